This design comes from an exercise in tuning for small area and a short achievable clock period on the open sky130 flow, not from production work.
RTL that was checked went through simulation tests only; none was proved equivalent to the original.
Order is by start time. A run may have started before the one above it ended, and the first run may already hold edits.
The series may have gaps, and a smaller design here may also do less where the tests do not look.
For run 11, only the layout was checked, not whether the RTL still works.
Power figures rest on the tool's default switching activity, not on a simulated workload.

--- design/flow/config.mk ---
export PLATFORM = sky130hd
export DESIGN_NAME = pll
export DESIGN_NICKNAME = pll
export VERILOG_FILES = /design/flow/design.v
export SDC_FILE = /design/flow/constraint.sdc
export NUM_CORES = 4
export LEC_CHECK = 0
export CAP_MARGIN = 20
export CORE_MARGIN = 2
export CORE_UTILIZATION = 40
export PLACE_DENSITY = 0.6
export SLEW_MARGIN = 20
--- design/flow/constraint.sdc ---
create_clock -name core_clock -period 5.2 [get_ports {i_clk}]
set_input_delay 1.0400 -clock core_clock [delete_from_list [all_inputs] [get_ports {i_clk}]]
set_output_delay 1.0400 -clock core_clock [all_outputs]
set_load 0.01 [all_outputs]
--- design/flow/design.v ---
module pll #(
    parameter PHASE_BITS = 32,
    parameter [0:0] OPT_TRACK_FREQUENCY = 1'b1,
    parameter [PHASE_BITS-1:0] INITIAL_PHASE_STEP = 0,
    parameter [0:0] OPT_GLITCHLESS = 1'b1
) (
    input wire i_clk,
    input wire i_reset,
    input wire i_ld,
    input wire [PHASE_BITS-1:0] i_step,
    input wire i_ce,
    input wire i_input,
    input wire [4:0] i_lgcoeff,
    output wire [PHASE_BITS-1:0] o_phase,
    output reg [1:0] o_err
);
    localparam MSB = PHASE_BITS - 1;
    reg agreed_output, lead;
    wire phase_err;
    reg [MSB:0] ctr, phase_correction, freq_correction, r_step;
    always @(posedge i_clk)
    if (i_reset)
        agreed_output <= 1'b0;
    else if (i_ce) begin
        if ((i_input) && (ctr[MSB]))
            agreed_output <= 1'b1;
        else if ((!i_input) && (!ctr[MSB]))
            agreed_output <= 1'b0;
    end
    always @(*) begin
        if (agreed_output)
            lead = (!ctr[MSB]) && (i_input);
        else
            lead = (ctr[MSB]) && (!i_input);
    end
    assign phase_err = (ctr[MSB] != i_input);
    always @(posedge i_clk)
        phase_correction <= {1'b1, {(MSB){1'b0}}} >> i_lgcoeff;
    always @(posedge i_clk)
    if (i_reset)
        ctr <= 0;
    else if (i_ce) begin
        if (!phase_err)
            ctr <= ctr + r_step;
        else if (lead) begin
            if (!OPT_GLITCHLESS || r_step > phase_correction)
                ctr <= ctr + r_step - phase_correction;
        end else begin
            ctr <= ctr + r_step + phase_correction;
        end
    end
    assign o_phase = ctr;
    always @(posedge i_clk)
        freq_correction <= {3'b001, {(MSB-2){1'b0}}} >> (2 * i_lgcoeff);
    always @(posedge i_clk)
    if (i_reset)
        r_step <= INITIAL_PHASE_STEP;
    else if (i_ld)
        r_step <= {1'b0, i_step[MSB-1:0]};
    else if ((i_ce) && (OPT_TRACK_FREQUENCY) && (phase_err)) begin
        if (lead)
            r_step <= r_step - freq_correction;
        else
            r_step <= r_step + freq_correction;
    end
    always @(posedge i_clk)
    if (i_reset)
        o_err <= 2'h0;
    else if (i_ce)
        o_err <= (!phase_err) ? 2'b00 : (lead ? 2'b11 : 2'b01);
endmodule
--- design/flow/run.sh ---
#!/bin/bash
# synth_recipe.tcl (not shown) runs the flow's synth.tcl, then flattens the netlist and writes it again
# the make line also repeats each setting of config.mk as NAME=value (left out here)
make -C /OpenROAD-flow-scripts/flow DESIGN_CONFIG=/design/flow/config.mk WORK_HOME=/design/flow/orfs CLKGATE_MAP_FILE= SYNTH_SCRIPT=/design/flow/synth_recipe.tcl finish
==> metrics.md, run 1 <==
| Metric | Value |
|---|---|
| Count of non-filler cells in the finished layout | 1867 |
| Root buffer cell | clkbuf_16 |
| RSZ-0062 raised after global routing | true |
| Core ar. | 0.02504 mm2 |
| Hold_sp | ctr[4] |
| Hold Path Class | reg2reg |
| Die height | 163.2 um |
| Hold depth | 2 |
| Global route total overflow | 0 |
| Crit path max-delay family | compound AO/OA/AOI/OAI gates |
| Number of synthesized flops with an enable pin | 0 |
| Multi-input logic area | between 0.007 and 0.008 mm2 |
| Fillers | roughly 2.6k |
| Share of cells above drive strength 1 | 14.05% |
| WS Path Type | in2reg |
| Worst path cell trace | clkdlybuf4s50_1 > inv_1 > ha_1 > mux2_2 > a31oi_1 > xnor2_1 > ha_1 > a21o_1 > or3_1 > o21ai_0 > buf_4 > a21oi_2 > o31ai_1 > buf_4 > a211oi_2 > mux2i_1 > xnor3_1 > nand2_1 > mux2_1 |
| DR vias/cell | 5.536 |
| Worst setup SP type | input pin |
| Placed inst area | approximately 0.012 mm2 |
| Max IR drop VDD | around 270 uV |
| Sequential cell area fraction in the yosys report | around 20% |
| Clock latency (worst-skew pair) | about 0.38 ns |
| Final setup vio count | 0 |
| H-tree depth | 3 |
| Worst Clk Skew | approximately 0.014 ns |
| Setup TNS | 0 ns |
| Pre-CTS setup slack | -0.3185 ns |
| Routed WL | between 30000 and 40000 um |
| First-pass GRT wire length | 52580 um |
| Area growth from synthesis to layout | 25.41% |
| P_leak | approximately 6 nW |
| Final Hold Fails | 0 |
| Placed Cells | roughly 1.9k |
| Final instance area | between 0.01 and 0.015 mm2 |
| Die W | ~160 um |
| Effective utilization at floorplan | around two fifths |
| Status | complete, no violations |
| Most common cell after layout, fill and taps aside | buf_4 |
| Io pins | 76 |
| Num CTS Buffers | 9 |
| Pwr per Cell Area | 546.2 mW/mm2 |
| Predominant post-synthesis flop cell | dfxtp_1 |
| Average size of a mapped cell | between 7 and 8 um2 |
| Most frequent cells in the layout | buf_4 (163), nor2_1 (160), a21oi_1 (137) |
| Row cnt | just under 60 |
| Clock Tree Buf Depth | 2 |
| Slowest cell on crit path | clkdlybuf4s50_1 |
| Vias in the first global route | roughly 10k |
| Tot Pwr | 6.946 mW |
| Final Max Tran Viols | 0 |
| Critical Path End Type | register |
| Cells on worst reg2reg path | 20 |
| Max Fclk | 198.6 MHz |
| CTS tree | done |
| Tot GR Track Use | 24.98% |
| CTS Sinks | 99 |
| Library cells used by synthesis | 73 |
| Die footprint | 0.02664 mm2 |
| Initial antenna violation count | 0 |
| Fin util | about 50% |
| Worst EP arrival | approximately 5.3 ns |
| Drt first pass iters | 7 |
| Hold path endpoint | ctr[4] |
| #FFs+latches synth | slightly below 100 |
| Worst Path Buf+Inv | 4 |
| Clk pin slew, worst setup/hold paths | 0.09 ns |
| Reg2Reg Setup Slack | around 0.25 ns |
| Fin Hold WS | approximately 0.52 ns |
| Vias post-DR | 10.34k |
| Setup ws final | between 0.15 and 0.2 ns |
| Routed Antenna Nets | 0 |
| IO buf count | 74 |
| WL/cell | between 15 and 20 um |
| Ys async rst share | 0% |
| Initial drt markers | between 600 and 700 |
| RD Place Congestion | 0.9308 |
| FF-to-FF End | ctr[31] |
| Reg2reg start | r_step[5] |
| Max-cap viol count | 0 |
| Critical path's largest stage delay | slightly above 0.5 ns |
| Slew @ Worst Pin | around 0.74 ns |
| WP data required | between 5 and 6 ns |
| Final Cycle Share | about 97% |
| Antenna diodes | 0 |
| Post-Syn Area | between 0.01 and 0.015 mm2 |
| Pin count of the biggest net entering global routing | 44 |
| Relative slew slack | about half |
| Ys Warns | 1 |
| Residual DRC count | 0 |
| Crit-path max FO | 9 |
| # nets final | 1706 |
| Synth Instances | 1336 |
| Post-DP HPWL | 26750 um |
| Mapped Nets | approximately 1.5k |
| Register area | between 0.0015 and 0.002 mm2 |
| Tmin final | 5.035 ns |
==> final cells by class <==
type	count	area share [%]
multi-input cells	1127	61.44
well taps	330	3.247
flip-flops and latches	99	15.59
clock inverters	6	0.6002
clock buffers	10	1.879
inverters	57	1.683
repair buffers	238	15.57
==> sequential cells by signal, indices dropped and copies added, names as in the netlist <==
| signal | count |
|---|---|
| agreed_output | 1 |
| ctr | 32 |
| freq_correction | 1 |
| o_err | 2 |
| phase_correction | 31 |
| r_step | 32 |
==> what timing repair did <==
item / in CTS / in global routing
hold buffers: 0 / 0
setup endpoints to repair: 1 / 9
resized for setup: 5 / 16
pin swaps: 1 / 5
buffers inserted: 0 / 1
==> logic make-up after synthesis <==
| group | share of synthesized area, % |
|---|---|
| AND/OR/NAND/NOR | 20.29 |
| AO/OA/AOI/OAI | 27.74 |
| adder cells (fa/ha/maj) | 16.44 |
| XOR/XNOR | 10.23 |
| buffers and inverters | 4.146 |
| flip-flops | 19.55 |
| multiplexers | 1.616 |
==> power by group <==
| part | switching [mW] | internal, mW | total [mW] |
|---|---|---|---|
| Combinational | 2.62 | 2.51 | 5.12 |
| Sequential | 0.168 | 0.887 | 1.05 |
| Clock | 0.370 | 0.398 | 0.768 |
| Total | 3.16 | 3.79 | 6.95 |
==> layer usage <==
metal  share of wire [%]  vias up  global-route usage, %
li1                    -     5279                      -
met1                  45     4770                  31.22
met2                  48      231                  43.57
met3                 3.2       55                  3.022
met4                 3.8        0                  9.815
met5                   0        -                      0
==> worst max-delay path by stage <==
| stage | endpoint | cells past startpoint | from |
|---|---|---|---|
| finish | ctr[31] | 19 | i_input |
| global placement | ctr[30] | 19 | i_input |
| detailed placement | ctr[30] | 19 | i_input |
| global route | ctr[31] | 19 | i_input |
| floorplan | ctr[31] | 19 | i_input |
| CTS | ctr[31] | 21 | ctr[0] |
==> synth_stat cells (all sizes together), types with 15 or more instances <==
cell type | n | share of area, %
xnor2 | 86 | 7.5
nor3 | 25 | 1.2
nand4 | 20 | 1.2
clkbuf | 48 | 1.8
nand2 | 101 | 3.8
nor2b | 19 | 1.2
a21o | 69 | 5.1
a21oi | 140 | 6.9
nor2 | 160 | 5.9
o21ai | 64 | 3.2
nand2b | 15 | 0.93
inv | 56 | 2.1
ha | 130 | 16
xor2 | 29 | 2.5
nand3 | 28 | 1.4
a211oi | 28 | 2.1
a31oi | 15 | 0.93
dfxtp | 99 | 20
o21a | 15 | 1.1
==> tightest hold or removal path, delay by kind of cell, from the launching register on <==
family           cells  cell delay (ns)
flip-flops           1             0.33
AND/OR/NAND/NOR      2             0.15
==> run 2: changes to the inputs <==
==> design/flow/design.v (replaced) <==
module pll #(
    parameter PHASE_BITS = 32,
    parameter [0:0] OPT_TRACK_FREQUENCY = 1'b1,
    parameter [PHASE_BITS-1:0] INITIAL_PHASE_STEP = 0,
    parameter [0:0] OPT_GLITCHLESS = 1'b1
) (
    input wire i_clk,
    input wire i_reset,
    input wire i_ld,
    input wire [PHASE_BITS-1:0] i_step,
    input wire i_ce,
    input wire i_input,
    input wire [4:0] i_lgcoeff,
    output wire [PHASE_BITS-1:0] o_phase,
    output reg [1:0] o_err
);
    reg agreed_output;
    reg [31:0] ctr, r_step;
    reg [4:0] lgc;        
    always @(posedge i_clk)
        lgc <= i_lgcoeff;
    wire [31:0] pge, fge;
    genvar i, l;
    generate
        for (i = 0; i < 32; i = i + 1) begin : g_mask
            assign pge[i] = (lgc >= 31 - i);
            if (i >= 1 && i <= 29 && (i % 2) == 1)
                assign fge[i] = (lgc >= (29 - i) / 2) && (lgc < 15);
            else if (i >= 30)
                assign fge[i] = (lgc < 15);
            else if (i >= 1)
                assign fge[i] = fge[i-1];
            else
                assign fge[i] = 1'b0;
        end
    endgenerate
    wire [31:0] pc = pge & ~{pge[30:0], 1'b0};
    wire s = ctr[31];
    wire pe = s ^ i_input;
    wire lead = agreed_output ^ s;      
    wire [31:0] g0 = ctr & r_step;
    wire [31:0] p0 = ctr ^ r_step;
    wire [31:0] G [0:5];
    wire [31:0] P [0:5];
    assign G[0] = g0;
    assign P[0] = p0;
    generate
        for (l = 0; l < 5; l = l + 1) begin : g_lvl
            for (i = 0; i < 32; i = i + 1) begin : g_bit
                if ((i >> l) & 1) begin
                    assign G[l+1][i] = G[l][i] | (P[l][i] & G[l][((i >> l) << l) - 1]);
                    assign P[l+1][i] = P[l][i] & P[l][((i >> l) << l) - 1];
                end else begin
                    assign G[l+1][i] = G[l][i];
                    assign P[l+1][i] = P[l][i];
                end
            end
        end
    endgenerate
    wire [31:0] sum0 = p0 ^ {G[5][30:0], 1'b0};
    wire [31:0] m = (sum0 ^ {32{lead}}) | ~pge;
    wire [31:0] A [0:5];
    assign A[0] = m;
    generate
        for (l = 0; l < 5; l = l + 1) begin : g_alvl
            for (i = 0; i < 32; i = i + 1) begin : g_abit
                if ((i >> l) & 1)
                    assign A[l+1][i] = A[l][i] & A[l][((i >> l) << l) - 1];
                else
                    assign A[l+1][i] = A[l][i];
            end
        end
    endgenerate
    wire [31:0] pflip = pge & {A[5][30:0], 1'b1};
    wire above = |(r_step & {pge[30:0], 1'b0});
    wire rk = |(r_step & pc);
    wire below = |(r_step & ~pge);
    wire cmp = above | (rk & below);
    wire hold = lead & ~cmp;
    wire [31:0] fm = (r_step ^ {32{lead}}) | ~fge;
    wire [31:0] B [0:5];
    assign B[0] = fm;
    generate
        for (l = 0; l < 5; l = l + 1) begin : g_blvl
            for (i = 0; i < 32; i = i + 1) begin : g_bbit
                if ((i >> l) & 1)
                    assign B[l+1][i] = B[l][i] & B[l][((i >> l) << l) - 1];
                else
                    assign B[l+1][i] = B[l][i];
            end
        end
    endgenerate
    wire [31:0] fflip = fge & {B[5][30:0], 1'b1};
    always @(posedge i_clk)
    if (i_reset)
        agreed_output <= 1'b0;
    else if (i_ce && !pe)
        agreed_output <= s;
    always @(posedge i_clk)
    if (i_reset)
        ctr <= 0;
    else if (i_ce)
        ctr <= !pe ? sum0 : hold ? ctr : (sum0 ^ pflip);
    assign o_phase = ctr;
    always @(posedge i_clk)
    if (i_reset)
        r_step <= 0;
    else if (i_ld)
        r_step <= {1'b0, i_step[30:0]};
    else if (i_ce && pe)
        r_step <= r_step ^ fflip;
    always @(posedge i_clk)
    if (i_reset)
        o_err <= 2'h0;
    else if (i_ce)
        o_err <= {pe & lead, pe};
endmodule
==> metrics.md, run 2 <==
| Metric | Value |
|---|---|
| Pwr per Cell Area | 250.3 mW/mm2 (-54%) |
| Synth top area share | 19.23% (-0.32 points) |
| Max IR drop VDD | 143.9 uV (-46%) |
| # nets final | 1149 (-33%) |
| Clock latency (worst-skew pair) | 0.35 ns (-0.03 ns) |
| Status | complete, no violations |
| Fillers | 1898 (-26%) |
| Initial antenna violation count | 0 (unchanged) |
| Tmin final | 4.955 ns (-0.07937 ns) |
| Setup ws final | 0.2446 ns (+0.07937 ns) |
| Area growth from synthesis to layout | 19.16% |
| Most common cell after layout, fill and taps aside | nor2_1 |
| Count leader, synth | nor2_1 |
| Final setup vio count | 0 (unchanged) |
| Num CTS Buffers | 9 (unchanged) |
| Routed Antenna Nets | 0 (unchanged) |
| Number of synthesized flops with an enable pin | 0 (unchanged) |
| Clock power frac | 35.4% (+24 points) |
| Placed Cells | 1293 (-30%) |
| Crit-path max FO | 6 (-3) |
| Sequential cell area fraction in the yosys report | 19.23% (-0.32 points) |
| Biggest regs | ctr x32, r_step x32, lgc x5 |
| H-tree depth | 3 (unchanged) |
| Row cnt | 50 (-14%) |
| Predominant post-synthesis flop cell | dfxtp_1 |
| FF-to-FF End | ctr[31] |
| Slowest cell on crit path | or4_4 |
| Post-DP HPWL | 19110 um (-29%) |
| Sequential share of power | 29.7% (+14 points) |
| First-pass GRT wire length | 40260 um (-23%) |
| CTS Sinks | 72 (-27%) |
| Clock Tree Buf Depth | 2 (unchanged) |
| Io pins | 76 (unchanged) |
| Relative slew slack | 39.36% (-11 points) |
| Share of cells above drive strength 1 | 8.364% (-5.7 points) |
| Combinational Power Share | 34.9% (-39 points) |
| WL/cell | 19.40 um (+9.1%) |
| DR vias/cell | 6.011 (+8.6%) |
| Final Max Tran Viols | 0 (unchanged) |
| Worst path cell trace | ha_1 > and2_1 > a221o_1 > a21oi_2 > and2_1 > inv_1 > fa_1 > xnor2_1 > xnor2_1 > o21ai_0 > a31o_1 > or4_4 > nor4_4 > nand4_1 > mux2i_1 > mux2_1 |
| Area leader, netlist | dfxtp_1 |
| Reg2Reg Setup Slack | 0.24 ns (about the same) |
| Hold_sp | o_err[0] |
| Sw frac | 33.80% (-12 points) |
| Max Fclk | 201.8 MHz (+1.6%) |
| Critical Path End Type | register |
| P_int | 1.481 mW (-61%) |
| Vias post-DR | 7874 (-24%) |
| Pin count of the biggest net entering global routing | 46 (+4.5%) |
| Setup TNS | 0 ns (unchanged) |
| Worst setup SP type | register |
| Mapped Nets | 1098 (-27%) |
| #FFs+latches synth | 72 (-27%) |
| Average size of a mapped cell | 7.343 um2 (-3.2%) |
| Worst EP arrival | 5.20 ns (-0.09 ns) |
| Hold Path Class | reg2reg |
| RSZ-0062 raised after global routing | false |
| Initial drt markers | 652 (+6.2%) |
| Core ar. | 0.01852 mm2 (-26%) |
| WS Path Type | reg2reg |
| Final Hold Fails | 0 (unchanged) |
| Die height | 140.9 um (-14%) |
| RD Place Congestion | 0.9857 (+5.9%) |
| Ys async rst share | 0% (unchanged) |
| Cells on worst reg2reg path | 16 (-20%) |
| IO buf count | 74 (unchanged) |
| Slew @ Worst Pin | 0.9083 ns (+0.1729 ns) |
| Drt first pass iters | 6 (-1) |
| Synth Instances | 1021 (-24%) |
| Reg2reg start | r_step[14] |
| Ys Warns | 1 (unchanged) |
| Count of non-filler cells in the finished layout | 1310 (-30%) |
| Hold-fix buffers, CTS | 0 (unchanged) |
| Final Cycle Share | 95.30% (-1.5 points) |
| Hold path endpoint | o_err[0] |
| Post-Syn Area | 0.007497 mm2 (-26%) |
| Effective utilization at floorplan | 40.49% (about the same) |
| Clk pin slew, worst setup/hold paths | 0.06 ns (-0.03 ns) |
| Max-cap viol count | 0 (unchanged) |
| Switching pwr | 755.9 uW (-76%) |
| Pre-CTS setup slack | 0.2249 ns (+0.5434 ns) |
| Top area cells in the synthesized netlist | dfxtp_1 (19%), xnor2_1 (8.9%), nor2_1 (7.1%), a21oi_1 (5.3%), ha_1 (5.0%) |
| Global route total overflow | 0 (unchanged) |
| Routed WL | 25410 um (-23%) |
| Die footprint | 0.01985 mm2 (-25%) |
| Antenna diodes | 0 (unchanged) |
| Residual DRC count | 0 (unchanged) |
| CTS tree | done |
| Die W | 140.9 um (-14%) |
| Worst Clk Skew | 0.005782 ns (-0.007887 ns) |
| Hold depth | 2 (unchanged) |
| Tot GR Track Use | 25.85% (+0.87 points) |
| P_leak | 3.366 nW (-42%) |
| Library cells used by synthesis | 89 (+22%) |
| WP data required | 5.44 ns (-0.02 ns) |
| Top cells by count, synth | nor2_1 (142), nand2_1 (91), a21oi_1 (79) |
| Root buffer cell | clkbuf_16 |
| Critical path's largest stage delay | 0.52 ns (about the same) |
| Most frequent cells in the layout | nor2_1 (142), nand2_1 (91), a21oi_1 (79) |
| Vias in the first global route | 7226 (-28%) |
==> run 2: worst max-delay path, delay by kind of cell, from the launching register on <==
family                     cells  cell delay [ns]
DFF                            1             0.44
AOI/OAI and AO/OA              4             1.02
buffers and inverters          1             0.07
muxes                          2             0.62
xor gates and xnor gates       2             0.44
adders and majority gates      2             0.71
and+or+nand+nor                5             1.56
==> run 2: cells by family (layout without fill, tap and decap cells) <==
logic type | count (synthesis) | count (layout) | share of synthesized area [%]
AO/OA/AOI/OAI | 276 | 276 | 25.85
XOR/XNOR | 111 | 111 | 14.00
adder cells (fa/ha/maj) | 35 | 35 | 6.342
buffers and inverters | 93 | 148 | 4.840
flip-flops | 72 | 72 | 19.23
multiplexers | 21 | 21 | 3.004
AND/OR/NAND/NOR | 413 | 413 | 26.74
==> run 2: power groups by stage <==
stage / Sequential [mW] / Combinational, mW / Clock (mW)
after floorplan: 0.651 / 0.552 / 0
after global placement: 0.675 / 0.766 / 0
after detailed placement: 0.675 / 0.769 / 0
after CTS: 0.663 / 0.776 / 0.801
after global routing: 0.670 / 0.859 / 0.825
final: 0.665 / 0.781 / 0.791
==> run 2: worst max-delay path by stage <==
stage / from / endpoint / slack (ns)
after floorplan: ctr[0] / ctr[31] / 0.71
after global placement: ctr[0] / ctr[31] / 0.33
after detailed placement: ctr[0] / ctr[31] / 0.22
after CTS: ctr[0] / ctr[31] / 0.20
after global routing: r_step[14] / ctr[31] / 0.02
final: r_step[14] / ctr[31] / 0.24
==> run 2: per-stage QoR <==
| step | power, mW | hold WS [ns] | util, % | area, um2 |
|---|---|---|---|---|
| floorplan | 1.203 | 0.4805 | - | 7497 |
| global placement | 1.441 | 0.4545 | 46.16 | 8548 |
| detailed placement | 1.444 | 0.4573 | 46.16 | 8548 |
| CTS | 2.240 | 0.4659 | 48.15 | 8916 |
| global route | 2.355 | 0.4883 | 48.24 | 8934 |
| finish | 2.236 | 0.4638 | 48.24 | 8934 |
==> run 2: area by class of cell <==
cell class | instances | area [um2] | share of cell area (%)
Inverter | 20 | 75.07 | 0.8403
Multi-Input combinational cell | 856 | 5713 | 63.95
Sequential cell | 72 | 1444 | 16.16
Tap cell | 234 | 292.8 | 3.277
Timing Repair Buffer | 113 | 1041 | 11.65
Clock inverter | 5 | 128.9 | 1.443
Clock buffer | 10 | 239.0 | 2.675
==> run 2: metal layers <==
metal	wire length [um]	track usage (%)	part of all wire, %
met2	11270	40.33	44
met3	1572	4.076	6.2
met4	1053	11.05	4.1
met1	11520	35.46	45
met5	0	0	0
==> run 2: what timing repair did <==
| item | in CTS | in global routing |
|---|---|---|
| gates resized for setup | 0 | 2 |
| buffers inserted | 0 | 2 |
| setup endpoints to repair | 0 | 1 |
==> run 3: changes to the inputs <==
--- a/design/flow/config.mk
+++ b/design/flow/config.mk
@@ -11,2 +11,3 @@
 export PLACE_DENSITY = 0.6
+export SETUP_SLACK_MARGIN = 1.5
 export SLEW_MARGIN = 20
==> metrics.md, run 3 <==
| Metric | Value |
|---|---|
| Average size of a mapped cell | 7.343 um2 (unchanged) |
| Worst Clk Skew | 0.008542 ns (+0.002760 ns) |
| Library cells used by synthesis | 89 (unchanged) |
| Row cnt | 50 (unchanged) |
| Critical Path End Type | register |
| Global route total overflow | 0 (unchanged) |
| Reg2reg start | ctr[0] |
| Mapped Nets | 1098 (unchanged) |
| Io pins | 76 (unchanged) |
| Fillers | 1841 (-3.0%) |
| Max Fclk | 226.4 MHz (+12%) |
| Routed Antenna Nets | 0 (unchanged) |
| P_leak | 3.506 nW (+4.2%) |
| Synth top area share | 19.23% (unchanged) |
| WP data required | 5.44 ns (about the same) |
| Pin count of the biggest net entering global routing | 39 (-15%) |
| Final Hold Fails | 0 (unchanged) |
| Clock latency (worst-skew pair) | 0.35 ns (about the same) |
| Antenna diodes | 0 (unchanged) |
| First-pass GRT wire length | 40420 um (+0.39%) |
| RSZ-0062 raised after global routing | true |
| Num CTS Buffers | 9 (unchanged) |
| Core ar. | 0.01852 mm2 (unchanged) |
| Die W | 140.9 um (unchanged) |
| Ys async rst share | 0% (unchanged) |
| RD Place Congestion | 0.9833 (-0.24%) |
| Die height | 140.9 um (unchanged) |
| WS Path Type | reg2reg |
| Post-Syn Area | 0.007497 mm2 (unchanged) |
| Final Cycle Share | 84.94% (-10 points) |
| Top area cells in the synthesized netlist | dfxtp_1 (19%), xnor2_1 (8.9%), nor2_1 (7.1%), a21oi_1 (5.3%), ha_1 (5.0%) |
| Placed Cells | 1291 (-0.15%) |
| Most common cell after layout, fill and taps aside | nor2_1 |
| Final setup vio count | 0 (unchanged) |
| Ys Warns | 1 (unchanged) |
| #FFs+latches synth | 72 (unchanged) |
| Routed WL | 26310 um (+3.5%) |
| Root buffer cell | clkbuf_16 |
| DR vias/cell | 5.948 (-1.0%) |
| Clk pin slew, worst setup/hold paths | 0.06 ns (about the same) |
| Post-DP HPWL | 19280 um (+0.92%) |
| Worst EP arrival | 4.65 ns (-0.55 ns) |
| Sequential cell area fraction in the yosys report | 19.23% (unchanged) |
| Initial antenna violation count | 0 (unchanged) |
| Drt first pass iters | 5 (-1) |
| Clock Tree Buf Depth | 2 (unchanged) |
| Most frequent cells in the layout | nor2_1 (136), nand2_1 (89), a21oi_1 (73), clkdlybuf4s50_1 (73), xnor2_1 (69) |
| FF-to-FF End | ctr[31] |
| Tot GR Track Use | 25.89% (+0.045 points) |
| Vias in the first global route | 7306 (+1.1%) |
| Max-cap viol count | 0 (unchanged) |
| IO buf count | 74 (unchanged) |
| Status | complete, no violations |
| Hold_sp | o_err[0] |
| Synth Instances | 1021 (unchanged) |
| Slew @ Worst Pin | 0.9207 ns (+0.01238 ns) |
| CTS Sinks | 72 (unchanged) |
| Initial drt markers | 579 (-11%) |
| Relative slew slack | 38.32% (-1.0 points) |
| Tot Pwr | 2.265 mW (+1.3%) |
| Predominant post-synthesis flop cell | dfxtp_1 |
| Die footprint | 0.01985 mm2 (unchanged) |
| WL/cell | 19.77 um (+1.9%) |
| Vias post-DR | 7917 (+0.55%) |
| Crit-path max FO | 5 (-1) |
| Count leader, synth | nor2_1 |
| Pwr per Cell Area | 239.5 mW/mm2 (-4.3%) |
| Worst setup SP type | register |
| # nets final | 1169 (+1.7%) |
| Final Max Tran Viols | 0 (unchanged) |
| Biggest regs | ctr x32, r_step x32, lgc x5 |
| Area leader, netlist | dfxtp_1 |
| Number of synthesized flops with an enable pin | 0 (unchanged) |
| Top cells by count, synth | nor2_1 (142), nand2_1 (91), a21oi_1 (79) |
| Hold depth | 2 (unchanged) |
| Setup TNS | 0 ns (unchanged) |
| CTS tree | done |
| Max IR drop VDD | 136.2 uV (-5.4%) |
| Effective utilization at floorplan | 40.49% (unchanged) |
| Fin util | 51.07% (+2.8 points) |
| Residual DRC count | 0 (unchanged) |
| Hold path endpoint | o_err[0] |
| Reg2Reg Setup Slack | 0.78 ns (+0.54 ns) |
| Hold Path Class | reg2reg |
| Count of non-filler cells in the finished layout | 1331 (+1.6%) |
| Cells on worst reg2reg path | 18 (+2) |
| Tmin final | 4.417 ns (-0.5386 ns) |
| Share of cells above drive strength 1 | 15.59% (+7.2 points) |
| H-tree depth | 3 (unchanged) |
| Area growth from synthesis to layout | 26.15% |
-- run 3: worst max-delay path by stage --
stage,slack (ns),to,startpoint,cells after the start
final,0.78,ctr[31],ctr[0],18
after CTS,0.76,ctr[31],ctr[0],17
after global routing,0.62,ctr[31],ctr[0],18
after detailed placement,0.42,ctr[31],r_step[7],16
after floorplan,0.92,ctr[31],r_step[0],18
after global placement,0.46,ctr[31],r_step[7],16
-- run 3: kinds of logic after synthesis --
logic type	Yosys count	share of synthesized area [%]
buf+inv	93	4.840
mux	21	3.004
simple gates	413	26.74
xor+xnor	111	14.00
flops	72	19.23
compound gates	276	25.85
fa+ha+maj	35	6.342
-- run 3: layout make-up --
cell class | instances | area (um2) | area share [%]
Clock buffer | 11 | 232.7 | 2.461
Clock inverter | 5 | 106.4 | 1.124
Inverter | 20 | 75.07 | 0.7938
Multi-Input combinational cell | 856 | 6057 | 64.04
Sequential cell | 72 | 1473 | 15.57
Tap cell | 234 | 292.8 | 3.096
Timing Repair Buffer | 133 | 1221 | 12.91
-- run 3: report_power, final --
group | internal [mW] | leakage [nW] | switching, mW
Sequential | 0.595 | 0.601 | 0.0725
Clock | 0.470 | 0.160 | 0.260
Combinational | 0.404 | 2.75 | 0.463
Total | 1.47 | 3.51 | 0.796
-- run 3: metrics by stage --
stage | setup WS, ns | hold WS, ns | instance area (um2)
2_1_floorplan | 0.9185 | 0.4805 | 7592
3_3_place_gp | 0.4627 | 0.4479 | 8628
3_5_place_dp | 0.4157 | 0.4465 | 8628
4_1_cts | 0.7603 | 0.4556 | 9135
5_1_grt | 0.6202 | 0.4976 | 9458
6_report | 0.7832 | 0.4540 | 9458
-- run 3: per-layer routing --
| metal | routed length [um] | GRT usage (%) |
|---|---|---|
| met3 | 1722 | 3.635 |
| met5 | 0 | 0 |
| met1 | 11630 | 35.14 |
| met2 | 11930 | 41.23 |
| met4 | 1031 | 11.05 |
-- run 3: worst max-delay path, cell delays in order, from the launching register on --
cell	delay, ns
dfxtp_4	0.36
ha_4	0.12
inv_2	0.04
fa_2	0.34
nand2b_4	0.20
a211oi_4	0.34
o211ai_4	0.12
and2_4	0.19
inv_2	0.05
fa_1	0.44
xnor2_1	0.15
nand2_1	0.10
o21ai_2	0.08
a31o_1	0.19
or4_4	0.46
nor4_4	0.35
nand4_1	0.15
mux2i_1	0.27
mux2_1	0.35
-- run 3: timing repair --
item	in CTS	in global routing
hold buffers	0	0
buffers inserted	9	15
endpoints found under the setup margin	41	39
gates cloned	0	0
hold endpoints to repair	0	0
pin swaps	18	28
resized for setup	27	46
==> run 4: changes to the inputs <==
==> design/flow/flow/run.sh (new file) <==
#!/bin/bash
# Standard layout, except that after the standard synthesis the combinational
# logic is mapped again with a delay-driven ABC script (flow/remap.abc). The
# flip-flops of the standard synthesis are kept as they are (same cells, same
# names); only the gates between them change.
set -euo pipefail
W=$PWD
RES=$W/orfs/results/$FLOW_PLATFORM/pll/base
LIB=$FLOW_HOME/platforms/sky130hd/lib/sky130_fd_sc_hd__tt_025C_1v80.lib
YOSYS=$FLOW_HOME/../tools/install/yosys/bin/yosys
[ -x "$YOSYS" ] || YOSYS=yosys

# 1. the standard synthesis
bash standard.sh synth > $W/log_1_synth.txt 2>&1

# 2. re-map the logic between the flip-flops
cp $RES/1_2_yosys.v $W/std_1_2_yosys.v
DU=""
for c in sky130_fd_sc_hd__probe_p_8 sky130_fd_sc_hd__probec_p_8 \
    $(grep -o "sky130_fd_sc_hd__lpflow_[a-z0-9_]*" $FLOW_HOME/platforms/sky130hd/config.mk); do
  DU="$DU -dont_use $c"
done
cat > $W/remap.ys <<EOS
read_liberty -wb -ignore_miss_func $LIB
read_verilog $W/std_1_2_yosys.v
hierarchy -top $FLOW_TOP
setattr -mod -set keep_hierarchy 1 =sky130_fd_sc_hd__df* =sky130_fd_sc_hd__edf* =sky130_fd_sc_hd__sdf*
flatten -wb
opt_clean -purge
select $FLOW_TOP
abc -script $W/flow/remap.abc -liberty $LIB $DU
opt_clean -purge
hilomap -singleton -hicell sky130_fd_sc_hd__conb_1 HI -locell sky130_fd_sc_hd__conb_1 LO
splitnets
insbuf -buf sky130_fd_sc_hd__buf_4 A X
opt_clean -purge
stat -liberty $LIB
write_verilog -noattr -nohex -nodec -selected $W/remapped.v
EOS
$YOSYS -l $W/log_2_remap.txt -q $W/remap.ys
# same flip-flops as the standard synthesis
grep -oE "sky130_fd_sc_hd__[a-z]*df[a-z0-9_]* +[^ ]+" $W/std_1_2_yosys.v | sort > $W/ff_std.txt
grep -oE "sky130_fd_sc_hd__[a-z]*df[a-z0-9_]* +[^ ]+" $W/remapped.v | sort > $W/ff_new.txt
cmp $W/ff_std.txt $W/ff_new.txt
cp $W/remapped.v $RES/1_2_yosys.v
touch $RES/1_2_yosys.v

# 3. the rest of the standard layout
bash standard.sh finish > $W/log_3_finish.txt 2>&1
==> design/flow/flow/remap.abc (new file) <==
strash
dch -f
map -D 2500
buffer -p
upsize -D 2500
dnsize -D 2500
==> design/flow/standard.sh (new file) <==
#!/bin/bash
# synth_recipe.tcl (not shown) runs the flow's synth.tcl, then flattens the netlist and writes it again
# the make line also repeats each setting of config.mk as NAME=value (left out here)
make -C /OpenROAD-flow-scripts/flow DESIGN_CONFIG=/design/flow/config.mk WORK_HOME=/design/flow/orfs CLKGATE_MAP_FILE= SYNTH_SCRIPT=/design/flow/synth_recipe.tcl "${@:-finish}"
--- a/design/flow/config.mk
+++ b/design/flow/config.mk
@@ -11,3 +11,2 @@
 export PLACE_DENSITY = 0.6
-export SETUP_SLACK_MARGIN = 1.5
 export SLEW_MARGIN = 20
removed: design/flow/run.sh
==> metrics.md, run 4 <==
| Metric | Value |
|---|---|
| Clk pin slew, worst setup/hold paths | 0.07 ns (about the same) |
| Mapped Nets | 1241 (+13%) |
| RSZ-0062 raised after global routing | false |
| Area growth from synthesis to layout | 16.39% |
| WP data required | 5.45 ns (about the same) |
| Critical path's largest stage delay | 0.53 ns (+0.07 ns) |
| Hold Path Class | reg2reg |
| Vias in the first global route | 7248 (-0.79%) |
| Cells on worst reg2reg path | 17 (-1) |
| First-pass GRT wire length | 40160 um (-0.65%) |
| Worst Path Buf+Inv | 2 (unchanged) |
| Share of cells above drive strength 1 | 7.907% (-7.7 points) |
| Routed WL | 26100 um (-0.79%) |
| Status | complete, no violations |
| Hold path endpoint | ctr[9] |
| Relative slew slack | 50.24% (+12 points) |
| Reg2reg start | lgc[3] |
| Post-CTS Repair Setup Buffers | 0 (-9) |
| Clock Tree Buf Depth | 2 (unchanged) |
| Root buffer cell | clkbuf_16 |
| Hold-fix buffers, CTS | 0 (unchanged) |
| Max Fclk | 244.1 MHz (+7.8%) |
| Crit path max-delay family | simple AND/OR/NAND/NOR gates |
| Pwr per Cell Area | 272.1 mW/mm2 (+14%) |
| Most common cell after layout, fill and taps aside | nor2_1 |
| Final Cycle Share | 78.79% (-6.1 points) |
| Combinational Power Share | 38.1% (-0.2 points) |
| Worst EP arrival | 4.35 ns (-0.30 ns) |
| Worst Clk Skew | 0.01166 ns (+0.003122 ns) |
| H-tree depth | 3 (unchanged) |
| P_leak | 3.461 nW (-1.3%) |
| Die height | 137.6 um (-2.3%) |
| Hold depth | 2 (unchanged) |
| CTS Sinks | 72 (unchanged) |
| Average size of a mapped cell | 5.954 um2 (-19%) |
| Slew @ Worst Pin | 0.7370 ns (-0.1837 ns) |
| Io pins | 76 (unchanged) |
| Reg2Reg Setup Slack | 1.18 ns (+0.40 ns) |
| Max IR drop VDD | 183.6 uV (+35%) |
| Routed Antenna Nets | 0 (unchanged) |
| Clock latency (worst-skew pair) | 0.36 ns (about the same) |
| CTS tree | done |
| Final setup vio count | 0 (unchanged) |
| Post_cts resized | 0 (-100%) |
| Final instance area | 0.008309 mm2 (-12%) |
| Crit-path max FO | 5 (unchanged) |
| Synth Instances | 1199 (+17%) |
| Switching pwr | 875.8 uW (+10%) |
| Sw frac | 38.73% (+3.6 points) |
| Setup TNS | 0 ns (unchanged) |
| Tot GR Track Use | 28.10% (+2.2 points) |
| Worst path cell trace | clkdlybuf4s50_1 > xor2_1 > nand2_1 > a21oi_1 > nand2_1 > a21oi_2 > nand2_1 > a21oi_1 > and3_1 > nand2_1 > nor4_4 > nand2_2 > nor2_8 > inv_2 > o21bai_2 > nand3_1 > nand3_1 > o21ai_0 |
| # nets final | 1289 (+10%) |
| Residual DRC count | 0 (unchanged) |
| Pin count of the biggest net entering global routing | 29 (-26%) |
| WS Path Type | in2reg |
| Most frequent cells in the layout | nor2_1 (229), nand2_1 (149), inv_1 (142) |
| Global route total overflow | 0 (unchanged) |
| Clock power frac | 31.5% (-0.7 points) |
| FF-to-FF End | ctr[15] |
| Fin util | 47.87% (-3.2 points) |
| IO buf count | 74 (unchanged) |
| Core ar. | 0.01736 mm2 (-6.3%) |
| Most used cell, CP | nand2_1 |
| Vias post-DR | 8095 (+2.2%) |
| Initial drt markers | 616 (+6.4%) |
| Max-cap viol count | 0 (unchanged) |
| Sequential share of power | 30.3% (+0.8 points) |
| Effective utilization at floorplan | 41.13% (+0.65 points) |
| Worst setup SP type | input pin |
| Initial antenna violation count | 0 (unchanged) |
| Final Hold Fails | 0 (unchanged) |
| Critical Path End Type | register |
| Row cnt | 48 (-4.0%) |
| P_int | 1.386 mW (-5.7%) |
| DR vias/cell | 5.481 (-7.9%) |
| Die W | 137.6 um (-2.3%) |
| WL/cell | 17.67 um (-11%) |
| Die footprint | 0.01893 mm2 (-4.6%) |
| Drt first pass iters | 6 (+1) |
| Post-DP HPWL | 20660 um (+7.1%) |
| Slowest cell on crit path | clkdlybuf4s50_1 |
| Antenna diodes | 0 (unchanged) |
| Final Max Tran Viols | 0 (unchanged) |
| RD Place Congestion | 1.020 (+3.7%) |
| Placed inst area | 0.007978 mm2 (-7.5%) |
| Biggest regs | ctr x32, r_step x32, lgc x5 |
| Hold_sp | ctr[9] |
| Post-Syn Area | 0.007139 mm2 (-4.8%) |
| Tmin final | 4.097 ns (-0.3198 ns) |
| Num CTS Buffers | 9 (unchanged) |
| Ys Warns | 1 (unchanged) |
-- run 4: power groups by stage --
stage	clock (mW)	combinational (mW)	sequential [mW]
2_1_floorplan	0	0.634	0.671
3_3_place_gp	0	0.849	0.696
3_5_place_dp	0	0.852	0.697
4_1_cts	0.724	0.858	0.685
5_1_grt	0.746	0.963	0.694
6_report	0.713	0.862	0.686
-- run 4: routing by layer --
| metal | wire (um) | GRT usage [%] |
|---|---|---|
| met1 | 11870 | 37.08 |
| met2 | 11760 | 45.77 |
| met3 | 1739 | 5.592 |
| met4 | 729 | 9.336 |
| met5 | 0 | 0 |
-- run 4: how the worst max path moves through the flow --
| stage | from | end | slack, ns | cells past startpoint |
|---|---|---|---|---|
| 2_1_floorplan | i_input | ctr[29] | 1.93 | 15 |
| 3_3_place_gp | i_input | ctr[29] | 0.79 | 16 |
| 3_5_place_dp | i_input | ctr[31] | 0.73 | 18 |
| 4_1_cts | i_input | ctr[31] | 1.10 | 18 |
| 5_1_grt | i_input | ctr[31] | 0.74 | 19 |
| 6_report | i_input | ctr[31] | 1.10 | 18 |
-- run 4: metrics by stage --
stage	hold slack, ns	total power [mW]	cells	setup WS, ns
after CTS	0.4897	2.267	1477	1.097
after global placement	0.4812	1.546	1461	0.7855
after floorplan	0.4535	1.305	1199	1.928
final	0.4882	2.261	1477	1.103
after global routing	0.5066	2.403	1477	0.7370
after detailed placement	0.4805	1.549	1461	0.7278
-- run 4: final cells by class --
class                           instances  area, um2
Timing Repair Buffer                   96      905.9
Clock inverter                          5      78.83
Multi-Input combinational cell        896       4696
Inverter                              172      653.1
Clock buffer                           11      252.7
Sequential cell                        72       1441
Tap cell                              225      281.5
Fill cell                            1889       9047
-- run 4: worst min-delay path, delay by kind of cell (launching register included) --
kind,cells,cell delay (ns)
buffers and inverters,1,0.06
DFF,1,0.33
AOI/OAI and AO/OA,1,0.05
==> run 5: changes to the inputs <==
==> design/flow/flow/run.sh (replaced) <==
#!/bin/bash
# Own layout flow. It is the standard layout (standard.sh) except for the
# mapping of the logic between the flip-flops:
#  1. the standard synthesis runs unchanged (standard.sh synth);
#  2. the design is synthesised again with the same Yosys steps up to the
#     flip-flop mapping, so the flip-flops come out with the same names and
#     cells; then the gates are mapped with delay-driven ABC scripts in two
#     parts: the logic fed by the input ports (which arrive late) and the rest;
set -euo pipefail
W=$PWD
RES=$W/orfs/results/$FLOW_PLATFORM/pll/base
LIB=$FLOW_HOME/platforms/sky130hd/lib/sky130_fd_sc_hd__tt_025C_1v80.lib
CFG=$FLOW_HOME/platforms/sky130hd/config.mk
YOSYS=$FLOW_HOME/../tools/install/yosys/bin/yosys
[ -x "$YOSYS" ] || YOSYS=yosys

bash standard.sh synth > $W/log_1_std_synth.txt 2>&1
cp $RES/1_2_yosys.v $W/std_1_2_yosys.v

DU=""
for c in sky130_fd_sc_hd__probe_p_8 sky130_fd_sc_hd__probec_p_8 \
    $(grep -o "sky130_fd_sc_hd__lpflow_[a-z0-9_]*" $CFG); do
  DU="$DU -dont_use $c"
done
cat > $W/own_synth.ys <<EOS
read_liberty -lib $LIB
read_verilog -defer $FLOW_DESIGN
hierarchy -check -top $FLOW_TOP
synth -flatten -nofsm -noshare -top $FLOW_TOP -run :fine
synth -nofsm -noshare -top $FLOW_TOP -run fine:
rename -wire
opt -purge
dfflibmap -liberty $LIB $DU
opt
setundef -zero
select -set ins w:i_ce w:i_reset w:i_ld w:i_step w:i_input
select -set late @ins %co*:-sky130_fd_sc_hd__dfxtp_1[Q] t:sky130_fd_sc_hd__dfxtp_1 %d
select -set early t:* @late %d t:sky130_fd_sc_hd__dfxtp_1 %d
abc -script $W/flow/early.abc -liberty $LIB $DU @early
abc -script $W/flow/late.abc -liberty $LIB $DU @late
opt_clean -purge
hilomap -singleton -hicell sky130_fd_sc_hd__conb_1 HI -locell sky130_fd_sc_hd__conb_1 LO
splitnets
insbuf -buf sky130_fd_sc_hd__buf_4 A X
opt_clean -purge
rename -hide w:*\$func\$*
check -assert -mapped
stat -liberty $LIB
write_verilog -noattr -nohex -nodec $W/own_1_2_yosys.v
EOS
$YOSYS -l $W/log_2_own_synth.txt -q $W/own_synth.ys > /dev/null

grep -oE "sky130_fd_sc_hd__[a-z]*df[a-z0-9_]* +[^ ]+" $W/std_1_2_yosys.v | sort > $W/ff_std.txt
grep -oE "sky130_fd_sc_hd__[a-z]*df[a-z0-9_]* +[^ ]+" $W/own_1_2_yosys.v | sort > $W/ff_own.txt
cmp $W/ff_std.txt $W/ff_own.txt
cp $W/own_1_2_yosys.v $RES/1_2_yosys.v
touch $RES/1_2_yosys.v

bash standard.sh finish > $W/log_3_finish.txt 2>&1
==> design/flow/flow/early.abc (new file) <==
strash
dch -f
map -D 2000
buffer -p
upsize -D 2000
dnsize -D 2000
==> design/flow/flow/late.abc (new file) <==
strash
dch -f
map -D 400
buffer -p
upsize -D 400
dnsize -D 400
removed: design/flow/flow/remap.abc
==> metrics.md, run 5 <==
| Metric | Value |
|---|---|
| Status | complete, no violations |
| Cells on worst reg2reg path | 20 (+3) |
| FF-to-FF End | r_step[31] |
| CTS Sinks | 72 (unchanged) |
| Clock Tree Buf Depth | 2 (unchanged) |
| Row cnt | 52 (+8.3%) |
| Max Fclk | 222.4 MHz (-8.9%) |
| Vias in the first global route | 8526 (+18%) |
| P_int | 1.530 mW (+10%) |
| Num CTS Buffers | 9 (unchanged) |
| Die footprint | 0.02204 mm2 (+16%) |
| Worst Path Buf+Inv | 2 (unchanged) |
| Io pins | 76 (unchanged) |
| Vias post-DR | 9207 (+14%) |
| Post-Syn Area | 0.008348 mm2 (+17%) |
| Slowest cell on crit path | dfxtp_1 |
| Initial antenna violation count | 0 (unchanged) |
| Reg2Reg Setup Slack | 0.70 ns (-0.48 ns) |
| Clk pin slew, worst setup/hold paths | 0.06 ns (about the same) |
| Placed Cells | 1616 (+11%) |
| # nets final | 1400 (+8.6%) |
| Relative slew slack | 29.28% (-21 points) |
| H-tree depth | 3 (unchanged) |
| Hold path endpoint | o_err[0] |
| Tot GR Track Use | 24.88% (-3.2 points) |
| Pin count of the biggest net entering global routing | 65 (+120%) |
| RSZ-0062 raised after global routing | false |
| Initial drt markers | 717 (+16%) |
| Count of non-filler cells in the finished layout | 1633 (+11%) |
| Final Cycle Share | 86.48% (+7.7 points) |
| Sw frac | 39.95% (+1.2 points) |
| Antenna diodes | 0 (unchanged) |
| Area growth from synthesis to layout | 14.85% |
| Reg2reg start | lgc[3] |
| Combinational Power Share | 42.8% (+4.7 points) |
| Synth Instances | 1313 (+9.5%) |
| Worst Clk Skew | 0.006167 ns (-0.005496 ns) |
| Clock power frac | 30.0% (-1.5 points) |
| Post-CTS Repair Setup Buffers | 0 (unchanged) |
| Most common cell after layout, fill and taps aside | nand2_1 |
| Die W | 148.5 um (+7.9%) |
| Most frequent cells in the layout | nand2_1 (283), nor2_1 (160), inv_1 (129) |
| Pwr per Cell Area | 265.7 mW/mm2 (-2.4%) |
| Residual DRC count | 0 (unchanged) |
| Max IR drop VDD | 158.3 uV (-14%) |
| Sequential share of power | 27.2% (-3.1 points) |
| IO buf count | 74 (unchanged) |
| WL/cell | 16.83 um (-4.8%) |
| Core ar. | 0.02036 mm2 (+17%) |
| Hold-fix buffers, CTS | 0 (unchanged) |
| Drt first pass iters | 8 (+2) |
| Clock latency (worst-skew pair) | 0.35 ns (about the same) |
| First-pass GRT wire length | 43990 um (+9.5%) |
| Routed Antenna Nets | 0 (unchanged) |
| Hold_sp | o_err[0] |
| Global route total overflow | 0 (unchanged) |
| Hold depth | 2 (unchanged) |
| Effective utilization at floorplan | 40.99% (-0.14 points) |
| Root buffer cell | clkbuf_16 |
| Mapped Nets | 1355 (+9.2%) |
| Ys Warns | 1 (unchanged) |
| Setup TNS | 0 ns (unchanged) |
| Die height | 148.5 um (+7.9%) |
| Hold Path Class | reg2reg |
| DR vias/cell | 5.638 (+2.9%) |
| Levels on crit path | 20 (+2) |
| Post_cts resized | 0 (unchanged) |
| Max-cap viol count | 0 (unchanged) |
| Final Hold Fails | 0 (unchanged) |
| Routed WL | 27480 um (+5.3%) |
| Crit path max-delay family | simple AND/OR/NAND/NOR gates |
| Worst path cell trace | clkinv_1 > nor2_1 > nand2_1 > nand2_1 > nor2_1 > o21ai_0 > a21boi_0 > nand3_1 > a31oi_1 > o31a_1 > nand2_1 > nor2_1 > inv_1 > nor2_1 > nand2_1 > a311oi_2 > nand2_1 > xor2_1 > nand3_1 > a21oi_1 |
| Worst EP arrival | 4.79 ns (+0.44 ns) |
| Critical Path End Type | register |
| Crit-path max FO | 15 (+10) |
| Critical path's largest stage delay | 0.50 ns (-0.03 ns) |
| Average size of a mapped cell | 6.358 um2 (+6.8%) |
| WS Path Type | reg2reg |
| Slew @ Worst Pin | 1.061 ns (+0.3238 ns) |
| Tot Pwr | 2.548 mW (+13%) |
| Switching pwr | 1.018 mW (+16%) |
| RD Place Congestion | 0.9342 (-8.4%) |
| Tmin final | 4.497 ns (+0.4001 ns) |
| WP data required | 5.49 ns (+0.04 ns) |
| Worst setup SP type | register |
| CTS tree | done |
| P_leak | 4.419 nW (+28%) |
| Final Max Tran Viols | 0 (unchanged) |
| Most used cell, CP | nand2_1 |
| Post-DP HPWL | 20440 um (-1.0%) |
| Final setup vio count | 0 (unchanged) |
| Share of cells above drive strength 1 | 6.383% (-1.5 points) |
| Biggest regs | ctr x32, r_step x32, lgc x5 |
run 5: changes by cell type in the layout (fill, tap and decap cells not counted), sizes merged, moves of 25 or more:
cell    previous run  this run
nand2            158       286
nor2             235       165
a21oi            106        40
nand3b             1        61
o211a              4        61
o21ai            136        79
nand4              8        58
nand3             58        85
xor2              43        69
inv              168       143
run 5: worst max path at each step:
| stage | from | end |
|---|---|---|
| detailed placement | lgc[3] | r_step[30] |
| floorplan | ctr[31] | r_step[30] |
| CTS | lgc[3] | r_step[30] |
| finish | lgc[3] | r_step[31] |
| global placement | r_step[1] | ctr[25] |
| global route | lgc[3] | r_step[31] |
run 5: cell type report:
class / count / area [um2]
Clock buffer: 11 / 252.7
Clock inverter: 5 / 102.6
Fill cell: 2165 / 10780
Inverter: 144 / 555.5
Multi-Input combinational cell: 1043 / 6032
Sequential cell: 72 / 1441
Tap cell: 270 / 337.8
Timing Repair Buffer: 88 / 865.8
run 5: layer usage:
| metal | routed length (um) | GRT usage [%] |
|---|---|---|
| met3 | 1537 | 3.497 |
| met1 | 12470 | 32.88 |
| met2 | 12800 | 41.81 |
| met4 | 671 | 8.190 |
| met5 | 0 | 0 |
run 5: worst reg2reg max path, delay by kind of cell, from the launching register on:
family	cells	cell delay, ns
AO/OA/AOI/OAI	6	1.36
AND/OR/NAND/NOR	11	2.00
XOR/XNOR	1	0.16
flip-flops	1	0.50
buffers and inverters	2	0.40
run 5: through the flow:
step / setup WS (ns) / cell area, um2 / utilization, % / hold slack (ns)
5_1_grt: 0.2897 / 9588 / 47.08 / 0.5089
3_3_place_gp: 0.8954 / 9205 / 45.20 / 0.4602
4_1_cts: 0.7942 / 9560 / 46.95 / 0.4796
6_report: 0.7028 / 9588 / 47.08 / 0.4837
3_5_place_dp: 0.8128 / 9205 / 45.20 / 0.4675
2_1_floorplan: 1.877 / 8348 / - / 0.4611
run 5: power groups by stage:
stage / sequential [mW] / clock (mW) / combinational (mW)
4_1_cts: 0.692 / 0.781 / 1.08
3_5_place_dp: 0.704 / 0 / 1.07
5_1_grt: 0.702 / 0.799 / 1.22
6_report: 0.693 / 0.765 / 1.09
3_3_place_gp: 0.702 / 0 / 1.06
2_1_floorplan: 0.693 / 0 / 0.794
==> run 6: changes to the inputs <==
==> design/flow/flow/early.abc (replaced) <==
strash
dch -f
map -D 2600
buffer -p
upsize -D 2600
dnsize -D 2600
==> metrics.md, run 6 <==
| Metric | Value |
|---|---|
| Average size of a mapped cell | 6.563 um2 (+3.2%) |
| IO buf count | 74 (unchanged) |
| Hold Path Class | reg2reg |
| WS Path Type | reg2reg |
| Multi-input logic area | 0.005725 mm2 (-5.1%) |
| Effective utilization at floorplan | 40.91% (-0.085 points) |
| Root buffer cell | clkbuf_16 |
| Tot GR Track Use | 25.08% (+0.20 points) |
| Critical Path End Type | register |
| Final Max Tran Viols | 0 (unchanged) |
| Drt first pass iters | 7 (-1) |
| Most common cell after layout, fill and taps aside | nand2_1 |
| CTS Sinks | 72 (unchanged) |
| Levels on crit path | 20 (unchanged) |
| Core ar. | 0.01959 mm2 (-3.8%) |
| Max-cap viol count | 0 (unchanged) |
| Die W | 145.5 um (-2.0%) |
| Slew @ Worst Pin | 0.9687 ns (-0.09210 ns) |
| Biggest regs | ctr x32, r_step x32, lgc x5 |
| Routed Antenna Nets | 0 (unchanged) |
| Most used cell, CP | nor2_1 |
| Critical path's largest stage delay | 0.57 ns (+0.07 ns) |
| Status | complete, no violations |
| Antenna diodes | 0 (unchanged) |
| Placed inst area | 0.008897 mm2 (-3.3%) |
| Mapped Nets | 1263 (-6.8%) |
| Worst Path Buf+Inv | 1 (-1) |
| Slowest cell on crit path | dfxtp_1 |
| Post-DP HPWL | 19550 um (-4.4%) |
| Pre-CTS setup slack | 0.7258 ns (-0.08700 ns) |
| WP data required | 5.46 ns (-0.03 ns) |
| Final instance area | 0.009233 mm2 (-3.7%) |
| Pwr per Cell Area | 258.1 mW/mm2 (-2.9%) |
| Pin count of the biggest net entering global routing | 65 (unchanged) |
| Worst path cell trace | inv_4 > nor2_2 > nor2_1 > a21oi_1 > nor2_1 > a211oi_2 > nor2_1 > a2111oi_0 > o21a_1 > nor2_1 > nor3_1 > xor2_1 > nand2_1 > o21ai_1 > nor4_4 > nand4_1 > xor2_1 > nand3b_1 > nand4_1 > o211a_1 |
| WL/cell | 17.27 um (+2.7%) |
| Die height | 145.5 um (-2.0%) |
| Clock Tree Buf Depth | 2 (unchanged) |
| Die footprint | 0.02118 mm2 (-3.9%) |
| RD Place Congestion | 0.9796 (+4.9%) |
| Max Fclk | 217.7 MHz (-2.1%) |
| RSZ-0062 raised after global routing | false |
| Final Hold Fails | 0 (unchanged) |
| Routed WL | 26570 um (-3.3%) |
| Share of cells above drive strength 1 | 7.070% (+0.69 points) |
| Io pins | 76 (unchanged) |
| Vias post-DR | 8572 (-6.9%) |
| Row cnt | 51 (-1.9%) |
| Global route total overflow | 0 (unchanged) |
| Hold depth | 2 (unchanged) |
| H-tree depth | 3 (unchanged) |
| Post_cts resized | 0 (unchanged) |
| Hold-fix buffers, CTS | 0 (unchanged) |
| Worst EP arrival | 4.85 ns (+0.06 ns) |
| Tmin final | 4.593 ns (+0.09600 ns) |
| Max IR drop VDD | 171.6 uV (+8.4%) |
| Crit-path max FO | 10 (-5) |
| Worst setup SP type | register |
| First-pass GRT wire length | 43460 um (-1.2%) |
| Initial antenna violation count | 0 (unchanged) |
| Most frequent cells in the layout | nand2_1 (200), nor2_1 (186), inv_1 (118) |
| Cells on worst reg2reg path | 20 (unchanged) |
| Final setup vio count | 0 (unchanged) |
| Register area | 0.001441 mm2 (unchanged) |
| Initial drt markers | 767 (+7.0%) |
| Vias in the first global route | 8206 (-3.8%) |
| Relative slew slack | 33.75% (+4.5 points) |
| Worst Clk Skew | 0.008731 ns (+0.002563 ns) |
| P_leak | 4.179 nW (-5.4%) |
| Setup TNS | 0 ns (unchanged) |
| Residual DRC count | 0 (unchanged) |
| Crit path max-delay family | simple AND/OR/NAND/NOR gates |
| # nets final | 1313 (-6.2%) |
| Fillers | 2082 (-3.8%) |
| Setup ws final | 0.6068 ns (-0.09600 ns) |
| DR vias/cell | 5.573 (-1.1%) |
| Post-CTS Repair Setup Buffers | 0 (unchanged) |
| Area growth from synthesis to layout | 15.21% |
| Num CTS Buffers | 9 (unchanged) |
| Final Cycle Share | 88.33% (+1.8 points) |
| Post-Syn Area | 0.008014 mm2 (-4.0%) |
| Synth Instances | 1221 (-7.0%) |
| CTS tree | done |
| Clock latency (worst-skew pair) | 0.36 ns (about the same) |
| Clk pin slew, worst setup/hold paths | 0.06 ns (about the same) |
| Ys Warns | 1 (unchanged) |
## run 6: changes by cell type in the layout (fill, tap and decap cells not counted), moves of 4 or more
cell     previous run  this run
nand2_1           283       200
nand3_1            82        47
xor2_1             68        95
nor2_1            160       186
o21ai_0            43        25
nand4_1            57        44
inv_1             129       118
inv_2              10        21
nor3_1             14        21
xnor2_1            21        28
or2_2               8         2
o21ai_1            35        39
## run 6: metrics by stage
stage	hold slack, ns	instances	total power [mW]	util [%]
2_1_floorplan	0.4813	1221	1.471	-
3_3_place_gp	0.4556	1523	1.745	45.42
3_5_place_dp	0.4632	1523	1.755	45.42
4_1_cts	0.4721	1536	2.380	46.85
5_1_grt	0.5021	1538	2.545	47.13
6_report	0.4684	1538	2.383	47.13
## run 6: tightest hold or removal path, delay by kind of cell, from the launching register on
family / cells / cell delay (ns)
AND/OR/NAND/NOR: 1 / 0.06
flip-flops: 1 / 0.30
AO/OA/AOI/OAI: 1 / 0.06
## run 6: final cells by class
| class | instances | share of cell area [%] |
|---|---|---|
| multi-input cells | 955 | 62.01 |
| inverters | 145 | 6.153 |
| well taps | 265 | 3.591 |
| repair buffers | 88 | 9.595 |
| clock buffers | 13 | 3.036 |
| flip-flops and latches | 72 | 15.61 |
## run 6: power breakdown
part / total, mW / internal [mW] / switching [mW]
registers: 0.695 / 0.606 / 0.0890
logic: 1.07 / 0.431 / 0.640
clock network: 0.617 / 0.367 / 0.250
## run 6: path summary, 6_finish.rpt
check             from       end  slack [ns]
max reg2reg  r_step[9]   ctr[27]        0.61
min reg2reg   o_err[0]  o_err[0]        0.47
max          r_step[9]   ctr[27]        0.61
min           o_err[0]  o_err[0]        0.47
## run 6: routing by layer
metal,global-route usage [%],vias to the layer above,routed length (um)
met5,0,-,0
met4,8.382,0,474
met3,4.263,41,1455
met2,40.95,224,12230
met1,33.61,4054,12410
li1,-,4253,-
==> run 7: changes to the inputs <==
==> design/flow/flow/early.abc (replaced) <==
strash
dch -f
map -D 1500
buffer -p
upsize -D 1500
dnsize -D 1500
==> metrics.md, run 7 <==
| Metric | Value |
|---|---|
| Crit-path max FO | 25 (+15) |
| Effective utilization at floorplan | 40.84% (-0.065 points) |
| Routed WL | 31520 um (+19%) |
| Sequential share of power | 26.7% (-2.5 points) |
| IO buf count | 74 (unchanged) |
| Final Hold Fails | 0 (unchanged) |
| Worst path cell trace | inv_1 > nand2_1 > nand2_2 > inv_1 > buf_4 > nand2_1 > nand3_1 > nand2_1 > nor2_1 > o211a_4 > o2111ai_4 > nor2_1 > nand4_1 > o31ai_1 > nand2_1 > nand3b_1 > nand4_1 > o211a_1 |
| H-tree depth | 3 (unchanged) |
| Critical path's largest stage delay | 0.77 ns (+0.20 ns) |
| Pre-CTS setup slack | 1.215 ns (+0.4895 ns) |
| RSZ-0062 raised after global routing | false |
| Global route total overflow | 0 (unchanged) |
| Core ar. | 0.02271 mm2 (+16%) |
| P_int | 1.533 mW (+9.2%) |
| Biggest regs | ctr x32, r_step x32, lgc x5 |
| CTS tree | done |
| Tmin final | 4.036 ns (-0.5569 ns) |
| Worst Path Buf+Inv | 3 (+2) |
| Most common cell after layout, fill and taps aside | nand2_1 |
| Post-Syn Area | 0.009275 mm2 (+16%) |
| Worst EP arrival | 4.28 ns (-0.57 ns) |
| WL/cell | 17.44 um (+0.97%) |
| Max Fclk | 247.8 MHz (+14%) |
| Hold-fix buffers, CTS | 0 (unchanged) |
| Clock Tree Buf Depth | 2 (unchanged) |
| Clk pin slew, worst setup/hold paths | 0.06 ns (about the same) |
| Pin count of the biggest net entering global routing | 65 (unchanged) |
| Hold Path Class | reg2reg |
| Drt first pass iters | 5 (-2) |
| Area growth from synthesis to layout | 13.06% |
| WP data required | 5.45 ns (about the same) |
| Synth Instances | 1472 (+21%) |
| Mapped Nets | 1514 (+20%) |
| Post-DP HPWL | 23100 um (+18%) |
| Setup ws final | 1.164 ns (+0.5569 ns) |
| WS Path Type | reg2reg |
| Max IR drop VDD | 132.8 uV (-23%) |
| Tot GR Track Use | 26.07% (+0.99 points) |
| Crit path max-delay family | simple AND/OR/NAND/NOR gates |
| Most used cell, CP | nand2_1 |
| Vias post-DR | 10.56k (+23%) |
| Relative slew slack | 35.62% (+1.9 points) |
| Post-CTS Repair Setup Buffers | 0 (unchanged) |
| Status | complete, no violations |
| Root buffer cell | clkbuf_16 |
| Post_cts resized | 0 (unchanged) |
| Ys Warns | 1 (unchanged) |
| Row cnt | 55 (+7.8%) |
| Initial drt markers | 791 (+3.1%) |
| Worst setup SP type | register |
| Routed Antenna Nets | 0 (unchanged) |
| Initial antenna violation count | 0 (unchanged) |
| Pwr per Cell Area | 253.1 mW/mm2 (-1.9%) |
| Io pins | 76 (unchanged) |
| Max-cap viol count | 0 (unchanged) |
| Residual DRC count | 0 (unchanged) |
| Combinational Power Share | 46.3% (+1.4 points) |
| Slowest cell on crit path | dfxtp_1 |
| Final Cycle Share | 77.62% (-11 points) |
| Slew @ Worst Pin | 0.9657 ns (-0.002976 ns) |
| Clock power frac | 27.0% (+1.1 points) |
| Antenna diodes | 0 (unchanged) |
| # nets final | 1559 (+19%) |
| Worst Clk Skew | 0.005610 ns (-0.003121 ns) |
| Switching pwr | 1.121 mW (+15%) |
| DR vias/cell | 5.845 (+4.9%) |
| Share of cells above drive strength 1 | 6.439% (-0.63 points) |
| Most frequent cells in the layout | nand2_1 (348), inv_1 (143), nand3_1 (136) |
| Sw frac | 42.23% (+1.2 points) |
| Final setup vio count | 0 (unchanged) |
| Die footprint | 0.02442 mm2 (+15%) |
| RD Place Congestion | 0.9455 (-3.5%) |
| P_leak | 5.021 nW (+20%) |
| Clock latency (worst-skew pair) | 0.35 ns (about the same) |
| Final Max Tran Viols | 0 (unchanged) |
| Setup TNS | 0 ns (unchanged) |
| CTS Sinks | 72 (unchanged) |
| Critical Path End Type | register |
| Die height | 156.3 um (+7.4%) |
| Die W | 156.3 um (+7.4%) |
| Num CTS Buffers | 9 (unchanged) |
| Average size of a mapped cell | 6.301 um2 (-4.0%) |
| First-pass GRT wire length | 51270 um (+18%) |
| Vias in the first global route | 9962 (+21%) |
-- run 7: layout make-up --
type | instances | area (um2)
multi-input cells | 1185 | 6882
clock buffers | 11 | 252.7
clock inverters | 5 | 78.83
fillers | 2450 | 12220
flip-flops and latches | 72 | 1441
repair buffers | 93 | 878.3
well taps | 285 | 356.6
inverters | 156 | 596.8
-- run 7: path summary, 6_finish.rpt --
kind / slack [ns] / to / from / depth (start not counted)
worst min register to register: 0.47 / o_err[0] / o_err[0] / 2
worst min-delay path: 0.47 / o_err[0] / o_err[0] / 2
worst max register to register: 1.16 / ctr[20] / ctr[31] / 18
worst max-delay path: 1.16 / ctr[20] / ctr[31] / 18
-- run 7: power by group through the flow --
stage / sequential [mW] / clock (mW) / combinational, mW
after global routing: 0.718 / 0.753 / 1.37
after CTS: 0.706 / 0.730 / 1.22
final: 0.708 / 0.718 / 1.23
after detailed placement: 0.719 / 0 / 1.21
after global placement: 0.717 / 0 / 1.20
after floorplan: 0.702 / 0 / 0.906
-- run 7: tightest hold or removal path: stages (launching register included) --
cell     delay (ns)
dfxtp_1        0.31
nand2_1        0.06
a21oi_1        0.05
-- run 7: stage by stage --
stage          hold WS, ns  utilization, %  instances  power, mW  area (um2)
6_report            0.4745           46.18       1807      2.654       10490
4_1_cts             0.4721           46.17       1807      2.656       10490
5_1_grt             0.5159           46.18       1807      2.844       10490
2_1_floorplan       0.4733               -       1472      1.608        9275
3_5_place_dp        0.4603           44.71       1791      1.931       10150
3_3_place_gp        0.4579           44.71       1791      1.919       10150
-- run 7: routing by layer --
metal	share of wire (%)	wire length, um	vias to the layer above	GRT usage [%]
met1	45	14160	4904	33.83
met5	0	0	-	0
met4	2.9	919	0	10.05
met3	5.9	1850	66	3.960
li1	-	-	5228	-
met2	46	14580	364	43.53
==> run 8: changes to the inputs <==
==> design/flow/flow/early.abc (replaced) <==
strash
dch -f
map -D 2000
buffer -p
upsize -D 2000
dnsize -D 2000
--- a/design/flow/config.mk
+++ b/design/flow/config.mk
@@ -11,2 +11,3 @@
 export PLACE_DENSITY = 0.6
+export SETUP_SLACK_MARGIN = 2.0
 export SLEW_MARGIN = 20
==> metrics.md, run 8 <==
| Metric | Value |
|---|---|
| Reg2reg start | r_step[7] |
| Register area | 0.001519 mm2 (+5.4%) |
| Worst Clk Skew | 0.008745 ns (+0.003135 ns) |
| Final Max Tran Viols | 0 (unchanged) |
| Drt first pass iters | 7 (+2) |
| P_leak | 5.229 nW (+4.1%) |
| Routed Antenna Nets | 0 (unchanged) |
| # nets final | 1517 (-2.7%) |
| Fin Hold WS | 0.4789 ns (+0.004438 ns) |
| Post-DP HPWL | 20360 um (-12%) |
| Sw frac | 40.51% (-1.7 points) |
| Antenna diodes | 0 (unchanged) |
| Cells on worst reg2reg path | 21 (+3) |
| Routed WL | 32350 um (+2.7%) |
| FF-to-FF End | ctr[26] |
| Status | complete, no violations |
| WS Path Type | reg2reg |
| Hold path endpoint | o_err[0] |
| Most common cell after layout, fill and taps aside | nand2_1 |
| Hold_sp | o_err[0] |
| Average size of a mapped cell | 6.358 um2 (+0.90%) |
| Ys Warns | 1 (unchanged) |
| Pin count of the biggest net entering global routing | 65 (unchanged) |
| Max IR drop VDD | 168.7 uV (+27%) |
| Hold depth | 2 (unchanged) |
| Num CTS Buffers | 9 (unchanged) |
| Die footprint | 0.02204 mm2 (-9.7%) |
| Slew @ Worst Pin | 1.078 ns (+0.1121 ns) |
| Clock latency (worst-skew pair) | 0.36 ns (about the same) |
| Final setup vio count | 0 (unchanged) |
| RD Place Congestion | 0.9404 (-0.54%) |
| Final Cycle Share | 67.35% (-10 points) |
| Vias in the first global route | 9067 (-9.0%) |
| Reg2Reg Setup Slack | 1.70 ns (+0.53 ns) |
| Worst setup SP type | register |
| Tot GR Track Use | 28.04% (+2.0 points) |
| Setup TNS | 0 ns (unchanged) |
| Global route total overflow | 0 (unchanged) |
| Share of cells above drive strength 1 | 27.43% (+21 points) |
| Tmin final | 3.502 ns (-0.5342 ns) |
| Post-Syn Area | 0.008348 mm2 (-10%) |
| Max Fclk | 285.5 MHz (+15%) |
| CTS tree | done |
| IO buf count | 74 (unchanged) |
| First-pass GRT wire length | 48270 um (-5.9%) |
| CTS Sinks | 72 (unchanged) |
| Effective utilization at floorplan | 40.99% (+0.15 points) |
| Clock power frac | 26.9% (about the same) |
| Pwr per Cell Area | 256.7 mW/mm2 (+1.4%) |
| Synth Instances | 1313 (-11%) |
| Sequential share of power | 23.2% (-3.5 points) |
| Hold Path Class | reg2reg |
| Biggest regs | ctr x32, r_step x32, lgc x5 |
| WP data required | 5.51 ns (+0.06 ns) |
| Residual DRC count | 0 (unchanged) |
| Most frequent cells in the layout | nand2_1 (268), inv_1 (112), buf_4 (100) |
| Final Hold Fails | 0 (unchanged) |
| Io pins | 76 (unchanged) |
| H-tree depth | 3 (unchanged) |
| Fillers | 1917 (-22%) |
| Combinational Power Share | 49.9% (+3.6 points) |
| P_int | 1.797 mW (+17%) |
| Crit-path max FO | 7 (-72%) |
| Vias post-DR | 10.07k (-4.7%) |
| Switching pwr | 1.224 mW (+9.2%) |
| Clk pin slew, worst setup/hold paths | 0.07 ns (about the same) |
| Core ar. | 0.02036 mm2 (-10%) |
| Fin util | 57.79% (+12 points) |
| Mapped Nets | 1355 (-11%) |
| Multi-input logic area | 0.007018 mm2 (+2.0%) |
| Pre-CTS setup slack | 0.8757 ns (-0.3396 ns) |
| Row cnt | 52 (-5.5%) |
| DR vias/cell | 5.751 (-1.6%) |
| Root buffer cell | clkbuf_16 |
| Critical Path End Type | register |
| Die height | 148.5 um (-5.0%) |
| Max-cap viol count | 0 (unchanged) |
| Worst EP arrival | 3.81 ns (-0.47 ns) |
| WL/cell | 18.49 um (+6.0%) |
| Clock Tree Buf Depth | 2 (unchanged) |
| Area growth from synthesis to layout | 40.98% |
| Initial antenna violation count | 0 (unchanged) |
| Initial drt markers | 745 (-5.8%) |
| RSZ-0062 raised after global routing | true |
| Relative slew slack | 28.15% (-7.5 points) |
| Setup ws final | 1.698 ns (+0.5342 ns) |
| Die W | 148.5 um (-5.0%) |
## run 8: cell count changes in the layout (fill, tap and decap cells not counted), moves of 18 or more
cell / delta
buf_6: +18
nor2_2: +32
dfxtp_1: -32
o21ai_0: -27
buf_4: +81
nand3_1: -66
nor2_4: +27
inv_1: -31
nor2_1: -18
nand2_1: -80
## run 8: area by class of cell
cell class,count,share of cell area (%)
clock buffers,10,2.031
clock inverters,6,1.106
inverters,144,5.018
multi-input cells,1045,59.63
flip-flops and latches,72,12.91
well taps,270,2.871
repair buffers,203,16.44
## run 8: worst max-delay path by stage
stage	startpoint	end	slack [ns]	depth (start not counted)
detailed placement	r_step[1]	ctr[30]	0.88	21
global placement	r_step[1]	ctr[30]	0.90	21
CTS	r_step[3]	ctr[30]	1.72	23
finish	r_step[7]	ctr[26]	1.70	21
floorplan	r_step[3]	ctr[16]	2.00	21
global route	r_step[17]	ctr[30]	1.41	21
## run 8: power by group through the flow
| stage | Clock (mW) | Combinational (mW) | Sequential [mW] |
|---|---|---|---|
| global route | 0.838 | 1.63 | 0.708 |
| detailed placement | 0 | 1.07 | 0.707 |
| finish | 0.812 | 1.51 | 0.702 |
| CTS | 0.815 | 1.28 | 0.693 |
| floorplan | 0 | 0.795 | 0.693 |
| global placement | 0 | 1.06 | 0.707 |
## run 8: through the flow
stage	cells	area [um2]	total power [mW]
3_3_place_gp	1615	9204	1.765
2_1_floorplan	1313	8354	1.488
6_report	1750	11770	3.022
4_1_cts	1695	10710	2.788
3_5_place_dp	1615	9204	1.777
5_1_grt	1750	11770	3.173
## run 8: layer usage
metal,global-route usage (%),up-vias,part of all wire (%),wire (um)
li1,-,4832,-,-
met4,10.14,0,3.7,1182
met2,47.29,366,48,15420
met5,0,-,0,0
met1,35.23,4777,42,13650
met3,6.135,90,6.5,2098
## run 8: timing repair
item                       CTS  global route
buffers inserted            59            54
hold buffers                 0             0
gates resized for setup    163           167
setup endpoints to repair   56            51
pin swaps                   75            61
gates cloned                 5             1
## run 8: worst max-delay path, stage by stage, from the launching register on
cell      delay, ns
dfxtp_2        0.35
inv_2          0.13
nor2_4         0.07
nor2_4         0.14
nand2_2        0.11
nor3_4         0.27
o21bai_4       0.16
buf_4          0.19
o21a_4         0.22
o211ai_1       0.30
xnor2_2        0.21
a21oi_1        0.10
o21ai_0        0.08
nand2_1        0.11
nor3_4         0.27
buf_6          0.16
buf_16         0.11
nand4_1        0.07
nand2_1        0.07
nand3b_1       0.07
nand4_1        0.10
o211a_1        0.15
==> run 9: changes to the inputs <==
--- a/design/flow/flow/run.sh
+++ b/design/flow/flow/run.sh
@@ -6,4 +6,4 @@
 #     flip-flop mapping, so the flip-flops come out with the same names and
-#     cells; then the gates are mapped with delay-driven ABC scripts in two
-#     parts: the logic fed by the input ports (which arrive late) and the rest;
+#     cells; then the gates are mapped with a delay-driven ABC script
+#     (flow/map.abc) instead of the standard one;
 set -euo pipefail
@@ -35,7 +35,3 @@
 setundef -zero
-select -set ins w:i_ce w:i_reset w:i_ld w:i_step w:i_input
-select -set late @ins %co*:-sky130_fd_sc_hd__dfxtp_1[Q] t:sky130_fd_sc_hd__dfxtp_1 %d
-select -set early t:* @late %d t:sky130_fd_sc_hd__dfxtp_1 %d
-abc -script $W/flow/early.abc -liberty $LIB $DU @early
-abc -script $W/flow/late.abc -liberty $LIB $DU @late
+abc -script $W/flow/map.abc -liberty $LIB $DU
 opt_clean -purge
@@ -58,2 +54,3 @@
 
+export BUFFER_PORTS_ARGS="-buffer_cell sky130_fd_sc_hd__buf_1"
 bash standard.sh finish > $W/log_3_finish.txt 2>&1
==> design/flow/flow/map.abc (new file) <==
strash
dch -f
map -D 2500
buffer -p
upsize -D 2500
dnsize -D 2500
--- a/design/flow/config.mk
+++ b/design/flow/config.mk
@@ -9,5 +9,5 @@
 export CORE_MARGIN = 2
-export CORE_UTILIZATION = 40
-export PLACE_DENSITY = 0.6
-export SETUP_SLACK_MARGIN = 2.0
+export CORE_UTILIZATION = 50
+export PLACE_DENSITY = 0.7
+export SETUP_SLACK_MARGIN = 1.8
 export SLEW_MARGIN = 20
removed: design/flow/flow/early.abc
removed: design/flow/flow/late.abc
==> metrics.md, run 9 <==
| Metric | Value |
|---|---|
| Most common cell after layout, fill and taps aside | nor2_1 |
| Setup TNS | 0 ns (unchanged) |
| Clock latency (worst-skew pair) | 0.36 ns (about the same) |
| Status | complete, no violations |
| Ys Warns | 1 (unchanged) |
| Slew @ Worst Pin | 1.038 ns (-0.04014 ns) |
| Mapped Nets | 1180 (-13%) |
| CTS tree | done |
| Antenna diodes | 0 (unchanged) |
| Pin count of the biggest net entering global routing | 60 (-7.7%) |
| Most frequent cells in the layout | nor2_1 (171), nand2_1 (163), inv_1 (116) |
| Hold path endpoint | r_step[28] |
| Relative slew slack | 30.40% (+2.2 points) |
| P_leak | 3.458 nW (-34%) |
| WP data required | 5.44 ns (-0.07 ns) |
| Initial drt markers | 836 (+12%) |
| Core ar. | 0.01324 mm2 (-35%) |
| Effective utilization at floorplan | 51.37% (+10 points) |
| Io pins | 76 (unchanged) |
| Fin Hold WS | 0.4787 ns (-0.0002410 ns) |
| Post-DP HPWL | 16140 um (-21%) |
| RD Place Congestion | 0.9755 (+3.7%) |
| Synth Instances | 1138 (-13%) |
| Final setup vio count | 0 (unchanged) |
| Reg2reg start | r_step[11] |
| Worst Clk Skew | 0.007292 ns (-0.001453 ns) |
| Hold_sp | r_step[28] |
| WS Path Type | reg2reg |
| IO buf count | 74 (unchanged) |
| Final Hold Fails | 0 (unchanged) |
| Drt first pass iters | 8 (+1) |
| Area growth from synthesis to layout | 27.53% |
| Vias in the first global route | 7425 (-18%) |
| RSZ-0062 raised after global routing | true |
| Critical Path End Type | register |
| Initial antenna violation count | 0 (unchanged) |
| DR vias/cell | 5.772 (+0.36%) |
| Max IR drop VDD | 157.7 uV (-6.5%) |
| Die footprint | 0.01455 mm2 (-34%) |
| Routed WL | 23820 um (-26%) |
| Die height | 120.6 um (-19%) |
| Routed Antenna Nets | 0 (unchanged) |
| Hold-fix buffers, CTS | 0 (unchanged) |
| Share of cells above drive strength 1 | 19.21% (-8.2 points) |
| Register area | 0.001499 mm2 (-1.3%) |
| Final Cycle Share | 65.81% (-1.5 points) |
| Root buffer cell | clkbuf_16 |
| Row cnt | 42 (-19%) |
| Fillers | 1260 (-34%) |
| Max-cap viol count | 0 (unchanged) |
| First-pass GRT wire length | 37290 um (-23%) |
| CTS Sinks | 72 (unchanged) |
| Die W | 120.6 um (-19%) |
| Clk pin slew, worst setup/hold paths | 0.06 ns (about the same) |
| Crit-path max FO | 6 (-1) |
| Max Fclk | 292.2 MHz (+2.3%) |
| Clock Tree Buf Depth | 2 (unchanged) |
| Hold Path Class | reg2reg |
| Worst setup SP type | register |
| Residual DRC count | 0 (unchanged) |
| Reg2Reg Setup Slack | 1.78 ns (+0.08 ns) |
| H-tree depth | 3 (unchanged) |
| Pwr per Cell Area | 249.9 mW/mm2 (-2.6%) |
| WL/cell | 16.53 um (-11%) |
| Average size of a mapped cell | 5.978 um2 (-6.0%) |
| # nets final | 1304 (-14%) |
| FF-to-FF End | ctr[27] |
| Multi-input logic area | 0.005211 mm2 (-26%) |
| Global route total overflow | 0 (unchanged) |
| Final Max Tran Viols | 0 (unchanged) |
| Worst EP arrival | 3.66 ns (-0.15 ns) |
| Cells on worst reg2reg path | 21 (unchanged) |
| Biggest regs | ctr x32, r_step x32, lgc x5 |
| Tot GR Track Use | 31.84% (+3.8 points) |
| Hold depth | 2 (unchanged) |
| Post-Syn Area | 0.006803 mm2 (-19%) |
| Num CTS Buffers | 9 (unchanged) |
| Tmin final | 3.422 ns (-0.07979 ns) |
| Vias post-DR | 8318 (-17%) |
[run 9: how the worst max path moves through the flow]
stage,from,to,slack (ns),cells past startpoint
2_1_floorplan,i_input,ctr[10],2.03,13
6_report,r_step[11],ctr[27],1.78,21
3_3_place_gp,lgc[1],r_step[30],0.92,20
5_1_grt,r_step[8],ctr[30],1.55,17
4_1_cts,r_step[3],ctr[28],1.79,21
3_5_place_dp,lgc[1],r_step[30],0.83,20
[run 9: routing by layer]
metal / global-route usage [%] / part of all wire (%) / up-vias
li1: - / - / 4079
met5: 0 / 0 / -
met2: 50.78 / 47 / 365
met4: 13.15 / 3.2 / 0
met3: 4.151 / 7.1 / 75
met1: 43.28 / 43 / 3799
[run 9: critical path: stages (launching register included)]
cell	delay (ns)
dfxtp_4	0.34
or2_1	0.24
nand2_2	0.13
nor2_4	0.05
a21oi_2	0.15
nor2_1	0.05
a311oi_1	0.25
a21boi_4	0.35
buf_6	0.15
inv_2	0.04
a21oi_4	0.15
xnor2_2	0.10
o21ai_1	0.13
a21oi_1	0.04
nand3b_1	0.21
nor2_2	0.17
nand2_2	0.12
nor2_4	0.21
buf_4	0.15
nand3_2	0.06
xor2_1	0.16
a21oi_1	0.08
[run 9: what timing repair did]
action                                  CTS  global route
cloned                                    1             2
pin swaps                                16            48
gates resized for setup                  77           125
endpoints found under the setup margin   50            41
setup buffers                            18            45
[run 9: area by class of cell]
cell class                      instances  area share, %
Timing Repair inverter                  1        0.08653
Inverter                              142          6.591
Multi-Input combinational cell        890          60.07
Sequential cell                        72          17.28
Clock inverter                          1        0.05769
Timing Repair Buffer                  146          10.50
Tap cell                              176          2.538
Clock buffer                           13          2.884
[run 9: power breakdown]
part / switching [mW] / internal (mW)
sequential: 0.0666 / 0.603
combinational: 0.567 / 0.355
clock: 0.247 / 0.330
[run 9: stage by stage]
step	cells	total power [mW]	instance area, um2	utilization [%]	setup WS (ns)
6_report	1441	2.169	8676	65.51	1.778
5_1_grt	1441	2.282	8676	65.51	1.554
4_1_cts	1394	2.015	7850	59.28	1.790
3_5_place_dp	1361	1.390	7222	54.54	0.8331
3_3_place_gp	1361	1.382	7222	54.54	0.9203
2_1_floorplan	1138	1.205	6803	-	2.027
==> run 10: changes to the inputs <==
--- a/design/flow/flow/run.sh
+++ b/design/flow/flow/run.sh
@@ -55,2 +55,3 @@
 export BUFFER_PORTS_ARGS="-buffer_cell sky130_fd_sc_hd__buf_1"
+export SKIP_INCREMENTAL_REPAIR=1
 bash standard.sh finish > $W/log_3_finish.txt 2>&1
--- a/design/flow/config.mk
+++ b/design/flow/config.mk
@@ -10,2 +10,4 @@
 export CORE_UTILIZATION = 50
+export CTS_BUF_LIST = sky130_fd_sc_hd__clkbuf_8
+export CTS_CLUSTER_SIZE = 40
 export PLACE_DENSITY = 0.7
==> metrics.md, run 10 <==
| Metric | Value |
|---|---|
| Met2 GRT Util | 51.41% (+0.64 points) |
| Ys Warns | 1 (unchanged) |
| Mapped Nets | 1180 (unchanged) |
| Slew @ Worst Pin | 1.078 ns (+0.03995 ns) |
| Share of cells above drive strength 1 | 9.918% (-9.3 points) |
| Worst Clk Skew | 0.008841 ns (+0.001549 ns) |
| Biggest regs | ctr x32, r_step x32, lgc x5 |
| Most frequent cells in the layout | nor2_1 (192), nand2_1 (166), inv_1 (129) |
| Crit-path max FO | 6 (unchanged) |
| Max-cap viol count | 0 (unchanged) |
| CTS Sinks | 72 (unchanged) |
| # nets final | 1259 (-3.5%) |
| Pwr per Cell Area | 238.9 mW/mm2 (-4.4%) |
| GRT busiest layer | met2 |
| Drt first pass iters | 5 (-3) |
| First-pass GRT wire length | 37380 um (+0.24%) |
| Synth Instances | 1138 (unchanged) |
| Area growth from synthesis to layout | 14.29% |
| Grt met1 use | 43.46% (+0.17 points) |
| Initial antenna violation count | 0 (unchanged) |
| Relative slew slack | 28.08% (-2.3 points) |
| Hold-fix buffers, CTS | 0 (unchanged) |
| Met3 usage | 4.009% (-0.14 points) |
| Vias post-DR | 8004 (-3.8%) |
| Max IR drop VDD | 123.7 uV (-22%) |
| Hold Path Class | reg2reg |
| Post-DP HPWL | 16140 um (unchanged) |
| Root buffer cell | clkbuf_8 |
| Tot GR Track Use | 31.97% (+0.13 points) |
| Clk pin slew, worst setup/hold paths | 0.08 ns (+0.02 ns) |
| P_leak | 3.093 nW (-11%) |
| Residual DRC count | 0 (unchanged) |
| Average size of a mapped cell | 5.978 um2 (unchanged) |
| WS Path Type | reg2reg |
| Die footprint | 0.01455 mm2 (unchanged) |
| Die W | 120.6 um (unchanged) |
| WL/cell | 16.17 um (-2.1%) |
| Final Cycle Share | 67.29% (+1.5 points) |
| Tmin final | 3.499 ns (+0.07699 ns) |
| Effective utilization at floorplan | 51.37% (unchanged) |
| Io pins | 76 (unchanged) |
| DR vias/cell | 5.734 (-0.67%) |
| Final Hold Fails | 0 (unchanged) |
| Row cnt | 42 (unchanged) |
| Setup ws final | 1.701 ns (-0.07699 ns) |
| Post-CTS Repair Setup Buffers | 20 (+2) |
| Initial drt markers | 701 (-16%) |
| Routed Antenna Nets | 0 (unchanged) |
| Setup TNS | 0 ns (unchanged) |
| Most common cell after layout, fill and taps aside | nor2_1 |
| Post-Syn Area | 0.006803 mm2 (unchanged) |
| CTS tree | done |
| RD Place Congestion | 0.9755 (unchanged) |
| IO buf count | 74 (unchanged) |
| Routed WL | 22580 um (-5.2%) |
| Worst EP arrival | 3.81 ns (+0.15 ns) |
| H-tree depth | 3 (unchanged) |
| Final Max Tran Viols | 0 (unchanged) |
| Status | complete, no violations |
| Pre-CTS setup slack | 0.8331 ns (unchanged) |
| WP data required | 5.51 ns (+0.07 ns) |
| Vias in the first global route | 7416 (-0.12%) |
| Post_cts resized | 82 (+6.5%) |
| Clock Tree Buf Depth | 2 (unchanged) |
| Max Fclk | 285.8 MHz (-2.2%) |
| Critical Path End Type | register |
| Final setup vio count | 0 (unchanged) |
| Pin count of the biggest net entering global routing | 60 (unchanged) |
| Core ar. | 0.01324 mm2 (unchanged) |
| Die height | 120.6 um (unchanged) |
| Worst setup SP type | register |
| Global route total overflow | 0 (unchanged) |
| Num CTS Buffers | 9 (unchanged) |
| Clock latency (worst-skew pair) | 0.39 ns (+0.03 ns) |
| Antenna diodes | 0 (unchanged) |
## run 10: changes by cell type in the layout (fill, tap and decap cells not counted), sizes merged
| cell | before | now |
|---|---|---|
| clkinvlp | 4 | 3 |
| clkbuf | 16 | 11 |
| bufinv | 0 | 1 |
| buf | 143 | 100 |
| inv | 138 | 140 |
| clkinv | 2 | 3 |
## run 10: power by group
| part | total (mW) | switching [mW] | internal [mW] |
|---|---|---|---|
| logic | 0.784 | 0.505 | 0.279 |
| registers | 0.667 | 0.0670 | 0.600 |
| clock network | 0.406 | 0.231 | 0.175 |
## run 10: critical path, stage by stage, from the launching register on
cell and delay [ns]:
dfxtp_2 0.39, inv_1 0.12, nor2_1 0.19, nor2_1 0.09, nand2_1 0.10, o21ai_1 0.11, or2_4 0.30, a21boi_4 0.29
buf_6 0.15, inv_2 0.03, a21oi_1 0.14, xnor2_1 0.13, o21ai_1 0.13, a21oi_1 0.05, nand3b_1 0.22, nor2_2 0.19
nand2_2 0.12, buf_4 0.16, nor2_1 0.09, nand2_1 0.07, nor2_1 0.13, a21oi_1 0.08, a21oi_1 0.14
## run 10: area by class of cell
class	count	area, um2
Fill cell	1378	5468
Multi-Input combinational cell	890	4861
Sequential cell	72	1478
Inverter	142	558.0
Timing Repair Buffer	101	496.7
Tap cell	176	220.2
Clock buffer	10	137.6
Clock inverter	4	16.27
Timing Repair inverter	1	7.507
## run 10: path summary, 6_finish.rpt
kind / start / to / slack [ns] / cells past startpoint
hold reg to reg: r_step[28] / r_step[28] / 0.48 / 2
hold / removal: r_step[28] / r_step[28] / 0.48 / 2
setup / recovery: r_step[6] / ctr[31] / 1.70 / 22
setup reg to reg: r_step[6] / ctr[31] / 1.70 / 22
## run 10: per-stage QoR
step	total power [mW]	std cells	hold slack [ns]	instance area, um2	utilization, %
after global placement	1.382	1361	0.4706	7222	54.54
after CTS	1.847	1396	0.4860	7775	58.71
after detailed placement	1.390	1361	0.4748	7222	54.54
final	1.858	1396	0.4823	7775	58.71
after global routing	1.978	1396	0.5316	7775	58.71
after floorplan	1.205	1138	0.4527	6803	-
## run 10: layer usage
| layer | wire length (um) | share of wire [%] |
|---|---|---|
| met1 | 10070 | 45 |
| met2 | 10460 | 46 |
| met3 | 1484 | 6.6 |
| met4 | 568 | 2.5 |
| met5 | 0 | 0 |
==> run 11: changes to the inputs <==
--- a/design/flow/design.v
+++ b/design/flow/design.v
@@ -18,14 +18,28 @@
     reg [31:0] ctr, r_step;
-    reg [4:0] lgc;        
-    always @(posedge i_clk)
-        lgc <= i_lgcoeff;
-    wire [31:0] pge, fge;
+    reg [3:1] th;
+    reg [7:1] tl;
+    always @(posedge i_clk) begin
+        th <= {i_lgcoeff[4:3] == 2'd3, i_lgcoeff[4], |i_lgcoeff[4:3]};
+        tl <= {i_lgcoeff[2:0] == 3'd7, i_lgcoeff[2:0] >= 3'd6, i_lgcoeff[2:0] >= 3'd5,
+               i_lgcoeff[2],
+               i_lgcoeff[2:0] >= 3'd3, |i_lgcoeff[2:1], |i_lgcoeff[2:0]};
+    end
+    wire [4:0] thx = {1'b0, th, 1'b1};       
+    wire [7:0] tlx = {tl, 1'b1};             
+    wire [31:0] gev;
     genvar i, l;
     generate
+        for (i = 0; i < 32; i = i + 1) begin : g_ge
+            assign gev[i] = thx[(i >> 3) + 1] | (thx[i >> 3] & tlx[i & 7]);
+        end
+    endgenerate
+    wire [31:0] pge, fge;
+    wire f_on = ~gev[15];
+    generate
         for (i = 0; i < 32; i = i + 1) begin : g_mask
-            assign pge[i] = (lgc >= 31 - i);
+            assign pge[i] = gev[31 - i];
             if (i >= 1 && i <= 29 && (i % 2) == 1)
-                assign fge[i] = (lgc >= (29 - i) / 2) && (lgc < 15);
+                assign fge[i] = gev[(29 - i) / 2] & f_on;
             else if (i >= 30)
-                assign fge[i] = (lgc < 15);
+                assign fge[i] = f_on;
             else if (i >= 1)
==> metrics.md, run 11 <==
| Metric | Value |
|---|---|
| Final Max Tran Viols | 0 (unchanged) |
| Die height | 122.3 um (+1.3%) |
| WS Path Type | reg2reg |
| Drt first pass iters | 5 (unchanged) |
| Clock Tree Buf Depth | 2 (unchanged) |
| Final setup vio count | 0 (unchanged) |
| Status | complete, no violations |
| Relative slew slack | 30.80% (+2.7 points) |
| Clock power frac | 23.4% (+1.6 points) |
| Cells on worst reg2reg path | 14 (-36%) |
| Die W | 122.3 um (+1.3%) |
| Vias post-DR | 7941 (-0.79%) |
| Antenna diodes | 0 (unchanged) |
| Global route total overflow | 0 (unchanged) |
| First-pass GRT wire length | 36910 um (-1.3%) |
| Hold-fix buffers, CTS | 0 (unchanged) |
| P_int | 1.075 mW (+1.9%) |
| Clock latency (worst-skew pair) | 0.40 ns (about the same) |
| Share of cells above drive strength 1 | 9.667% (-0.25 points) |
| Clk pin slew, worst setup/hold paths | 0.09 ns (about the same) |
| DR vias/cell | 5.754 (+0.36%) |
| Max IR drop VDD | 214.6 uV (+73%) |
| Die footprint | 0.01495 mm2 (+2.7%) |
| Final Hold Fails | 0 (unchanged) |
| Biggest regs | ctr x32, r_step x32, tl x7 |
| Residual DRC count | 0 (unchanged) |
| Post-DP HPWL | 16730 um (+3.7%) |
| H-tree depth | 3 (unchanged) |
| Average size of a mapped cell | 6.209 um2 (+3.9%) |
| Initial drt markers | 651 (-7.1%) |
| Most common cell after layout, fill and taps aside | nor2_1 |
| P_leak | 3.063 nW (-0.94%) |
| Area growth from synthesis to layout | 11.52% |
| Effective utilization at floorplan | 50.76% (-0.61 points) |
| Reg2reg start | th[3] |
| Combinational Power Share | 38.9% (-3.3 points) |
| Post-Syn Area | 0.006992 mm2 (+2.8%) |
| Io pins | 76 (unchanged) |
| Critical Path End Type | register |
| Tot Pwr | 1.880 mW (+1.2%) |
| Routed WL | 22660 um (+0.36%) |
| Vias in the first global route | 7236 (-2.4%) |
| Hold Path Class | reg2reg |
| Fillers | 1493 (+8.3%) |
| Max-cap viol count | 0 (unchanged) |
| Mapped Nets | 1168 (-1.0%) |
| Sequential share of power | 37.7% (+1.8 points) |
| # nets final | 1238 (-1.7%) |
| Tot GR Track Use | 31.06% (-0.90 points) |
| Initial antenna violation count | 0 (unchanged) |
| Row cnt | 43 (+2.4%) |
| Num CTS Buffers | 9 (unchanged) |
| Worst setup SP type | register |
| Final Cycle Share | 68.39% (+1.1 points) |
| Worst EP arrival | 3.84 ns (+0.03 ns) |
| Max Fclk | 281.2 MHz (-1.6%) |
| Reg2Reg Setup Slack | 1.64 ns (-0.06 ns) |
| Switching pwr | 804.4 uW (+0.19%) |
| RD Place Congestion | 0.9785 (+0.31%) |
| IO buf count | 74 (unchanged) |
| Crit-path max FO | 54 (+48) |
| Hold_sp | ctr[0] |
| Ys Warns | 1 (unchanged) |
| Pin count of the biggest net entering global routing | 55 (-8.3%) |
| Worst Clk Skew | 0.01583 ns (+0.006993 ns) |
| Hold path endpoint | ctr[0] |
| Post-CTS Repair Setup Buffers | 9 (-55%) |
| CTS Sinks | 77 (+6.9%) |
| Synth Instances | 1126 (-1.1%) |
| Post_cts resized | 36 (-56%) |
| Setup TNS | 0 ns (unchanged) |
| Tmin final | 3.556 ns (+0.05711 ns) |
| CTS tree | done |
| WL/cell | 16.42 um (+1.5%) |
| Core ar. | 0.01377 mm2 (+4.0%) |
| Pwr per Cell Area | 241.0 mW/mm2 (+0.90%) |
| FF-to-FF End | ctr[27] |
| Sw frac | 42.79% (-0.42 points) |
| Hold depth | 2 (unchanged) |
| Routed Antenna Nets | 0 (unchanged) |
| Root buffer cell | clkbuf_8 |
| Slew @ Worst Pin | 1.036 ns (-0.04202 ns) |
| WP data required | 5.48 ns (-0.03 ns) |
| Most frequent cells in the layout | nor2_1 (186), nand2_1 (148), a21oi_1 (120) |
run 11: worst max path at each step:
stage               slack [ns]         end  startpoint
floorplan                 2.08     ctr[29]      ctr[1]
global placement          1.18  r_step[31]       th[1]
detailed placement        1.10  r_step[31]       th[1]
CTS                       1.80     ctr[27]       th[3]
global route              1.32     ctr[26]       th[2]
finish                    1.64     ctr[27]       th[3]
run 11: routing by layer:
metal | part of all wire, % | vias up | global-route usage, %
li1 | - | 3949 | -
met1 | 46 | 3626 | 42.91
met2 | 45 | 317 | 50.14
met3 | 7.2 | 49 | 5.762
met4 | 1.7 | 0 | 7.471
met5 | 0 | - | 0
run 11: cell type report:
class,instances,area (um2),area share (%)
Tap cell,180,225.2,2.888
Clock inverter,5,28.78,0.3691
Inverter,128,501.7,6.435
Clock buffer,10,137.6,1.765
Multi-Input combinational cell,886,4888,62.69
Timing Repair Buffer,94,450.4,5.777
Sequential cell,77,1565,20.07
run 11: critical path, cell delays in order, from the launching register on:
cell and delay [ns]:
dfxtp_2 0.52, clkinvlp_4 0.34, a21oi_1 0.45, inv_1 0.11, nand3_1 0.11, nand4_1 0.10
nor4_1 0.34, nand4_1 0.14, o21ai_0 0.11, nand2_1 0.09, nand2_1 0.35, clkinv_1 0.11
buf_4 0.31, o21ai_0 0.27, a21oi_1 0.07
run 11: power by group through the flow:
stage | registers, mW | clock network, mW | logic (mW)
after floorplan | 0.711 | 0 | 0.522
after global placement | 0.718 | 0 | 0.690
after detailed placement | 0.718 | 0 | 0.698
after CTS | 0.706 | 0.440 | 0.721
after global routing | 0.717 | 0.463 | 0.816
final | 0.709 | 0.439 | 0.731
run 11: per-stage QoR:
stage / std cells / cell area, um2 / hold WS [ns] / util, % / worst slack [ns]
3_5_place_dp: 1356 / 7443 / 0.4909 / 54.04 / 1.099
2_1_floorplan: 1126 / 6992 / 0.4559 / - / 2.081
6_report: 1380 / 7797 / 0.5012 / 56.61 / 1.644
5_1_grt: 1380 / 7797 / 0.5368 / 56.61 / 1.318
4_1_cts: 1380 / 7797 / 0.5032 / 56.61 / 1.796
3_3_place_gp: 1356 / 7443 / 0.4858 / 54.04 / 1.180
==> run 12: changes to the inputs <==
--- a/design/flow/design.v
+++ b/design/flow/design.v
@@ -18,28 +18,14 @@
     reg [31:0] ctr, r_step;
-    reg [3:1] th;
-    reg [7:1] tl;
-    always @(posedge i_clk) begin
-        th <= {i_lgcoeff[4:3] == 2'd3, i_lgcoeff[4], |i_lgcoeff[4:3]};
-        tl <= {i_lgcoeff[2:0] == 3'd7, i_lgcoeff[2:0] >= 3'd6, i_lgcoeff[2:0] >= 3'd5,
-               i_lgcoeff[2],
-               i_lgcoeff[2:0] >= 3'd3, |i_lgcoeff[2:1], |i_lgcoeff[2:0]};
-    end
-    wire [4:0] thx = {1'b0, th, 1'b1};       
-    wire [7:0] tlx = {tl, 1'b1};             
-    wire [31:0] gev;
+    reg [4:0] lgc;        
+    always @(posedge i_clk)
+        lgc <= i_lgcoeff;
+    wire [31:0] pge, fge;
     genvar i, l;
     generate
-        for (i = 0; i < 32; i = i + 1) begin : g_ge
-            assign gev[i] = thx[(i >> 3) + 1] | (thx[i >> 3] & tlx[i & 7]);
-        end
-    endgenerate
-    wire [31:0] pge, fge;
-    wire f_on = ~gev[15];
-    generate
         for (i = 0; i < 32; i = i + 1) begin : g_mask
-            assign pge[i] = gev[31 - i];
+            assign pge[i] = (lgc >= 31 - i);
             if (i >= 1 && i <= 29 && (i % 2) == 1)
-                assign fge[i] = gev[(29 - i) / 2] & f_on;
+                assign fge[i] = (lgc >= (29 - i) / 2) && (lgc < 15);
             else if (i >= 30)
-                assign fge[i] = f_on;
+                assign fge[i] = (lgc < 15);
             else if (i >= 1)
@@ -88,6 +74,3 @@
     wire [31:0] pflip = pge & {A[5][30:0], 1'b1};
-    wire above = |(r_step & {pge[30:0], 1'b0});
-    wire rk = |(r_step & pc);
-    wire below = |(r_step & ~pge);
-    wire cmp = above | (rk & below);
+    wire cmp = |(r_step & pge);
     wire hold = lead & ~cmp;
==> metrics.md, run 12 <==
| Metric | Value |
|---|---|
| Hold depth | 2 (unchanged) |
| Status | complete, no violations |
| WS Path Type | reg2reg |
| Register area | 0.001478 mm2 (-5.6%) |
| Worst Setup SP | lgc[1] |
| Post_cts resized | 63 (+75%) |
| Routed Antenna Nets | 0 (unchanged) |
| Critical Path End Type | register |
| Worst setup SP type | register |
| Highest Signal Layer | met4 |
| Initial drt markers | 650 (-0.15%) |
| Max IR drop VDD | 164.5 uV (-23%) |
| Io pins | 76 (unchanged) |
| Initial antenna violation count | 0 (unchanged) |
| Metal-1 WL | 9072 um (-13%) |
| Ys Warns | 1 (unchanged) |
| Fillers | 1255 (-16%) |
| Die height | 116.7 um (-4.5%) |
| Fin Hold WS | 0.4748 ns (-0.02640 ns) |
| Post-DP HPWL | 14580 um (-13%) |
| Synth Instances | 1033 (-8.3%) |
| CTS Sinks | 72 (-6.5%) |
| Residual DRC count | 0 (unchanged) |
| Die W | 116.7 um (-4.5%) |
| Mapped Nets | 1075 (-8.0%) |
| Final instance area | 0.007356 mm2 (-5.7%) |
| Hold Path Class | reg2reg |
| Max-cap viol count | 0 (unchanged) |
| Clk pin slew, worst setup/hold paths | 0.09 ns (about the same) |
| Final Max Tran Viols | 0 (unchanged) |
| Reg2reg start | lgc[1] |
| Vias in the first global route | 6419 (-11%) |
| H-tree depth | 3 (unchanged) |
| Clock Tree Buf Depth | 2 (unchanged) |
| Multi-input logic area | 0.004452 mm2 (-8.9%) |
| Post-CTS Repair Setup Buffers | 14 (+5) |
| WP data required | 5.46 ns (-0.02 ns) |
| Effective utilization at floorplan | 50.77% (about the same) |
| Biggest regs | ctr x32, r_step x32, lgc x5 |
| Slew @ Worst Pin | 1.132 ns (+0.09669 ns) |
| WL/cell | 15.80 um (-3.8%) |
| Worst EP arrival | 3.75 ns (-0.09 ns) |
| Relative slew slack | 24.43% (-6.4 points) |
| Slowest cell on crit path | dfxtp_4 |
| Hold_sp | o_err[1] |
| Met2 routed WL | 9531 um (-7.1%) |
| Tmin final | 3.483 ns (-0.07357 ns) |
| Antenna diodes | 0 (unchanged) |
| Hold-fix buffers, CTS | 0 (unchanged) |
| Setup TNS | 0 ns (unchanged) |
| Vias post-DR | 7192 (-9.4%) |
| Row cnt | 41 (-4.7%) |
| Hold path endpoint | o_err[1] |
| Reg2Reg Setup Slack | 1.72 ns (+0.07 ns) |
| Cells on worst reg2reg path | 25 (+11) |
| Post-Syn Area | 0.006355 mm2 (-9.1%) |
| Tot Pwr | 1.882 mW (+0.13%) |
| Placed inst area | 0.006813 mm2 (-8.5%) |
| Share of cells above drive strength 1 | 10.81% (+1.1 points) |
| Final Hold Fails | 0 (unchanged) |
| Most common cell after layout, fill and taps aside | nor2_1 |
| Average size of a mapped cell | 6.152 um2 (-0.93%) |
| CTS tree | done |
| Die footprint | 0.01363 mm2 (-8.8%) |
| Pwr per Cell Area | 255.9 mW/mm2 (+6.1%) |
| Final setup vio count | 0 (unchanged) |
| Area growth from synthesis to layout | 15.75% |
| Worst Clk Skew | 0.01494 ns (-0.0008948 ns) |
| Num CTS Buffers | 9 (unchanged) |
| FF-to-FF End | r_step[30] |
| Root buffer cell | clkbuf_8 |
| Met3 WL | 1345 um (-18%) |
| Drt first pass iters | 5 (unchanged) |
| Core ar. | 0.01252 mm2 (-9.1%) |
| DR vias/cell | 5.571 (-3.2%) |
| Clock latency (worst-skew pair) | 0.40 ns (about the same) |
| IO buf count | 74 (unchanged) |
| Global route total overflow | 0 (unchanged) |
| P_leak | 2.967 nW (-3.2%) |
| Crit-path max FO | 5 (-91%) |
| Routed WL | 20400 um (-10%) |
| Max Fclk | 287.1 MHz (+2.1%) |
| Tot GR Track Use | 30.61% (-0.45 points) |
| RD Place Congestion | 0.9549 (-2.4%) |
| # nets final | 1156 (-6.6%) |
| Most frequent cells in the layout | nor2_1 (178), nand2_1 (157), a21oi_1 (104) |
| First-pass GRT wire length | 32280 um (-13%) |
| Pin count of the biggest net entering global routing | 41 (-25%) |
| Critical path's largest stage delay | 0.39 ns (-0.13 ns) |
| Final Cycle Share | 66.98% (-1.4 points) |
-- run 12: metrics by stage --
| step | util, % | std cells | setup WS (ns) |
|---|---|---|---|
| 2_1_floorplan | - | 1033 | 2.067 |
| 3_3_place_gp | 54.43 | 1260 | 1.096 |
| 3_5_place_dp | 54.43 | 1260 | 1.022 |
| 4_1_cts | 58.77 | 1291 | 1.803 |
| 5_1_grt | 58.77 | 1291 | 1.282 |
| 6_report | 58.77 | 1291 | 1.717 |
-- run 12: area by class of cell --
type                    count  share of cell area, %
clock inverters             6                  1.259
inverters                 116                  6.106
multi-input cells         814                  60.52
flip-flops and latches     72                  20.09
well taps                 172                  2.926
repair buffers            101                  7.229
clock buffers              10                  1.871
-- run 12: worst max-delay path, delay by kind of cell, from the launching register on --
family          cells  cell delay [ns]
simple gates       12             1.24
buf+inv             6             0.56
compound gates      7             1.16
flops               1             0.39
-- run 12: metal layers --
layer,vias up,track usage [%]
met4,0,11.14
met1,3275,39.75
met3,44,5.553
met2,250,50.83
met5,-,0
li1,3623,-
-- run 12: worst max path at each step --
stage,end,slack (ns),cells after the start
floorplan,r_step[31],2.07,25
global placement,r_step[30],1.10,25
detailed placement,r_step[30],1.02,25
CTS,r_step[30],1.80,25
global route,ctr[29],1.28,19
finish,r_step[30],1.72,25
-- run 12: power by group --
group | switching, mW | leakage (nW) | internal, mW
clock | 0.245 | 0.109 | 0.284
sequential | 0.0602 | 0.602 | 0.598
combinational | 0.442 | 2.26 | 0.253
==> run 13: changes to the inputs <==
--- a/design/flow/config.mk
+++ b/design/flow/config.mk
@@ -9,6 +9,6 @@
 export CORE_MARGIN = 2
-export CORE_UTILIZATION = 50
+export CORE_UTILIZATION = 60
 export CTS_BUF_LIST = sky130_fd_sc_hd__clkbuf_8
 export CTS_CLUSTER_SIZE = 40
-export PLACE_DENSITY = 0.7
+export PLACE_DENSITY = 0.75
 export SETUP_SLACK_MARGIN = 1.8
==> metrics.md, run 13 <==
| Metric | Value |
|---|---|
| Antenna diodes | 0 (unchanged) |
| Worst Clk Skew | 0.01550 ns (+0.0005607 ns) |
| IO buf count | 74 (unchanged) |
| DR vias/cell | 5.816 (+4.4%) |
| Vias in the first global route | 6882 (+7.2%) |
| Setup ws final | 1.636 ns (-0.08164 ns) |
| Final Hold Fails | 0 (unchanged) |
| Post-Syn Area | 0.006355 mm2 (unchanged) |
| Hold Path Class | reg2reg |
| Most frequent cells in the layout | nor2_1 (177), nand2_1 (155), a21oi_1 (103) |
| WS Path Type | reg2reg |
| Worst EP arrival | 3.81 ns (+0.06 ns) |
| Die height | 106.9 um (-8.4%) |
| Pre-CTS setup slack | 1.096 ns (+0.07383 ns) |
| Num CTS Buffers | 9 (unchanged) |
| # nets final | 1165 (+0.78%) |
| Vias post-DR | 7351 (+2.2%) |
| Final Max Tran Viols | 0 (unchanged) |
| Status | complete, no violations |
| Clock Tree Buf Depth | 2 (unchanged) |
| Tmin final | 3.564 ns (+0.08164 ns) |
| Core ar. | 0.01032 mm2 (-18%) |
| Routed Antenna Nets | 0 (unchanged) |
| Synth Instances | 1033 (unchanged) |
| Max-cap viol count | 0 (unchanged) |
| Sequential share of power | 34.9% (about the same) |
| Max Fclk | 280.5 MHz (-2.3%) |
| Clock latency (worst-skew pair) | 0.38 ns (-0.02 ns) |
| First-pass GRT wire length | 32510 um (+0.70%) |
| Sw frac | 39.75% (+0.069 points) |
| H-tree depth | 3 (unchanged) |
| Placed inst area | 0.006753 mm2 (-0.88%) |
| Switching pwr | 745.6 uW (-0.17%) |
| RD Place Congestion | 0.9334 (-2.3%) |
| Die W | 106.9 um (-8.4%) |
| Most common cell after layout, fill and taps aside | nor2_1 |
| P_int | 1.130 mW (-0.45%) |
| Fin Hold WS | 0.4764 ns (+0.001605 ns) |
| Biggest regs | ctr x32, r_step x32, lgc x5 |
| Pin count of the biggest net entering global routing | 38 (-7.3%) |
| Die footprint | 0.01143 mm2 (-16%) |
| Initial drt markers | 542 (-17%) |
| Placed Cells | 1222 (-3.0%) |
| Critical Path End Type | register |
| Clk pin slew, worst setup/hold paths | 0.08 ns (about the same) |
| Count of non-filler cells in the finished layout | 1264 (-2.1%) |
| Setup TNS | 0 ns (unchanged) |
| Clock power frac | 27.8% (-0.3 points) |
| CTS Sinks | 72 (unchanged) |
| WP data required | 5.45 ns (about the same) |
| Mapped Nets | 1075 (unchanged) |
| Post-CTS Repair Setup Buffers | 26 (+12) |
| Share of cells above drive strength 1 | 12.23% (+1.4 points) |
| Final instance area | 0.007395 mm2 (+0.53%) |
| Final Cycle Share | 68.55% (+1.6 points) |
| Hold-fix buffers, CTS | 0 (unchanged) |
| Tot Pwr | 1.876 mW (-0.34%) |
| Post_cts resized | 74 (+17%) |
| Slew @ Worst Pin | 1.173 ns (+0.04063 ns) |
| WL/cell | 15.88 um (+0.52%) |
| Worst setup SP type | register |
| Crit-path max FO | 8 (+3) |
| Pwr per Cell Area | 253.6 mW/mm2 (-0.86%) |
| Max IR drop VDD | 164.3 uV (-0.13%) |
| Io pins | 76 (unchanged) |
| Post-DP HPWL | 13850 um (-5.0%) |
| Routed WL | 20070 um (-1.6%) |
| Area growth from synthesis to layout | 16.36% |
| Ys Warns | 1 (unchanged) |
| Drt first pass iters | 7 (+2) |
| Residual DRC count | 0 (unchanged) |
| Combinational Power Share | 37.3% (+0.4 points) |
| Final setup vio count | 0 (unchanged) |
| CTS tree | done |
| Fin util | 71.63% (+13 points) |
| Initial antenna violation count | 0 (unchanged) |
| Root buffer cell | clkbuf_8 |
| Average size of a mapped cell | 6.152 um2 (unchanged) |
| Relative slew slack | 21.32% (-3.1 points) |
| Global route total overflow | 0 (unchanged) |
| Tot GR Track Use | 35.70% (+5.1 points) |
| Row cnt | 37 (-9.8%) |
| Effective utilization at floorplan | 61.56% (+11 points) |
| P_leak | 3.017 nW (+1.7%) |
-- run 13: critical path, cell delays in order (launching register included) --
cell,delay (ns)
dfxtp_1,0.37
inv_2,0.06
nor2_1,0.19
nor2_2,0.09
a311oi_2,0.26
buf_4,0.19
nor3_4,0.05
nor2_2,0.11
buf_6,0.14
buf_6,0.10
o21ai_4,0.06
buf_4,0.15
a21oi_1,0.16
xor2_1,0.32
a21oi_1,0.10
o21ai_0,0.09
nand3_1,0.16
nor2_4,0.17
nand2_2,0.10
inv_4,0.12
nand4_1,0.13
xnor2_1,0.23
a21oi_1,0.09
-- run 13: final timing paths --
check	slack, ns	cells past startpoint	endpoint	startpoint
setup reg to reg	1.64	22	ctr[21]	ctr[2]
hold reg to reg	0.48	2	o_err[1]	o_err[1]
hold / removal	0.48	2	o_err[1]	o_err[1]
setup / recovery	1.64	22	ctr[21]	ctr[2]
-- run 13: routing by layer --
| metal | vias up | track usage [%] | part of all wire (%) |
|---|---|---|---|
| met5 | - | 0 | 0 |
| met4 | 0 | 15.31 | 3.2 |
| met3 | 59 | 4.377 | 7.2 |
| met2 | 278 | 62.47 | 49 |
| met1 | 3372 | 44.04 | 41 |
| li1 | 3642 | - | - |
-- run 13: cell type report --
cell class,count,area (um2)
Inverter,116,446.7
Tap cell,136,170.2
Multi-Input combinational cell,814,4516
Clock inverter,6,82.58
Clock buffer,10,137.6
Sequential cell,72,1481
Timing Repair Buffer,110,560.5
Fill cell,936,2929
-- run 13: power by group through the flow --
| stage | logic (mW) | clock network [mW] | registers, mW |
|---|---|---|---|
| finish | 0.700 | 0.521 | 0.655 |
| global route | 0.774 | 0.548 | 0.661 |
| CTS | 0.682 | 0.521 | 0.653 |
| detailed placement | 0.623 | 0 | 0.666 |
| global placement | 0.618 | 0 | 0.666 |
| floorplan | 0.465 | 0 | 0.664 |
==> run 14: changes to the inputs <==
--- a/design/flow/config.mk
+++ b/design/flow/config.mk
@@ -9,6 +9,7 @@
 export CORE_MARGIN = 2
-export CORE_UTILIZATION = 60
-export CTS_BUF_LIST = sky130_fd_sc_hd__clkbuf_8
+export CORE_UTILIZATION = 50
+export CTS_BUF_LIST = sky130_fd_sc_hd__clkbuf_4 sky130_fd_sc_hd__clkbuf_8
 export CTS_CLUSTER_SIZE = 40
-export PLACE_DENSITY = 0.75
+export GPL_ROUTABILITY_DRIVEN = 0
+export PLACE_DENSITY = 0.7
 export SETUP_SLACK_MARGIN = 1.8
==> metrics.md, run 14 <==
| Metric | Value |
|---|---|
| H-tree depth | 3 (unchanged) |
| # nets final | 1156 (-0.77%) |
| Hold Path Class | reg2reg |
| Effective utilization at floorplan | 50.77% (-11 points) |
| Vias post-DR | 7192 (-2.2%) |
| Setup ws final | 1.717 ns (+0.08164 ns) |
| Routed Antenna Nets | 0 (unchanged) |
| Row cnt | 41 (+11%) |
| Antenna diodes | 0 (unchanged) |
| Hold-fix buffers, CTS | 0 (unchanged) |
| FF-to-FF End | r_step[30] |
| Worst Setup SP | lgc[1] |
| Reg2reg start | lgc[1] |
| Tot Pwr | 1.882 mW (+0.34%) |
| Initial drt markers | 650 (+20%) |
| Tot GR Track Use | 30.61% (-5.1 points) |
| Post_cts resized | 63 (-15%) |
| Max Fclk | 287.1 MHz (+2.3%) |
| Global route total overflow | 0 (unchanged) |
| Vias in the first global route | 6419 (-6.7%) |
| Clock latency (worst-skew pair) | 0.40 ns (+0.02 ns) |
| Die W | 116.7 um (+9.2%) |
| Initial antenna violation count | 0 (unchanged) |
| Grt met1 use | 39.75% (-4.3 points) |
| Mapped Nets | 1075 (unchanged) |
| Worst setup SP type | register |
| Ys Warns | 1 (unchanged) |
| Residual DRC count | 0 (unchanged) |
| Average size of a mapped cell | 6.152 um2 (unchanged) |
| Area growth from synthesis to layout | 15.75% |
| Max IR drop VDD | 164.5 uV (+0.13%) |
| CTS Sinks | 72 (unchanged) |
| Pre-CTS setup slack | 1.022 ns (-0.07383 ns) |
| Share of cells above drive strength 1 | 10.81% (-1.4 points) |
| Final Hold Fails | 0 (unchanged) |
| Io pins | 76 (unchanged) |
| Post-CTS Repair Setup Buffers | 14 (-46%) |
| First-pass GRT wire length | 32280 um (-0.70%) |
| Tmin final | 3.483 ns (-0.08164 ns) |
| Setup TNS | 0 ns (unchanged) |
| Met3 usage | 5.553% (+1.2 points) |
| Synth Instances | 1033 (unchanged) |
| Max-cap viol count | 0 (unchanged) |
| Num CTS Buffers | 9 (unchanged) |
| GRT busiest layer | met2 |
| WL/cell | 15.80 um (-0.52%) |
| Die height | 116.7 um (+9.2%) |
| Final setup vio count | 0 (unchanged) |
| Placed inst area | 0.006813 mm2 (+0.89%) |
| Final instance area | 0.007356 mm2 (-0.52%) |
| CTS tree | done |
| Critical Path End Type | register |
| Clock Tree Buf Depth | 2 (unchanged) |
| Root buffer cell | clkbuf_8 |
| P_leak | 2.967 nW (-1.7%) |
| Post-Syn Area | 0.006355 mm2 (unchanged) |
| Crit-path max FO | 5 (-3) |
| Worst EP arrival | 3.75 ns (-0.06 ns) |
| DR vias/cell | 5.571 (-4.2%) |
| Reg2Reg Setup Slack | 1.72 ns (+0.08 ns) |
| Biggest regs | ctr x32, r_step x32, lgc x5 |
| Relative slew slack | 24.43% (+3.1 points) |
| Final Cycle Share | 66.98% (-1.6 points) |
| Drt first pass iters | 5 (-2) |
| Die footprint | 0.01363 mm2 (+19%) |
| Worst Setup EP | r_step[30] |
| Pwr per Cell Area | 255.9 mW/mm2 (+0.87%) |
| WP data required | 5.46 ns (about the same) |
| Worst Clk Skew | 0.01494 ns (-0.0005607 ns) |
| Core ar. | 0.01252 mm2 (+21%) |
| Final Max Tran Viols | 0 (unchanged) |
| WS Path Type | reg2reg |
| Met2 GRT Util | 50.83% (-12 points) |
| Most frequent cells in the layout | nor2_1 (178), nand2_1 (157), a21oi_1 (104) |
| Fin util | 58.77% (-13 points) |
| IO buf count | 74 (unchanged) |
| Slew @ Worst Pin | 1.132 ns (-0.04063 ns) |
| Most common cell after layout, fill and taps aside | nor2_1 |
| Cells on worst reg2reg path | 25 (+14%) |
| Status | complete, no violations |
| Clk pin slew, worst setup/hold paths | 0.09 ns (about the same) |
| Pin count of the biggest net entering global routing | 41 (+7.9%) |
| Routed WL | 20400 um (+1.6%) |
| Post-DP HPWL | 14580 um (+5.3%) |
## run 14: worst min-delay path by stage
stage                from  slack [ns]    endpoint  cells past startpoint
6_report         o_err[1]        0.47    o_err[1]                      2
5_1_grt          o_err[1]        0.50    o_err[1]                      2
4_1_cts          o_err[1]        0.48    o_err[1]                      2
3_5_place_dp     o_err[1]        0.47    o_err[1]                      2
3_3_place_gp     o_err[1]        0.46    o_err[1]                      2
2_1_floorplan  r_step[26]        0.45  r_step[26]                      2
## run 14: critical path: stages, from the launching register on
cell	delay [ns]
dfxtp_4	0.39
inv_2	0.07
nor2_4	0.15
inv_1	0.10
nor2_1	0.09
nor2_1	0.09
inv_2	0.11
nor2_1	0.09
inv_1	0.09
nor2_1	0.07
o211ai_2	0.08
nand2_1	0.09
a21oi_2	0.14
o311ai_1	0.12
inv_1	0.12
nand2_2	0.09
a211oi_4	0.27
o2111a_2	0.29
nand2_1	0.09
nor2_2	0.12
inv_1	0.07
or2_1	0.24
nand2_1	0.07
nand2_1	0.05
o221ai_1	0.17
a21oi_1	0.09
## run 14: final cells by class
class,count,area [um2]
clock buffers,10,137.6
clock inverters,6,92.59
inverters,116,449.2
repair buffers,101,531.8
multi-input cells,814,4452
fillers,1255,5161
well taps,172,215.2
flip-flops and latches,72,1478
## run 14: per-layer routing
metal / wire length [um] / part of all wire (%) / vias to the layer above
met4: 448 / 2.2 / 0
met2: 9531 / 47 / 250
met1: 9072 / 44 / 3275
met3: 1345 / 6.6 / 44
li1: - / - / 3623
met5: 0 / 0 / -
## run 14: stage by stage
step           hold WS, ns  cells
2_1_floorplan       0.4527   1033
3_3_place_gp        0.4638   1260
3_5_place_dp        0.4674   1260
4_1_cts             0.4783   1291
5_1_grt             0.4993   1291
6_report            0.4748   1291
## run 14: power breakdown
group / internal [mW] / switching (mW) / leakage, nW
combinational: 0.253 / 0.442 / 2.26
sequential: 0.598 / 0.0602 / 0.602
clock: 0.284 / 0.245 / 0.109

-- afterwards: timing with drivers on the ports --
No port has a modelled driver above. Below, the same layouts with a new extraction and two added sets of constraints.
Step 1 sets driving cells, clkbuf_16 on the clock port and buf_2 on the other inputs (assumed; they add their load-dependent delay and slew).
Step 2, shift: input delay + t, output delay - t, t = (earliest + latest rising clock arrival at the registers) / 2. This alone moves slack from input paths to output paths.
Slacks: ideal ports / drivers / drivers and shift; pairs: ideal ports / drivers.
| run | shift t [ns] | setup WS [ns] | worst hold slack (ns) |
|---|---|---|---|
| run 1 | 0.415 | 0.165 / 0.179 / -0.236 | 0.521 / 0.521 / 0.521 |
| run 2 | 0.395 | 0.245 / 0.245 / 0.245 | 0.464 / 0.464 / 0.464 |
| run 3 | 0.398 | 0.783 / 0.783 / 0.682 | 0.454 / 0.454 / 0.454 |
| run 4 | 0.397 | 1.103 / 1.119 / 0.722 | 0.488 / 0.488 / 0.488 |
| run 5 | 0.395 | 0.703 / 0.703 / 0.703 | 0.484 / 0.484 / 0.484 |
| run 6 | 0.403 | 0.607 / 0.607 / 0.607 | 0.468 / 0.468 / 0.468 |
| run 7 | 0.402 | 1.164 / 1.164 / 1.164 | 0.474 / 0.474 / 0.474 |
| run 8 | 0.405 | 1.698 / 1.698 / 1.698 | 0.479 / 0.479 / 0.479 |
| run 9 | 0.399 | 1.778 / 1.778 / 1.712 | 0.479 / 0.479 / 0.479 |
| run 10 | 0.420 | 1.701 / 1.701 / 1.500 | 0.482 / 0.482 / 0.482 |
| run 11 | 0.423 | 1.644 / 1.644 / 1.389 | 0.501 / 0.501 / 0.501 |
| run 12 | 0.435 | 1.717 / 1.717 / 1.704 | 0.475 / 0.475 / 0.475 |
| run 13 | 0.406 | 1.636 / 1.636 / 1.636 | 0.476 / 0.476 / 0.476 |
| run 14 | 0.435 | 1.717 / 1.717 / 1.704 | 0.475 / 0.475 / 0.475 |
With both steps, setup timing fails in run 1, where it was met with ideal ports. The setup slack of run 1, which loses most, moves by +0.014 ns with the drivers and by -0.401 ns with both steps.
